Background: an optimization exercise with open tools, aiming at small area. Do not read the settings as production practice.
RTL that was checked went through simulation tests only; none was proved equivalent to the original.
Runs are listed by start time; runs that overlapped did not see each other's results, and the first one shown may already differ from the original design.
The series may have gaps, and a smaller design here may also do less where the tests do not look.
Only the layout flow was run in runs 9 and 10; the RTL was not checked for function there.
Power is estimated from default activity; no workload was simulated.

[flow/design.v]
`timescale 1ns / 1ps
module top(
    input clk,
    input reset,
    input start,
    input [7:0] a,
    input [7:0] b,
    output [6:0] seg,
    output [7:0] an
);
wire [15:0] product;
wire sign;
wire [3:0] ten_thousands, thousands, hundreds, tens, ones;
signed_multiplier mult (
    .clk(clk),
    .reset(reset),
    .start(start),
    .a(a),
    .b(b),
    .product(product)
);
binary_to_bcd bcd_conv (
    .bin(product),
    .sign(sign),
    .ten_thousands(ten_thousands),
    .thousands(thousands),
    .hundreds(hundreds),
    .tens(tens),
    .ones(ones)
);
seven_segment display (
    .clk(clk),
    .reset(reset),
    .sign(sign),
    .ten_thousands(ten_thousands),
    .thousands(thousands),
    .hundreds(hundreds),
    .tens(tens),
    .ones(ones),
    .seg(seg),
    .an(an)
);
endmodule
module signed_multiplier(
    input clk,
    input reset,
    input start,
    input signed [7:0] a,
    input signed [7:0] b,
    output reg signed [15:0] product
);
reg [1:0] state;
localparam IDLE = 2'b00;
localparam CALC = 2'b01;
localparam DONE = 2'b10;
reg [15:0] product_reg;
reg [7:0] counter;
reg result_sign;
reg [7:0] a_abs, b_abs;
always @(posedge clk or posedge reset) begin
    if (reset) begin
        state <= IDLE;
        product <= 16'b0;
        product_reg <= 16'b0;
        counter <= 8'b0;
        result_sign <= 1'b0;
    end else case(state)
        IDLE: if (start) begin
            result_sign <= a[7] ^ b[7];
            a_abs <= a[7] ? -a : a;
            b_abs <= b[7] ? -b : b;
            product_reg <= 0;
            counter <= b[7] ? -b : b;
            state <= CALC;
        end
        CALC: if (counter) begin
            product_reg <= product_reg + a_abs;
            counter <= counter - 1;
        end else state <= DONE;
        DONE: begin
            product <= result_sign ? -product_reg : product_reg;
            state <= IDLE;
        end
    endcase
end
endmodule
module binary_to_bcd(
    input signed [15:0] bin,
    output reg sign,
    output reg [3:0] ten_thousands,
    output reg [3:0] thousands,
    output reg [3:0] hundreds,
    output reg [3:0] tens,
    output reg [3:0] ones
);
reg [35:0] shift_reg;
integer i;
always @(*) begin
    sign = bin[15];
    shift_reg = {20'd0, sign ? -bin : bin};
    for (i = 0; i < 16; i = i+1) begin
        if (shift_reg[19:16] >= 5) shift_reg[19:16] = shift_reg[19:16] +3;
        if (shift_reg[23:20] >= 5) shift_reg[23:20] = shift_reg[23:20] +3;
        if (shift_reg[27:24] >= 5) shift_reg[27:24] = shift_reg[27:24] + 3;
        if (shift_reg[31:28] >= 5) shift_reg[31:28] = shift_reg[31:28] + 3;
        if (shift_reg[35:32] >= 5) shift_reg[35:32] = shift_reg[35:32] + 3;
        shift_reg = shift_reg << 1;
    end
    ten_thousands = shift_reg[35:32];
    thousands = shift_reg[31:28];
    hundreds = shift_reg[27:24];
    tens = shift_reg[23:20];
    ones = shift_reg[19:16];
end
endmodule
module seven_segment(
    input clk,
    input reset,
    input sign,
    input [3:0] ten_thousands,
    input [3:0] thousands,
    input [3:0] hundreds,
    input [3:0] tens,
    input [3:0] ones,
    output reg [6:0] seg,
    output reg [7:0] an
);
reg [14:0] counter;
reg [2:0] sel;
always @(posedge clk or posedge reset) begin
    if (reset) counter <= 0;
    else counter <= counter + 1;
end
always @(posedge clk) begin
    if (reset) sel <= 0;
    else if (&counter) sel <= (sel == 3'd5) ? 0 : sel + 1;
end
always @(*) begin
    an = 8'b11111111;
    seg = 7'b1111111;
    case(sel)
        3'd0: begin  
            an = 8'b11111110;
            seg = sign ? 7'b0111111 : 7'b1111111;
        end
        3'd1: begin  
            an = 8'b11111101;
            seg = get_segment(ten_thousands);
        end
        3'd2: begin  
            an = 8'b11111011;
            seg = get_segment(thousands);
        end
        3'd3: begin  
            an = 8'b11110111;
            seg = get_segment(hundreds);
        end
        3'd4: begin  
            an = 8'b11101111;
            seg = get_segment(tens);
        end
        3'd5: begin  
            an = 8'b11011111;
            seg = get_segment(ones);
        end
    endcase
end
function [6:0] get_segment(input [3:0] num);
    case(num)
        4'd0: get_segment = 7'b1000000;
        4'd1: get_segment = 7'b1111001;
        4'd2: get_segment = 7'b0100100;
        4'd3: get_segment = 7'b0110000;
        4'd4: get_segment = 7'b0011001;
        4'd5: get_segment = 7'b0010010;
        4'd6: get_segment = 7'b0000010;
        4'd7: get_segment = 7'b1111000;
        4'd8: get_segment = 7'b0000000;
        4'd9: get_segment = 7'b0010000;
        default: get_segment = 7'b1111111;
    endcase
endfunction
endmodule
[flow/run.sh]
#!/bin/bash
# synth_recipe.tcl (not shown) runs the flow's synth.tcl, then flattens the netlist and writes it again
# the make line also repeats each setting of config.mk as NAME=value (left out here)
make -C /OpenROAD-flow-scripts/flow DESIGN_CONFIG=/design/flow/config.mk WORK_HOME=/design/flow/orfs CLKGATE_MAP_FILE= SYNTH_SCRIPT=/design/flow/synth_recipe.tcl finish
[flow/config.mk]
export PLATFORM = sky130hd
export DESIGN_NAME = top
export DESIGN_NICKNAME = top
export VERILOG_FILES = /design/flow/design.v
export SDC_FILE = /design/flow/constraint.sdc
export NUM_CORES = 4
export LEC_CHECK = 0
export CAP_MARGIN = 20
export CORE_MARGIN = 2
export CORE_UTILIZATION = 40
export SLEW_MARGIN = 20
[flow/constraint.sdc]
create_clock -name core_clock -period 30.0 [get_ports {clk}]
set_input_delay 6.0000 -clock core_clock [delete_from_list [all_inputs] [get_ports {clk}]]
set_output_delay 6.0000 -clock core_clock [all_outputs]
set_load 0.01 [all_outputs]
==> flow_summary.ini, run 1 <==
[outcome]
status = complete, no violations

[yosys]
async_reset_ff_share_pct = 84.1
yosysTopAreaCellShare_pct = 13.0
ys_types = 132
ys_ff_latch = 69
synth_edf_count = 8
synthTopCellsByArea = dfrtp_1, ha_1, a21oi_1
synthCells = 1427
synth.avg_cell_area_um2 = 7.81
synth_area_leader_cell = dfrtp_1
syn-cell-area_um2 = 11100
yosysSeqAreaShare_pct = 15.7
yosysWarningCount = 3
synth-main-ff-cell = dfrtp_1

[die]
die_h_um = 171
initial_utilization_pct = 40.3
coreArea_um2 = 27600
dieArea_um2 = 29200
die_w_um = 171
rows = 61
io_pins = 34

[layout]
area_delta_synth_final_pct = 8.41
n_antenna_cell = 0
largest_reg_flops = 32
num-fill-cells = 2880
fin_nets = 1540
drive_above_1_share_pct = 10.5

[global_routing]
gr-total-overflow = 0
grt_first_pass_wirelength_um = 44700
grt_pass1_vias = 9521
grtUsageMet1_pct = 24.9
top_usage_layer = met2
grt_use_met3_pct = 1.48
grt.total_usage_pct = 17.9
met2_usage_pct = 30.2
antenna_found_initial = 0
grt_max_degree = 39

[worst_setup_path]
regToRegSetupSlack_ns = 26.81
crit_slowest_cell = mux2i_1
crit-reg2reg-launch = mult.state[1]$_DFFE_PP0P_
crit_cells = 73
max_stage_delay_ns = 0.80
critPathBufInv = 8
regToRegEndpoint = mult.product_reg[14]$_DFFE_PP0P_
r2r_cells = 11
crit_required_ns = 24.00
crit_type = flip-flop to output pin
crit_end = seg[1]
crit_path_start_kind = flip-flop
cp_top_family = compound AO/OA/AOI/OAI gates
cp_common_cell = ha_1
worstSetupStartpoint = mult.product[0]$_DFFE_PP0N_
arrival_ns = 18.52
crit_fanout = 13
worst_setup_path_end_kind = output pin

[timing]
finalCritPeriodShare_pct = 81.7
rsz0062_at_grt = no
fin_ws_ns = 5.48
period_minus_slack_ns = 24.52
worst_pin_slew_ns = 1.03
fmax_mhz = 40.8
slew_violations = 0
relSlewSlack_pct = 29.9
clock-skew-final_ns = 0.00491
setup_viol = 0
tns_ns = 0
final_hold_viol_count = 0

[clock_network]
cts_sinks = 69
clock_path_buffers = 2
cts_buffers = 9
cts_resized = 0
cts_tree = built
cts.clk_slew.worst_paths_ns = 0.05
ctsHoldBuffers = 0
cts.htree.levels = 3
clockRootBuffer = clkbuf_16
cts_setup_buffers = 0
insertion_delay_ns = 0.33

[detailed_routing]
drtAntennaViolNets = 0
num_vias = 10400
wl_per_cell_um = 14.4
dr.pass1.iters = 7
wirelength_um = 26000
routed_via_density = 5.74
drt_iter0_markers = 639
drc = 0

[placement]
dp_slack_ns = 6.15
numPortBuffers = 31
gp_congestion = 0.882
hpwl_um = 20400

[job]
maxCapViolations = 0

[hold_path]
hp-class = flip-flop to flip-flop
[metrics by stage]
| step | util, % | std cells | cell area (um^2) | hold slack (ns) |
|---|---|---|---|---|
| floorplan | - | 1428 | 11200 | 0.422 |
| global placement | 42.5 | 1797 | 11700 | 0.444 |
| detailed placement | 42.5 | 1797 | 11700 | 0.446 |
| CTS | 43.7 | 1813 | 12100 | 0.454 |
| global route | 43.7 | 1813 | 12100 | 0.471 |
| finish | 43.7 | 1813 | 12100 | 0.451 |
[layout by cell type (no fill, tap or decap), types with 26 or more instances in the layout]
cell type          n
a21oi_1          107
clkdlybuf4s50_1   31
dfrtp_1           58
ha_1              90
inv_1             80
mux2i_1           26
nand2_1          109
nand3_1           50
nor2_1           131
nor3_1            31
o21ai_0           72
xnor2_1           53
xor2_1            39
[area by class of cell]
cell class	instances	area (um^2)	area share [%]
tap	378	473	3.91
multi-input combinational	1224	8840	73.1
inverter	92	345	2.86
clock inverter	2	60.1	0.497
clock buffer	14	287	2.37
timing repair buffer	34	333	2.75
sequential	69	1750	14.5
[per-layer routing]
layer / wire length [um] / share of wire, %
met1: 12700 / 49
met2: 12100 / 46
met3: 812 / 3.1
met4: 435 / 1.7
met5: 0 / 0
[how the worst min path moves through the flow]
| stage | cells after the start | startpoint | to |
|---|---|---|---|
| 2_1_floorplan | 1 | display.counter[0]$_DFF_PP0_ | display.counter[0]$_DFF_PP0_ |
| 3_3_place_gp | 1 | display.counter[0]$_DFF_PP0_ | display.counter[0]$_DFF_PP0_ |
| 3_5_place_dp | 1 | display.counter[0]$_DFF_PP0_ | display.counter[0]$_DFF_PP0_ |
| 4_1_cts | 1 | display.counter[0]$_DFF_PP0_ | display.counter[0]$_DFF_PP0_ |
| 5_1_grt | 1 | display.counter[0]$_DFF_PP0_ | display.counter[0]$_DFF_PP0_ |
| 6_report | 1 | display.counter[0]$_DFF_PP0_ | display.counter[0]$_DFF_PP0_ |
[cell families (layout without fill, tap and decap cells)]
family | after synthesis | in the layout | share of synthesized area (%)
adder cells (fa/ha/maj) | 93 | 93 | 10.5
flip-flops | 69 | 69 | 15.7
multiplexers | 64 | 64 | 7.09
buffers and inverters | 135 | 142 | 5.06
other | 1 | 2 | 0.0336
XOR/XNOR | 100 | 100 | 8.46
AND/OR/NAND/NOR | 507 | 507 | 23.7
AO/OA/AOI/OAI | 458 | 458 | 29.5
[worst reg2reg max path: stages (launching register included)]
cell     delay, ns
dfrtp_1       0.41
inv_1         0.10
ha_1          0.40
inv_1         0.21
a41oi_1       0.30
nor2b_1       0.57
nor2_1        0.30
a21oi_1       0.27
and2_1        0.22
nand2_1       0.08
xor2_1        0.14
nor2_1        0.05
[synthesized netlist by cell type (6+ instances only)]
library cell  number
or4_1              7
a21oi_1          107
inv_2             10
nand2_1          109
clkbuf_1          23
inv_1             81
nand3_1           50
o211ai_1          18
ha_1              90
a211oi_1          20
and2_1            17
xnor2_1           53
o31ai_1           15
o21ai_0           72
dfrtp_1           58
nor4_1            19
a21oi_2            6
buf_4              8
mux2i_4            8
and3_1            13
mux2_2            22
a21o_1            24
nor2b_1           17
xor2_1            39
o21a_1             6
o22ai_1           18
or3_1             16
buf_2             10
o21ai_1           20
a21boi_1           7
nor3_1            31
nor3b_1            6
a221o_1            7
a211o_1            6
nand4_1           12
mux2i_1           26
nand2b_1          24
nor2_1           131
edfxtp_1           8
a22oi_1            6
a31oi_1           15
Power of run 1 is not shown: the default activity estimate is doubtful for this run.
==> inputs of run 2 (changes only) <==
==> flow/design.v (replaced) <==
`timescale 1ns / 1ps
module top(
    input clk,
    input reset,
    input start,
    input [7:0] a,
    input [7:0] b,
    output reg [6:0] seg,
    output reg [7:0] an
);
reg [14:0] cnt;
reg [2:0] sel;
wire wrap = &cnt;
wire c31 = &cnt[4:0];
wire [4:0] s = cnt[4:0];
always @(posedge clk or posedge reset)
    if (reset) cnt <= 15'd0;
    else cnt <= cnt + 15'd1;
always @(posedge clk or posedge reset)
    if (reset) sel <= 3'd0;
    else if (wrap) sel <= (sel == 3'd5) ? 3'd0 : sel + 3'd1;
reg p, v;
always @(posedge clk or posedge reset)
    if (reset) begin
        p <= 1'b0;
        v <= 1'b0;
    end else begin
        p <= start | (p & ~(v & c31));
        v <= ~start & (v | (p & c31));
    end
wire run  = p & v;
wire mult = run & (s[4:3] == 2'b00);
wire conv = run & s[4] & (s[3:0] != 4'd15);
wire [3:0] i = s[3:0];
reg [7:0] ap;       
reg [6:0] hp;       
reg [7:0] bp;       
reg sgn;            
reg seen;           
wire sb = sgn ^ ap[7];
wire bb = bp[0] ^ (sb & seen);
wire [6:0] aoc = ap[6:0] ^ {7{ap[7]}};
wire [7:0] sum = {1'b0, hp} + (bb ? {1'b0, aoc} : 8'd0) + {7'd0, bb & ap[7]};
wire [17:0] r = {ap[2:0], hp, bp};
wire e1  = (i != 4'd0);
wire e5  = (i >= 4'd5);
wire e9  = (i >= 4'd9);
wire e13 = (i >= 4'd13);
function [3:0] add3(input [3:0] d, input en);
    add3 = (en && d >= 4'd5) ? d + 4'd3 : d;
endfunction
wire [3:0] o_c  = add3({r[0], r[17:15]}, e1);
wire [3:0] t_c  = add3(r[4:1], e5);
wire [3:0] h_c  = add3(r[8:5], e9);
wire [3:0] th_c = add3(r[12:9], e13);
wire [17:0] rc = {o_c[2:0] & {3{e1}}, r[14:13], th_c, h_c, t_c, o_c[3]};
wire [17:0] rn = {rc[16:0], rc[17]};
always @(posedge clk) begin
    if (start) begin
        ap <= a;
        bp <= b;
        hp <= 7'd0;
        sgn <= a[7] ^ b[7];
        seen <= 1'b0;
    end else if (mult) begin
        hp <= sum[7:1];
        bp <= {sum[0], bp[7:1]};
        seen <= seen | bp[0];
    end else if (conv) begin
        {ap[2:0], hp, bp} <= rn;
        seen <= (seen & e1) | r[14];
    end
end
function [6:0] seg7(input [3:0] d);
    case (d)
        4'd0: seg7 = 7'b1000000;
        4'd1: seg7 = 7'b1111001;
        4'd2: seg7 = 7'b0100100;
        4'd3: seg7 = 7'b0110000;
        4'd4: seg7 = 7'b0011001;
        4'd5: seg7 = 7'b0010010;
        4'd6: seg7 = 7'b0000010;
        4'd7: seg7 = 7'b1111000;
        4'd8: seg7 = 7'b0000000;
        4'd9: seg7 = 7'b0010000;
        default: seg7 = 7'b1111111;
    endcase
endfunction
reg [3:0] dig;
always @(*) begin
    an = 8'b11111111;
    dig = 4'd0;
    case (sel)
        3'd0: an = 8'b11111110;
        3'd1: begin an = 8'b11111101; dig = {3'd0, r[13]}; end
        3'd2: begin an = 8'b11111011; dig = r[12:9]; end
        3'd3: begin an = 8'b11110111; dig = r[8:5]; end
        3'd4: begin an = 8'b11101111; dig = r[4:1]; end
        3'd5: begin an = 8'b11011111; dig = {r[0], r[17:15]}; end
        default: ;
    endcase
    if (sel == 3'd0)
        seg = (v & sgn & seen) ? 7'b0111111 : 7'b1111111;
    else
        seg = seg7(v ? dig : 4'd0);
end
endmodule
==> run 2 against run 1 <==
Count of clock-buffer cells in the layout decreased by 8. Sequential cell count decreased by 24. Area after synthesis decreased by 70%. Wire length decreased by 71%. Global-route usage decreased by 0.32 points. Still clean. Final area decreased by 68%. Non-clock buffer count decreased by 1.
==> flow_summary.ini, run 2 <==
[timing]
setup_viol = 0
slew_violations = 0
worst_pin_slew_ns = 0.933
relSlewSlack_pct = 37.8
rsz0062_at_grt = no
clock-skew-final_ns = 0.00760
final_hold_viol_count = 0
hold-worst-slack_ns = 0.475
finalCritPeriodShare_pct = 31.7
period_minus_slack_ns = 9.52
tns_ns = 0
fmax_mhz = 105

[yosys]
ys_types = 58
synth.avg_cell_area_um2 = 8.88
yosys-top-cells-count = nor2_1, ha_1, nand2_1
yosysSeqAreaShare_pct = 34.5
yosysTopAreaCellShare_pct = 15.1
yosysWarningCount = 1
yosysMostFrequentCell = nor2_1
async_reset_ff_share_pct = 44.4
synthTopCellsByArea = edfxtp_1, dfrtp_1, ha_1
syn-cell-area_um2 = 3390
synth-main-ff-cell = dfrtp_1
synth_area_leader_cell = edfxtp_1
synthCells = 382
ys_ff_latch = 45
synth_edf_count = 17

[power]
power_density_nw_per_um2 = 34.2
power_w = 0.000134
power.leakage_nw = 1.49
vdd_drop_max_mv = 0.0288

[layout]
final_cell_mix = clkdlybuf4s50_1, nor2_1, nand2_1, ha_1, inv_1
largest_reg_flops = 15
top_regs = cnt x15, ap x8, bp x8
drive_above_1_share_pct = 5.61
fin_nets = 456
fin_area_um2 = 3910
largest_register = cnt
final_common_cell = clkdlybuf4s50_1
area_delta_synth_final_pct = 15.4
n_antenna_cell = 0

[global_routing]
grt.total_usage_pct = 17.6
grt_max_degree = 39
grt_first_pass_wirelength_um = 12600
grt_pass1_vias = 2624
antenna_found_initial = 0
gr-total-overflow = 0

[worst_setup_path]
worst_setup_path_end_kind = output pin
arrival_ns = 3.52
crit_required_ns = 24.00
crit_type = flip-flop to output pin
crit_fanout = 15
crit_path_start_kind = flip-flop

[detailed_routing]
wirelength_um = 7510
drc = 0
drt_iter0_markers = 149
wl_per_cell_um = 14.6
routed_via_density = 5.39
drtAntennaViolNets = 0
dr.pass1.iters = 4
num_vias = 2777

[clock_network]
clockRootBuffer = clkbuf_8
insertion_delay_ns = 0.30
cts_resized = 0
cts.htree.levels = 2
clock_path_buffers = 2
cts_setup_buffers = 0
cts_sinks = 45
cts_buffers = 5
ctsHoldBuffers = 0
cts_tree = built
cts.clk_slew.worst_paths_ns = 0.09

[placement]
hpwl_um = 5690
placed_cell_area_um2 = 3780
numPortBuffers = 31
gp_congestion = 0.843

[outcome]
status = complete, no violations

[die]
dieArea_um2 = 9230
die_h_um = 96.1
rows = 33
coreArea_um2 = 8220
io_pins = 34
die_w_um = 96.1
initial_utilization_pct = 41.3

[job]
maxCapViolations = 0

[hold_path]
hp-class = flip-flop to flip-flop
==> run 2: cell types whose count changed in the layout (fill, tap and decap cells not counted), sizes merged, moves of 24 or more <==
cell and change:
mux2 -24, dfrtp -38, nand2 -87, o21ai -72, a21oi -91, xor2 -35
ha -64, nor2 -102, xnor2 -35, nand3 -45, inv -66, mux2i -33
==> run 2: metrics by stage <==
stage	utilization, %	instances	setup slack (ns)
after floorplan	-	383	21.57
after global placement	46.0	507	20.93
after detailed placement	46.0	507	20.84
after CTS	47.6	515	20.48
after global routing	47.6	515	20.22
final	47.6	515	20.48
==> run 2: layer usage <==
| layer | vias to the layer above | global-route usage [%] | wire length, um |
|---|---|---|---|
| met3 | 7 | 2.43 | 276 |
| met4 | 0 | 4.76 | 114 |
| met5 | - | 0 | 0 |
| met2 | 63 | 28.1 | 3360 |
| li1 | 1417 | - | - |
| met1 | 1290 | 25.0 | 3760 |
==> run 2: report_power, final <==
group | internal, W | switching [W]
registers | 0.0000659 | 0.00000266
logic | 0.00000691 | 0.00000668
clock network | 0.0000298 | 0.0000218
==> run 2: final timing paths <==
path | startpoint | end | slack [ns] | cells past startpoint
max | sel[0]$_DFFE_PP0P_ | seg[0] | 20.48 | 12
min | cnt[12]$_DFF_PP0_ | cnt[12]$_DFF_PP0_ | 0.48 | 1
max reg2reg | ap[7]$_DFFE_PP_ | hp[6]$_SDFFE_PP0P_ | 26.87 | 11
min reg2reg | cnt[12]$_DFF_PP0_ | cnt[12]$_DFF_PP0_ | 0.48 | 1
max in group asynchronous | reset | sel[0]$_DFFE_PP0P_ | 23.40 | 2
min in group asynchronous | reset | cnt[11]$_DFF_PP0_ | 6.12 | 2
==> run 2: layout make-up <==
type	count	area [um^2]
tap	105	131
inverter	25	93.8
clock inverter	2	35.0
multi-input combinational	299	2060
timing repair buffer	33	325
fill	796	4310
clock buffer	6	93.8
sequential	45	1170
==> run 2: cells by family after synthesis <==
group	synth area share [%]
and+or+nand+nor	19.7
other	0.111
xor gates and xnor gates	7.49
buffers and inverters	4.80
muxes	2.32
DFF	34.5
adders and majority gates	10.8
AOI/OAI and AO/OA	20.3
==> run 2: worst max-delay path: stages, from the launching register on <==
cell and delay, ns:
dfrtp_1 0.66, inv_1 0.12, nor2_1 0.17, ha_1 0.30, nand2b_1 0.16, o221ai_2 0.19, nor2b_1 0.26, inv_1 0.11
ha_1 0.20, o21bai_1 0.15, a211o_1 0.32, o31a_1 0.11, clkdlybuf4s50_1 0.47
==> inputs of run 3 (changes only) <==
==> flow/design.v (replaced) <==
`timescale 1ns / 1ps
module top(
    input clk,
    input reset,
    input start,
    input [7:0] a,
    input [7:0] b,
    output [6:0] seg,
    output [7:0] an
);
reg [14:0] cnt;
reg [2:0] js;       
wire wrap = &cnt;
wire c31 = &cnt[4:0];
wire [4:0] s = cnt[4:0];
always @(posedge clk or posedge reset)
    if (reset) cnt <= 15'd0;
    else cnt <= cnt + 15'd1;
always @(posedge clk or posedge reset)
    if (reset) js <= 3'd0;
    else if (wrap) js <= {js[1:0], ~js[2]};
wire pos0 = ~js[2] & ~js[0];
wire pos1 = ~js[1] &  js[0];
wire pos2 = ~js[2] &  js[1];
wire pos3 =  js[2] &  js[0];
wire pos4 =  js[1] & ~js[0];
wire pos5 =  js[2] & ~js[1];
assign an = {2'b11, ~pos5, ~pos4, ~pos3, ~pos2, ~pos1, ~pos0};
reg p, v;
always @(posedge clk or posedge reset)
    if (reset) begin
        p <= 1'b0;
        v <= 1'b0;
    end else begin
        p <= start | (p & ~(v & c31));
        v <= ~start & (v | (p & c31));
    end
wire run  = p & v & ~start;
wire mult = run & ~s[4] & ~s[3];
wire conv = run & s[4] & ~(s[3] & s[2] & s[1] & s[0]);
wire [3:0] i = s[3:0];
reg [7:0] ap;       
reg [6:0] hp;       
reg [7:0] bp;       
reg sgn;            
reg seen;           
wire sb = sgn ^ ap[7];
wire bb = bp[0] ^ (sb & seen);
wire [6:0] aoc = (ap[6:0] ^ {7{ap[7]}}) & {7{bb}};
wire [7:0] sum = {1'b0, hp} + {1'b0, aoc} + {7'd0, bb & ap[7]};
wire [17:0] r = {ap[2:0], hp, bp};
wire e1  = |i;                         
wire e5  = i[3] | (i[2] & i[1]);       
wire e9  = i[3] & (i[2] | i[1] | i[0]);
wire e13 = i[3] & i[2] & (i[1] | i[0]);
function [3:0] add3(input [3:0] d, input en);
    reg c;
    begin
        c = en & (d[3] | (d[2] & (d[1] | d[0])));
        add3[3] = d[3] | c;
        add3[2] = c ? (d[3] & d[0]) : d[2];
        add3[1] = c ? ((d[1] & d[0]) | (d[3] & ~d[0])) : d[1];
        add3[0] = d[0] ^ c;
    end
endfunction
wire [3:0] o_c  = add3({r[0], r[17:15]}, e1);
wire [3:0] t_c  = add3(r[4:1], e5);
wire [3:0] h_c  = add3(r[8:5], e9);
wire [3:0] th_c = add3(r[12:9], e13);
wire [17:0] rc = {o_c[2:0] & {3{e1}}, r[14:13], th_c, h_c, t_c, o_c[3]};
wire [17:0] rn = {rc[16:0], rc[17]};
always @(posedge clk) begin
    if (start) begin
        ap <= a;
        bp <= b;
        hp <= 7'd0;
        sgn <= a[7] ^ b[7];
        seen <= 1'b0;
    end else if (mult) begin
        hp <= sum[7:1];
        bp <= {sum[0], bp[7:1]};
        seen <= seen | bp[0];
    end else if (conv) begin
        {ap[2:0], hp, bp} <= rn;
        seen <= (seen & e1) | r[14];
    end
end
wire [3:0] dig = ({4{pos1 & v}} & {3'd0, r[13]})
               | ({4{pos2 & v}} & r[12:9])
               | ({4{pos3 & v}} & r[8:5])
               | ({4{pos4 & v}} & r[4:1])
               | ({4{pos5 & v}} & {r[0], r[17:15]});
wire w = dig[3], x = dig[2], y = dig[1], z = dig[0];
wire [6:0] dec;
assign dec[0] = (~w & ~x & ~y & z) | (x & ~y & ~z);
assign dec[1] = x & (y ^ z);
assign dec[2] = ~x & y & ~z;
assign dec[3] = (~w & ~x & ~y & z) | (x & ~y & ~z) | (x & y & z);
assign dec[4] = z | (x & ~y);
assign dec[5] = (~w & ~x & z) | (~x & y) | (y & z);
assign dec[6] = (~w & ~x & ~y) | (x & y & z);
wire minus = v & sgn & seen;
assign seg = pos0 ? {~minus, 6'b111111} : dec;
endmodule
==> flow/flow/run.sh (new file) <==
#!/bin/bash
# Layout flow: the standard ORFS flow (standard.sh's make command) with
#  - synthesis by flow/synth.tcl: synth_recipe.tcl with ABC run on flow/area.abc
#    and no adder pre-mapping (ADDER_MAP_FILE empty), registers unchanged;
#  - buf_1 cells as the port buffers;
#  - CTS without dummy loads.
# Every tool's output goes to the ORFS logs under orfs/logs; make's own
# output goes to make.log here.
set -euo pipefail
W=$(pwd)
export MY_ABC_SCRIPT=$W/flow/area.abc
export ADDER_MAP_FILE=
export BUFFER_PORTS_ARGS="-buffer_cell sky130_fd_sc_hd__buf_1"
export CTS_ARGS="${MY_CTS_ARGS:--sink_clustering_enable -repair_clock_nets -dont_use_dummy_load}"
sed "s#SYNTH_SCRIPT=[^ ]*#SYNTH_SCRIPT=$W/flow/synth.tcl#" standard.sh > my_standard.sh
grep -q "SYNTH_SCRIPT=$W/flow/synth.tcl" my_standard.sh
bash my_standard.sh > make.log 2>&1
test -s out/final.def
==> flow/flow/area.abc (new file) <==
strash
&get -n
&fraig -x
&put
scorr
dc2
strash
&get -n
&dch -f
&nf -R 1000
&put
==> flow/flow/synth.tcl (new file) <==
# synth_recipe.tcl with ABC's script replaced by $MY_ABC_SCRIPT
proc synth {args} { yosys synth -nofsm -noshare {*}$args }
proc abc {args} {
  set i [lsearch -exact $args -script]
  if { $i >= 0 && [info exists ::env(MY_ABC_SCRIPT)] } {
    lset args [expr {$i + 1}] $::env(MY_ABC_SCRIPT)
  }
  yosys abc {*}$args
}
source $::env(SCRIPTS_DIR)/synth.tcl
# left out here: clear keep_hierarchy, flatten, clean up, hide names made inside functions, write 1_2_yosys.v
==> flow/standard.sh (new file) <==
#!/bin/bash
# synth_recipe.tcl (not shown) runs the flow's synth.tcl, then flattens the netlist and writes it again
# the make line also repeats each setting of config.mk as NAME=value (left out here)
make -C /OpenROAD-flow-scripts/flow DESIGN_CONFIG=/design/flow/config.mk WORK_HOME=/design/flow/orfs CLKGATE_MAP_FILE= SYNTH_SCRIPT=/design/flow/synth_recipe.tcl "${@:-finish}"
removed: flow/run.sh
==> run 3 against run 2 <==
First-iteration DRC count up 15%. Die area down 24%. Non-clock buffer count unchanged. Count of clock-buffer cells in the layout down 1. Clock power down 34%. Global-route usage down 0.83 points. Final cell count down 24%. Core utilization down 2.3 points. Highest routed layer unchanged.
==> flow_summary.ini, run 3 <==
[worst_setup_path]
r2r_cells = 17
worst_setup_path_end_kind = output pin
crit_end = seg[3]
regToRegSetupSlack_ns = 25.63
crit_path_start_kind = flip-flop
crit_required_ns = 24.00
crit_fanout = 7
crit-reg2reg-launch = ap[7]$_DFFE_PP_
arrival_ns = 2.71
crit_type = flip-flop to output pin
worstSetupStartpoint = js[0]$_DFFE_PP0P_
regToRegEndpoint = hp[6]$_SDFFE_PP0P_

[timing]
setup_viol = 0
rsz0062_at_grt = no
worst_pin_slew_ns = 0.889
fmax_mhz = 115
slew_violations = 0
clock-skew-final_ns = 0.0203
period_minus_slack_ns = 8.71
relSlewSlack_pct = 40.6
finalCritPeriodShare_pct = 29.0
final_hold_viol_count = 0
tns_ns = 0

[die]
die_w_um = 83.9
io_pins = 34
coreArea_um2 = 6280
die_h_um = 83.9
initial_utilization_pct = 40.7
rows = 29
dieArea_um2 = 7040

[detailed_routing]
wl_per_cell_um = 14.6
routed_via_density = 5.41
dr.pass1.iters = 4
drt_iter0_markers = 171
num_vias = 2106
drc = 0
drtAntennaViolNets = 0
wirelength_um = 5700

[clock_network]
cts_buffers = 5
cts_setup_buffers = 0
cts_tree = built
cts.htree.levels = 2
clock_path_buffers = 2
cts_resized = 0
clockRootBuffer = clkbuf_8
ctsHoldBuffers = 0
cts_sinks = 45
cts.clk_slew.worst_paths_ns = 0.09
insertion_delay_ns = 0.30

[yosys]
async_reset_ff_share_pct = 44.4
synth_top_family_by_area = compound AO/OA/AOI/OAI gates
synth_xor_area_share_pct = 10.6
ys_ff_latch = 45
synth_edf_count = 17
synth_adder_area_share_pct = 0.784
syn-cell-area_um2 = 2550
ys_types = 45
synth_area_leader_cell = edfxtp_1
synth.avg_cell_area_um2 = 9.28
synthTopCellsByArea = edfxtp_1, dfrtp_1, xor2_1
yosys.area_share.simple_pct = 18.9
synthCells = 275
yosysTopAreaCellShare_pct = 20.0
yosysWarningCount = 1
yosysSeqAreaShare_pct = 45.9
synth_mux_area_share_pct = 2.11
synth-main-ff-cell = dfrtp_1
yosysMostFrequentCell = nand2_1
yosys-top-cells-count = nand2_1, nor2_1, dfrtp_1, xor2_1, o21ai_0
synth_compound_area_share_pct = 19.8

[layout]
drive_above_1_share_pct = 2.56
largest_reg_flops = 15
fin_cells = 389
fin_nets = 333
largest_register = cnt
final_common_cell = nand2_1
n_antenna_cell = 0
top_regs = cnt x15, ap x8, bp x8
fin_area_um2 = 2840
final_cell_mix = nand2_1, buf_1, nor2_1
area_delta_synth_final_pct = 11.4

[placement]
hpwl_um = 4240
gp_congestion = 0.850
dp_cells = 384
numPortBuffers = 31
placed_cell_area_um2 = 2770

[power]
comb_power_share_pct = 8.2
power_density_nw_per_um2 = 39.2
p_sw_w = 0.0000267
pwr-share-clk_pct = 30.4
intPower_w = 0.0000847
power_w = 0.000111
p_sw_share_pct = 24.0
power.leakage_nw = 1.12
vdd_drop_max_mv = 0.0193
seqPwrFrac_pct = 61.4

[job]
maxCapViolations = 0

[global_routing]
grt.total_usage_pct = 16.8
antenna_found_initial = 0
grt_pass1_vias = 1933
grt_first_pass_wirelength_um = 9380
grt_max_degree = 35
gr-total-overflow = 0

[outcome]
status = complete, no violations

[hold_path]
hp-class = flip-flop to flip-flop
hp-start = cnt[12]$_DFF_PP0_
## run 3: cell count changes after synthesis, sizes merged, moves of 8 or more
cell,change
inv,-25
nor2b,-9
nor3,-8
nand2b,-9
nand2,+15
clkinv,+8
xnor2,-10
ha,-26
xor2,+12
## run 3: metal layers
| layer | global-route usage [%] | part of all wire [%] | vias to the layer above |
|---|---|---|---|
| met5 | 0 | 0 | - |
| met4 | 5.57 | 1.1 | 0 |
| met3 | 4.25 | 4.7 | 5 |
| met2 | 25.7 | 45 | 46 |
| met1 | 23.2 | 49 | 978 |
| li1 | - | - | 1077 |
## run 3: logic make-up (layout without fill, tap and decap cells)
kind of cell	Yosys count	count (layout)
XOR/XNOR	31	31
other	1	2
multiplexers	5	5
adder cells (fa/ha/maj)	2	2
flip-flops	45	45
AO/OA/AOI/OAI	76	76
buffers and inverters	10	46
AND/OR/NAND/NOR	105	105
## run 3: worst min path at each step
stage,cells past startpoint,to,slack (ns)
after floorplan,1,cnt[14]$_DFF_PP0_,0.44
after global placement,1,cnt[14]$_DFF_PP0_,0.46
after detailed placement,1,cnt[12]$_DFF_PP0_,0.47
after CTS,1,cnt[12]$_DFF_PP0_,0.48
after global routing,1,cnt[13]$_DFF_PP0_,0.50
final,1,cnt[12]$_DFF_PP0_,0.48
## run 3: per-stage QoR
| stage | hold slack, ns | worst slack (ns) | utilization, % |
|---|---|---|---|
| floorplan | 0.441 | 21.87 | - |
| global placement | 0.456 | 21.78 | 44.2 |
| detailed placement | 0.469 | 21.66 | 44.2 |
| CTS | 0.482 | 21.31 | 45.3 |
| global route | 0.499 | 20.99 | 45.3 |
| finish | 0.478 | 21.29 | 45.3 |
## run 3: area by class of cell
cell class | count | area [um^2]
multi-input combinational | 221 | 1350
clock buffer | 5 | 68.8
tap | 77 | 96.3
inverter | 8 | 30.0
sequential | 45 | 1170
timing repair buffer | 33 | 131
fill | 637 | 3430
## run 3: worst max-delay path: stages, from the launching register on
cell and delay (ns):
dfrtp_1 0.44, nand2_1 0.11, nor2_1 0.08, a222oi_1 0.32, a21boi_0 0.50, and3_1 0.25
clkinv_1 0.07, o21ai_0 0.21, o21a_1 0.16, or2_0 0.10, buf_1 0.15
## run 3: power groups by stage
stage	Clock, W	Combinational [W]	Sequential (W)
floorplan	0	0.00000649	0.0000687
global placement	0	0.00000915	0.0000696
detailed placement	0	0.00000929	0.0000697
CTS	0.0000351	0.00000934	0.0000683
global route	0.0000376	0.0000105	0.0000687
finish	0.0000339	0.00000915	0.0000684
==> inputs of run 4 (changes only) <==
--- a/flow/flow/run.sh
+++ b/flow/flow/run.sh
@@ -13,3 +13,3 @@
 export BUFFER_PORTS_ARGS="-buffer_cell sky130_fd_sc_hd__buf_1"
-export CTS_ARGS="${MY_CTS_ARGS:--sink_clustering_enable -repair_clock_nets -dont_use_dummy_load}"
+export CTS_ARGS="-sink_clustering_enable -sink_clustering_size 50 -sink_clustering_max_diameter 400 -buf_list sky130_fd_sc_hd__clkbuf_8 -repair_clock_nets -dont_use_dummy_load"
 sed "s#SYNTH_SCRIPT=[^ ]*#SYNTH_SCRIPT=$W/flow/synth.tcl#" standard.sh > my_standard.sh
--- a/flow/config.mk
+++ b/flow/config.mk
@@ -9,3 +9,3 @@
 export CORE_MARGIN = 2
-export CORE_UTILIZATION = 40
+export CORE_UTILIZATION = 70
 export SLEW_MARGIN = 20
==> run 4 against run 3 <==
Combinational power fell by 2%. Total power about the same. Final area is 1.5% lower. Register-to-register slack about the same. Maximum frequency up 0.49%. Critical path type unchanged. Count of clock-buffer cells in the layout did not move. First-iteration DRC count rose by 54%.
==> flow_summary.ini, run 4 <==
[outcome]
status = complete, no violations

[power]
p_sw_w = 0.0000267
intPower_w = 0.0000847
vdd_drop_max_mv = 0.0412
power_density_nw_per_um2 = 39.8
power.leakage_nw = 1.12
comb_power_share_pct = 8.1
seqPwrFrac_pct = 61.4
pwr-share-clk_pct = 30.6
p_sw_share_pct = 24.0

[worst_setup_path]
crit-reg2reg-launch = ap[7]$_DFFE_PP_
arrival_ns = 2.67
crit_fanout = 7
worstSetupStartpoint = js[0]$_DFFE_PP0P_
worst_setup_path_end_kind = output pin
crit_path_start_kind = flip-flop
crit_type = flip-flop to output pin
crit_required_ns = 24.00

[yosys]
yosysTopAreaCellShare_pct = 20.0
yosysWarningCount = 1
yosys-top-cells-count = nand2_1, nor2_1, dfrtp_1, xor2_1, o21ai_0
async_reset_ff_share_pct = 44.4
synth-main-ff-cell = dfrtp_1
synthTopCellsByArea = edfxtp_1, dfrtp_1, xor2_1
yosysSeqAreaShare_pct = 45.9
ys_types = 45
synth_area_leader_cell = edfxtp_1
ys_ff_latch = 45
synth_edf_count = 17
syn-cell-area_um2 = 2550
yosysMostFrequentCell = nand2_1
synth.avg_cell_area_um2 = 9.28
synthCells = 275

[detailed_routing]
drc = 0
num_vias = 2191
drtAntennaViolNets = 0
dr.pass1.iters = 5
drt_iter0_markers = 264
routed_via_density = 6.12
wl_per_cell_um = 15.3
wirelength_um = 5490

[clock_network]
cts.htree.levels = 2
cts_tree = built
cts_resized = 0
ctsHoldBuffers = 0
insertion_delay_ns = 0.30
cts_sinks = 45
cts_setup_buffers = 0
clock_path_buffers = 2
clockRootBuffer = clkbuf_8
cts_buffers = 5
cts.clk_slew.worst_paths_ns = 0.08

[timing]
setup_viol = 0
rsz0062_at_grt = no
fin_ws_ns = 21.33
slew_violations = 0
relSlewSlack_pct = 40.1
finalCritPeriodShare_pct = 28.9
tns_ns = 0
period_minus_slack_ns = 8.67
fmax_mhz = 115
clock-skew-final_ns = 0.0138
final_hold_viol_count = 0
worst_pin_slew_ns = 0.896

[job]
maxCapViolations = 0

[layout]
fin_nets = 333
final_cell_mix = nand2_1, buf_1, nor2_1
drive_above_1_share_pct = 2.24
final_common_cell = nand2_1
num-fill-cells = 227
largest_register = cnt
top_regs = cnt x15, ap x8, bp x8
fin_area_um2 = 2800
n_antenna_cell = 0
largest_reg_flops = 15
area_delta_synth_final_pct = 9.66

[global_routing]
grt_max_degree = 35
antenna_found_initial = 0
gr-total-overflow = 0
grt.total_usage_pct = 30.1
grt_first_pass_wirelength_um = 9570
grt_pass1_vias = 2037

[placement]
gp_congestion = 0.923
placed_cell_area_um2 = 2730
hpwl_um = 4000
dp_slack_ns = 21.71
numPortBuffers = 31

[die]
die_h_um = 64.4
rows = 21
initial_utilization_pct = 74.7
dieArea_um2 = 4150
io_pins = 34
die_w_um = 64.4
coreArea_um2 = 3420

[hold_path]
hp-start = cnt[12]$_DFF_PP0_
hp-class = flip-flop to flip-flop
==> run 4: layout make-up <==
class	instances	area (um^2)	share of cell area (%)
inverter	8	30.0	1.07
multi-input combinational	221	1340	47.9
tap	46	57.6	2.06
sequential	45	1170	41.8
timing repair buffer	33	131	4.69
clock buffer	5	68.8	2.46
==> run 4: critical path, cell delays in order (launching register included) <==
cell and delay [ns]:
dfrtp_1 0.44, nand2_1 0.11, nor2_1 0.08, a222oi_1 0.33
a21boi_0 0.45, and3_1 0.24, clkinv_1 0.08, o21ai_0 0.25
o21a_1 0.16, or2_0 0.10, buf_1 0.14
==> run 4: worst paths after layout <==
path	depth (start not counted)	endpoint	slack, ns
min reg2reg	1	cnt[12]$_DFF_PP0_	0.48
min	1	cnt[12]$_DFF_PP0_	0.48
max in group asynchronous	2	p$_DFF_PP0_	23.99
min in group asynchronous	2	cnt[12]$_DFF_PP0_	5.68
max	10	seg[3]	21.33
max reg2reg	17	hp[6]$_SDFFE_PP0P_	25.63
==> run 4: kinds of logic after synthesis <==
kind of cell / count (synthesis) / share of synthesized area, %
buf+inv: 10 / 1.76
xor+xnor: 31 / 10.6
mux: 5 / 2.11
flops: 45 / 45.9
other cells: 1 / 0.147
simple gates: 105 / 18.9
fa+ha+maj: 2 / 0.784
compound gates: 76 / 19.8
==> run 4: layer usage <==
| layer | GRT usage (%) | part of all wire [%] | vias to the layer above |
|---|---|---|---|
| li1 | - | - | 1072 |
| met1 | 42.8 | 44 | 1002 |
| met2 | 46.4 | 45 | 102 |
| met3 | 6.69 | 9.0 | 15 |
| met4 | 9.57 | 2.4 | 0 |
| met5 | 0 | 0 | - |
==> run 4: power groups by stage <==
stage | combinational [W] | sequential, W | clock [W]
floorplan | 0.00000649 | 0.0000687 | 0
global placement | 0.00000865 | 0.0000695 | 0
detailed placement | 0.00000892 | 0.0000695 | 0
CTS | 0.00000901 | 0.0000682 | 0.0000337
global route | 0.0000105 | 0.0000686 | 0.0000358
finish | 0.00000898 | 0.0000684 | 0.0000340
==> run 4: stage by stage <==
| stage | hold WS [ns] | util (%) | total power [W] | cells |
|---|---|---|---|---|
| 2_1_floorplan | 0.441 | - | 0.0000752 | 276 |
| 3_3_place_gp | 0.457 | 79.9 | 0.0000782 | 353 |
| 3_5_place_dp | 0.465 | 79.9 | 0.0000784 | 353 |
| 4_1_cts | 0.481 | 81.9 | 0.000111 | 358 |
| 5_1_grt | 0.507 | 81.9 | 0.000115 | 358 |
| 6_report | 0.475 | 81.9 | 0.000111 | 358 |
==> inputs of run 5 (changes only) <==
--- a/flow/design.v
+++ b/flow/design.v
@@ -15,6 +15,6 @@
 wire [4:0] s = cnt[4:0];
-always @(posedge clk or posedge reset)
+always @(posedge clk)
     if (reset) cnt <= 15'd0;
     else cnt <= cnt + 15'd1;
-always @(posedge clk or posedge reset)
+always @(posedge clk)
     if (reset) js <= 3'd0;
@@ -29,3 +29,3 @@
 reg p, v;
-always @(posedge clk or posedge reset)
+always @(posedge clk)
     if (reset) begin
==> run 5 against run 4 <==
Final cell count up 4.2%. Critical path depth fell by 1. Global-route usage down 0.62 points. Largest cell class unchanged.
==> flow_summary.ini, run 5 <==
[placement]
gp_congestion = 0.885
hpwl_um = 4100
dp_slack_ns = 21.69
numPortBuffers = 31
placed_cell_area_um2 = 2670

[die]
rows = 21
die_h_um = 63.6
die_w_um = 63.6
coreArea_um2 = 3360
dieArea_um2 = 4040
io_pins = 34
initial_utilization_pct = 73.9

[detailed_routing]
wirelength_um = 5730
dr.pass1.iters = 5
num_vias = 2306
drtAntennaViolNets = 0
wl_per_cell_um = 15.4
routed_via_density = 6.18
drt_iter0_markers = 237
drc = 0

[hold_path]
hp-class = flip-flop to flip-flop
min_path_cells = 2

[yosys]
synthCells = 289
syn-cell-area_um2 = 2480
synth_mux_area_share_pct = 1.61
synth-main-ff-cell = dfxtp_1
synth_adder_area_share_pct = 0.806
synth_area_leader_cell = dfxtp_1
synth_compound_area_share_pct = 24.0
async_reset_ff_share_pct = 0
synth_top_family_by_area = compound AO/OA/AOI/OAI gates
ys_types = 43
synth.avg_cell_area_um2 = 8.60
yosysSeqAreaShare_pct = 43.1
synth_xor_area_share_pct = 7.05
ys_ff_latch = 45
yosys.area_share.simple_pct = 21.8
yosysMostFrequentCell = nand2_1
synthTopCellsByArea = dfxtp_1, edfxtp_1, nand2_1
yosys-top-cells-count = nand2_1, nor2_1, dfxtp_1
synth_edf_count = 17
yosysTopAreaCellShare_pct = 22.6
yosysWarningCount = 1

[clock_network]
cts_sinks = 45
cts_tree = built
cts_setup_buffers = 0
clockRootBuffer = clkbuf_8
ctsHoldBuffers = 0
cts.clk_slew.worst_paths_ns = 0.08
cts_buffers = 5
clock_path_buffers = 2
insertion_delay_ns = 0.29
cts.htree.levels = 2
cts_resized = 0

[power]
seqPwrFrac_pct = 60.4
p_sw_share_pct = 24.8
intPower_w = 0.0000861
power.leakage_nw = 0.974
comb_power_share_pct = 10.6
pwr-share-clk_pct = 29.0
power_density_nw_per_um2 = 41.8
vdd_drop_max_mv = 0.0451
p_sw_w = 0.0000284

[timing]
setup_viol = 0
fin_ws_ns = 21.39
rsz0062_at_grt = no
finalCritPeriodShare_pct = 28.7
tns_ns = 0
slew_violations = 0
relSlewSlack_pct = 43.1
worst_pin_slew_ns = 0.853
clock-skew-final_ns = 0.0201
final_hold_viol_count = 0
fmax_mhz = 116
hold-worst-slack_ns = 0.489
period_minus_slack_ns = 8.61

[global_routing]
met2_usage_pct = 47.5
top_usage_layer = met2
gr-total-overflow = 0
grt_first_pass_wirelength_um = 9290
grt_max_degree = 37
grt_use_met3_pct = 6.07
grtUsageMet1_pct = 38.8
antenna_found_initial = 0
grt.total_usage_pct = 29.5
grt_pass1_vias = 2019

[worst_setup_path]
cp_cell_sequence = nand2b_1 -> nor2_1 -> a222oi_1 -> a21boi_0 -> nand3_1 -> o21ai_0 -> o21a_1 -> or2_0 -> buf_1
arrival_ns = 2.61
crit_slowest_cell = a21boi_0
worst_setup_path_end_kind = output pin
max_stage_delay_ns = 0.49
crit_fanout = 7
crit_path_start_kind = flip-flop
crit_type = flip-flop to output pin
crit_required_ns = 24.00
r2r_cells = 17

[layout]
top_regs = cnt x15, ap x8, bp x8
area_delta_synth_final_pct = 10.2
largest_register = cnt
final_cell_mix = nand2_1, buf_1, nor2_1
fin_nets = 348
drive_above_1_share_pct = 2.45
largest_reg_flops = 15
n_antenna_cell = 0
fin_area_um2 = 2740
final_common_cell = nand2_1

[outcome]
status = complete, no violations

[job]
maxCapViolations = 0
-- run 5: changes by cell type in the layout (fill, tap and decap cells not counted), sizes merged, moves of 7 or more --
cell / delta
dfrtp: -20
dfxtp: +20
a21oi: +9
nor3: +9
nand2: -7
-- run 5: kinds of logic (layout without fill, tap and decap cells) --
logic type,count (synthesis),count (layout)
buffers and inverters,8,45
XOR/XNOR,20,20
multiplexers,4,4
flip-flops,45,45
adder cells (fa/ha/maj),2,2
AO/OA/AOI/OAI,93,93
other,1,2
AND/OR/NAND/NOR,116,116
-- run 5: worst paths after layout --
path | to | from | slack (ns)
setup / recovery | seg[3] | js[1]$_SDFFE_PP0P_ | 21.39
hold reg to reg | cnt[11]$_SDFF_PP0_ | cnt[11]$_SDFF_PP0_ | 0.49
hold / removal | cnt[11]$_SDFF_PP0_ | cnt[11]$_SDFF_PP0_ | 0.49
setup reg to reg | hp[5]$_SDFFE_PP0P_ | ap[7]$_DFFE_PP_ | 26.14
-- run 5: power groups by stage --
stage          combinational (W)  clock [W]  sequential [W]
2_1_floorplan         0.00000833          0       0.0000695
3_3_place_gp           0.0000115          0       0.0000703
3_5_place_dp           0.0000120          0       0.0000704
4_1_cts                0.0000120  0.0000329       0.0000691
5_1_grt                0.0000136  0.0000360       0.0000694
6_report               0.0000121  0.0000332       0.0000692
-- run 5: area by class of cell --
class | instances | area (um^2)
Tap cell | 46 | 57.6
Sequential cell | 45 | 1070
Timing Repair Buffer | 34 | 139
Clock buffer | 5 | 68.8
Multi-Input combinational cell | 237 | 1380
Fill cell | 248 | 624
Inverter | 6 | 22.5
-- run 5: stage by stage --
step	cells	utilization, %	power [W]
3_5_place_dp	368	79.4	0.0000824
6_report	373	81.4	0.000115
4_1_cts	373	81.4	0.000114
5_1_grt	373	81.4	0.000119
3_3_place_gp	368	79.4	0.0000818
2_1_floorplan	290	-	0.0000778
-- run 5: critical path: cells and delay by family (launching register included) --
kind	cells	cell delay (ns)
simple gates	4	0.52
compound gates	4	1.24
flops	1	0.41
buf+inv	1	0.15
-- run 5: routing by layer --
layer  vias to the layer above  part of all wire, %  routed length [um]
li1                       1139                    -                   -
met1                      1061                   43                2490
met2                        91                   47                2720
met3                        15                  6.5                 370
met4                         0                  2.7                 153
met5                         -                    0                   0
==> inputs of run 6 (changes only) <==
==> flow/flow/area.abc (replaced) <==
strash
&get -n
&fraig -x
&put
scorr
&get -n
&deepsyn -T 20 -S 2
&put
strash
&get -n
&dch -f
&nf -R 1000
&put
--- a/flow/config.mk
+++ b/flow/config.mk
@@ -7,5 +7,5 @@
 export LEC_CHECK = 0
-export CAP_MARGIN = 20
+export CAP_MARGIN = 0
 export CORE_MARGIN = 2
 export CORE_UTILIZATION = 70
-export SLEW_MARGIN = 20
+export SLEW_MARGIN = 0
==> run 6 against run 5 <==
Hold slack better by 0.0046 ns. Combinational power is 6% higher. Largest cell class unchanged. Critical endpoint is now seg[1]. Final area is 3.2% lower. Critical path depth is 3 lower. Die area is 2.8% lower. Total power is 0.78% higher. Largest power group unchanged.
==> flow_summary.ini, run 6 <==
[layout]
largest_register = cnt
drive_above_1_share_pct = 1.88
fin_nets = 341
area_delta_synth_final_pct = 9.91
final_cell_mix = buf_1, nand2_1, nor2_1
final_common_cell = buf_1
largest_reg_flops = 15
post-route-util_pct = 80.0
n_antenna_cell = 0
fin_area_um2 = 2650
top_regs = cnt x15, ap x8, bp x8

[die]
rows = 21
die_w_um = 62.7
dieArea_um2 = 3930
io_pins = 34
coreArea_um2 = 3310
initial_utilization_pct = 72.8
die_h_um = 62.7

[timing]
fin_ws_ns = 21.68
finalCritPeriodShare_pct = 27.7
slew_violations = 0
tns_ns = 0
final_hold_viol_count = 0
rsz0062_at_grt = no
worst_pin_slew_ns = 0.836
setup_viol = 0
clock-skew-final_ns = 0.0197
relSlewSlack_pct = 43.8
period_minus_slack_ns = 8.32
fmax_mhz = 120

[worst_setup_path]
crit_fanout = 9
crit_type = flip-flop to output pin
worst_setup_path_end_kind = output pin
crit_path_start_kind = flip-flop
arrival_ns = 2.32
crit_required_ns = 24.00
crit_slowest_cell = dfxtp_1
max_stage_delay_ns = 0.51
critPathBufInv = 1
cp_cell_sequence = nor2b_1 -> a222oi_1 -> nand4_1 -> or2_0 -> a41o_1 -> buf_1
cp_top_family = compound AO/OA/AOI/OAI gates

[clock_network]
cts_sinks = 45
cts_resized = 0
cts.htree.levels = 2
cts_buffers = 5
ctsHoldBuffers = 0
cts_setup_buffers = 0
cts.clk_slew.worst_paths_ns = 0.08
cts_tree = built
clock_path_buffers = 2
clockRootBuffer = clkbuf_8
insertion_delay_ns = 0.30

[detailed_routing]
met3WireLength_um = 538
route.met2.wl_um = 2570
top_layer_used = met4
drt_iter0_markers = 337
dr.pass1.iters = 5
wirelength_um = 5540
met1_length_um = 2300
num_vias = 2351
drtAntennaViolNets = 0
wl_per_cell_um = 15.1
routed_via_density = 6.42
drc = 0

[power]
power_density_nw_per_um2 = 43.5
vdd_drop_max_mv = 0.0423
power_w = 0.000115
power.leakage_nw = 0.915

[yosys]
synthTopCellsByArea = dfxtp_1, edfxtp_1, a21oi_1
yosysWarningCount = 1
synth_area_leader_cell = dfxtp_1
async_reset_ff_share_pct = 0
synth.avg_cell_area_um2 = 8.49
synth_edf_count = 17
synthCells = 284
ys_ff_latch = 45
yosys-top-cells-count = nand2_1, nor2_1, a21oi_1, dfxtp_1, o21ai_0
syn-cell-area_um2 = 2410
ys_types = 41
synth-main-ff-cell = dfxtp_1
yosysTopAreaCellShare_pct = 23.2
yosysSeqAreaShare_pct = 44.4

[global_routing]
grt_max_degree = 29
grt_pass1_vias = 2145
grt.total_usage_pct = 30.4
grt_first_pass_wirelength_um = 9540
antenna_found_initial = 0
gr-total-overflow = 0

[job]
maxCapViolations = 0

[hold_path]
hp-class = flip-flop to flip-flop

[placement]
hpwl_um = 4040
numPortBuffers = 31
dp_slack_ns = 22.03
placed_cell_area_um2 = 2580
gp_congestion = 0.922

[outcome]
status = complete, no violations
==> run 6: cell count changes in the layout (fill, tap and decap cells not counted), sizes merged, moves of 4 or more <==
cell | before | now
nand2b | 7 | 0
nand2 | 34 | 30
mux2i | 4 | 0
a32oi | 0 | 4
xor2 | 14 | 5
nand4 | 0 | 4
clkinv | 6 | 15
nor2b | 2 | 8
==> run 6: area by class of cell <==
| cell class | count | area, um^2 |
|---|---|---|
| Inverter | 15 | 56.3 |
| Timing Repair Buffer | 32 | 124 |
| Tap cell | 46 | 57.6 |
| Fill cell | 242 | 661 |
| Clock buffer | 5 | 68.8 |
| Sequential cell | 45 | 1070 |
| Multi-Input combinational cell | 223 | 1270 |
==> run 6: worst min-delay path, cell delays in order, from the launching register on <==
cell and delay [ns]:
dfxtp_1 0.31, nor2_1 0.09, nor3_1 0.05
==> run 6: cell families after synthesis <==
| kind of cell | count (synthesis) | synth area share (%) |
|---|---|---|
| buffers and inverters | 17 | 2.96 |
| AND/OR/NAND/NOR | 108 | 20.7 |
| flip-flops | 45 | 44.4 |
| XOR/XNOR | 13 | 4.72 |
| adder cells (fa/ha/maj) | 2 | 0.830 |
| other | 1 | 0.156 |
| AO/OA/AOI/OAI | 98 | 26.3 |
==> run 6: metal layers <==
layer,vias to the layer above,global-route usage (%)
met2,143,49.2
met1,1056,40.6
met4,0,10.3
met3,19,6.67
met5,-,0
li1,1133,-
==> run 6: metrics by stage <==
stage / cells / hold slack [ns]
after floorplan: 285 / 0.451
after global routing: 366 / 0.526
after CTS: 366 / 0.498
after global placement: 361 / 0.469
final: 366 / 0.493
after detailed placement: 361 / 0.486
==> run 6: power breakdown <==
part            total, W  internal (W)  leakage (nW)  switching, W
sequential     0.0000691     0.0000661         0.393    0.00000293
clock          0.0000335     0.0000150        0.0359     0.0000185
combinational  0.0000128    0.00000506         0.486    0.00000771
total           0.000115     0.0000862         0.915     0.0000292
==> run 6: worst paths after layout <==
path | slack [ns] | start | depth (start not counted) | end
worst min register to register | 0.49 | cnt[11]$_SDFF_PP0_ | 2 | cnt[11]$_SDFF_PP0_
worst max-delay path | 21.68 | js[2]$_SDFFE_PP0P_ | 6 | seg[1]
worst max register to register | 26.28 | bp[0]$_DFFE_PP_ | 15 | hp[6]$_SDFFE_PP0P_
worst min-delay path | 0.49 | cnt[11]$_SDFF_PP0_ | 2 | cnt[11]$_SDFF_PP0_
==> inputs of run 7 (changes only) <==
--- a/flow/flow/run.sh
+++ b/flow/flow/run.sh
@@ -13,3 +13,3 @@
 export BUFFER_PORTS_ARGS="-buffer_cell sky130_fd_sc_hd__buf_1"
-export CTS_ARGS="-sink_clustering_enable -sink_clustering_size 50 -sink_clustering_max_diameter 400 -buf_list sky130_fd_sc_hd__clkbuf_8 -repair_clock_nets -dont_use_dummy_load"
+export CTS_ARGS="-sink_clustering_enable -buf_list {sky130_fd_sc_hd__clkbuf_4 sky130_fd_sc_hd__clkbuf_8} -root_buf sky130_fd_sc_hd__clkbuf_8 -repair_clock_nets -dont_use_dummy_load"
 sed "s#SYNTH_SCRIPT=[^ ]*#SYNTH_SCRIPT=$W/flow/synth.tcl#" standard.sh > my_standard.sh
==> run 7 against run 6 <==
Area after synthesis did not move. Maximum frequency did not move. Sequential share of layout area did not move. Non-clock buffer count did not move. Clock power barely moved. Global-route usage did not move.
==> flow_summary.ini, run 7 <==
[outcome]
status = complete, no violations

[yosys]
synthTopCellsByArea = dfxtp_1, edfxtp_1, a21oi_1
yosysSeqAreaShare_pct = 44.4
synth_area_leader_cell = dfxtp_1
async_reset_ff_share_pct = 0
yosysTopAreaCellShare_pct = 23.2
synth.avg_cell_area_um2 = 8.49
synth_edf_count = 17
ys_ff_latch = 45
ys_types = 41
synth-main-ff-cell = dfxtp_1
yosys-top-cells-count = nand2_1, nor2_1, a21oi_1, dfxtp_1, o21ai_0
synthCells = 284
yosysWarningCount = 1
syn-cell-area_um2 = 2410

[placement]
dp_cells = 361
hpwl_um = 4040
placed_cell_area_um2 = 2580
dp_slack_ns = 22.03
gp_congestion = 0.922
numPortBuffers = 31

[clock_network]
insertion_delay_ns = 0.30
cts_tree = built
clock_path_buffers = 2
ctsHoldBuffers = 0
cts_setup_buffers = 0
cts_buffers = 5
cts_resized = 0
cts_sinks = 45
cts.clk_slew.worst_paths_ns = 0.08
clockRootBuffer = clkbuf_8
cts.htree.levels = 2

[hold_path]
whs_endpoint = cnt[11]$_SDFF_PP0_
min_path_cells = 2
hp-start = cnt[11]$_SDFF_PP0_
hp-class = flip-flop to flip-flop

[worst_setup_path]
max_stage_delay_ns = 0.51
arrival_ns = 2.32
worst_setup_path_end_kind = output pin
crit_slowest_cell = dfxtp_1
crit_path_start_kind = flip-flop
regToRegEndpoint = hp[6]$_SDFFE_PP0P_
regToRegSetupSlack_ns = 26.28
cp_cell_sequence = nor2b_1 -> a222oi_1 -> nand4_1 -> or2_0 -> a41o_1 -> buf_1
crit_fanout = 9
crit-reg2reg-launch = bp[0]$_DFFE_PP_
crit_type = flip-flop to output pin
r2r_cells = 15
crit_required_ns = 24.00

[layout]
area_delta_synth_final_pct = 9.91
largest_register = cnt
fin_cells = 366
fin_nets = 341
n_antenna_cell = 0
largest_reg_flops = 15
final_common_cell = buf_1
post-route-util_pct = 80.0
fin_area_um2 = 2650
drive_above_1_share_pct = 1.88
num-fill-cells = 242
top_regs = cnt x15, ap x8, bp x8
final_cell_mix = buf_1, nand2_1, nor2_1

[timing]
rsz0062_at_grt = no
final_hold_viol_count = 0
fin_ws_ns = 21.68
fmax_mhz = 120
slew_violations = 0
period_minus_slack_ns = 8.32
clock-skew-final_ns = 0.0197
setup_viol = 0
tns_ns = 0
worst_pin_slew_ns = 0.836
finalCritPeriodShare_pct = 27.7
relSlewSlack_pct = 43.8

[die]
io_pins = 34
dieArea_um2 = 3930
initial_utilization_pct = 72.8
coreArea_um2 = 3310
die_h_um = 62.7
die_w_um = 62.7
rows = 21

[detailed_routing]
drt_iter0_markers = 337
wirelength_um = 5540
drc = 0
dr.pass1.iters = 5
drtAntennaViolNets = 0
wl_per_cell_um = 15.1
num_vias = 2351
routed_via_density = 6.42

[global_routing]
gr-total-overflow = 0
grt.total_usage_pct = 30.4
antenna_found_initial = 0
grt_max_degree = 29
grt_pass1_vias = 2145
grt_first_pass_wirelength_um = 9540

[power]
vdd_drop_max_mv = 0.0423
power.leakage_nw = 0.915
power_density_nw_per_um2 = 43.5

[job]
maxCapViolations = 0
[run 7: worst max path at each step]
| stage | from | to | cells past startpoint |
|---|---|---|---|
| floorplan | js[2]$_SDFFE_PP0P_ | seg[1] | 5 |
| global placement | js[2]$_SDFFE_PP0P_ | seg[1] | 6 |
| detailed placement | js[2]$_SDFFE_PP0P_ | seg[1] | 6 |
| CTS | js[2]$_SDFFE_PP0P_ | seg[1] | 6 |
| global route | js[2]$_SDFFE_PP0P_ | seg[1] | 6 |
| finish | js[2]$_SDFFE_PP0P_ | seg[1] | 6 |
[run 7: power by group]
part | total (W) | internal [W] | switching, W
sequential | 0.0000691 | 0.0000661 | 0.00000293
clock | 0.0000335 | 0.0000150 | 0.0000185
combinational | 0.0000128 | 0.00000506 | 0.00000771
total | 0.000115 | 0.0000862 | 0.0000292
[run 7: routing by layer]
metal  GRT usage [%]  vias to the layer above  routed length (um)
met4            10.3                        0                 130
met3            6.67                       19                 538
li1                -                     1133                   -
met1            40.6                     1056                2300
met5               0                        -                   0
met2            49.2                      143                2570
[run 7: cell families (layout without fill, tap and decap cells)]
family / count (synthesis) / count (layout) / share of synthesized area (%)
simple gates: 108 / 108 / 20.7
other cells: 1 / 2 / 0.156
buf+inv: 17 / 52 / 2.96
fa+ha+maj: 2 / 2 / 0.830
compound gates: 98 / 98 / 26.3
xor+xnor: 13 / 13 / 4.72
flops: 45 / 45 / 44.4
[run 7: metrics by stage]
step	power, W	hold slack [ns]
after floorplan	0.0000784	0.451
after global placement	0.0000823	0.469
after detailed placement	0.0000828	0.486
after CTS	0.000115	0.498
after global routing	0.000120	0.526
final	0.000115	0.493
[run 7: cell type report]
type | instances | area, um^2 | area share (%)
multi-input cells | 223 | 1270 | 48.0
flip-flops and latches | 45 | 1070 | 40.4
repair buffers | 32 | 124 | 4.67
clock buffers | 5 | 68.8 | 2.60
well taps | 46 | 57.6 | 2.17
inverters | 15 | 56.3 | 2.12
[run 7: critical path: cells and delay by family (launching register included)]
kind	cells	cell delay [ns]
DFF	1	0.51
AOI/OAI and AO/OA	2	0.74
and+or+nand+nor	3	0.64
buffers and inverters	1	0.12
==> inputs of run 8 (changes only) <==
--- a/flow/flow/run.sh
+++ b/flow/flow/run.sh
@@ -13,3 +13,3 @@
 export BUFFER_PORTS_ARGS="-buffer_cell sky130_fd_sc_hd__buf_1"
-export CTS_ARGS="-sink_clustering_enable -buf_list {sky130_fd_sc_hd__clkbuf_4 sky130_fd_sc_hd__clkbuf_8} -root_buf sky130_fd_sc_hd__clkbuf_8 -repair_clock_nets -dont_use_dummy_load"
+export CTS_ARGS="-sink_clustering_enable -buf_list sky130_fd_sc_hd__clkbuf_4 -root_buf sky130_fd_sc_hd__clkbuf_8 -repair_clock_nets -dont_use_dummy_load"
 sed "s#SYNTH_SCRIPT=[^ ]*#SYNTH_SCRIPT=$W/flow/synth.tcl#" standard.sh > my_standard.sh
==> run 8 against run 7 <==
Worst setup slack unchanged. Largest power group unchanged. Final cell count is the same. Combinational power barely moved. First-iteration DRC count did not move. Wire length stayed put. Clock power barely moved. Die area unchanged. Sequential share of layout area stayed put. Clock skew unchanged. Critical endpoint unchanged. Total power stayed put. Synthesized cell count stayed put. Count of clock-buffer cells in the layout unchanged.
==> flow_summary.ini, run 8 <==
[worst_setup_path]
crit_path_start_kind = flip-flop
worst_setup_path_end_kind = output pin
cp_top_family = compound AO/OA/AOI/OAI gates
cp_cell_sequence = nor2b_1 -> a222oi_1 -> nand4_1 -> or2_0 -> a41o_1 -> buf_1
max_stage_delay_ns = 0.51
regToRegSetupSlack_ns = 26.28
crit_required_ns = 24.00
arrival_ns = 2.32
crit_fanout = 9
crit_type = flip-flop to output pin
crit_slowest_cell = dfxtp_1
critPathBufInv = 1

[timing]
worst_pin_slew_ns = 0.836
slew_violations = 0
tns_ns = 0
relSlewSlack_pct = 43.8
clock-skew-final_ns = 0.0197
finalCritPeriodShare_pct = 27.7
fmax_mhz = 120
final_hold_viol_count = 0
period_minus_slack_ns = 8.32
rsz0062_at_grt = no
setup_viol = 0

[die]
dieArea_um2 = 3930
initial_utilization_pct = 72.8
die_h_um = 62.7
io_pins = 34
rows = 21
die_w_um = 62.7
coreArea_um2 = 3310

[outcome]
status = complete, no violations

[layout]
final_cell_mix = buf_1, nand2_1, nor2_1
num-fill-cells = 242
drive_above_1_share_pct = 1.88
n_antenna_cell = 0
final_common_cell = buf_1
fin_nets = 341
largest_register = cnt
fin_area_um2 = 2650
top_regs = cnt x15, ap x8, bp x8
area_delta_synth_final_pct = 9.91
largest_reg_flops = 15

[detailed_routing]
routed_via_density = 6.42
wirelength_um = 5540
drt_iter0_markers = 337
drtAntennaViolNets = 0
num_vias = 2351
dr.pass1.iters = 5
wl_per_cell_um = 15.1
drc = 0

[hold_path]
hp-class = flip-flop to flip-flop

[clock_network]
cts_buffers = 5
insertion_delay_ns = 0.30
cts.clk_slew.worst_paths_ns = 0.08
clock_path_buffers = 2
cts_tree = built
cts_sinks = 45
cts_resized = 0
clockRootBuffer = clkbuf_8
cts.htree.levels = 2
ctsHoldBuffers = 0
cts_setup_buffers = 0

[yosys]
ys_ff_latch = 45
synth_edf_count = 17
async_reset_ff_share_pct = 0
syn-cell-area_um2 = 2410
ys_types = 41
yosysWarningCount = 1
synth_area_leader_cell = dfxtp_1
synthCells = 284
yosysSeqAreaShare_pct = 44.4
synth.avg_cell_area_um2 = 8.49
synthTopCellsByArea = dfxtp_1, edfxtp_1, a21oi_1
yosys-top-cells-count = nand2_1, nor2_1, a21oi_1, dfxtp_1, o21ai_0
yosysTopAreaCellShare_pct = 23.2
synth-main-ff-cell = dfxtp_1

[placement]
hpwl_um = 4040
numPortBuffers = 31
gp_congestion = 0.922
placed_cell_area_um2 = 2580

[global_routing]
antenna_found_initial = 0
grt_first_pass_wirelength_um = 9540
grt_pass1_vias = 2145
grt_max_degree = 29
grt.total_usage_pct = 30.4
gr-total-overflow = 0

[power]
power.leakage_nw = 0.915
power_density_nw_per_um2 = 43.5
vdd_drop_max_mv = 0.0423

[job]
maxCapViolations = 0
run 8: path summary, 6_finish.rpt:
kind / start / endpoint / cells past startpoint
worst max-delay path: js[2]$_SDFFE_PP0P_ / seg[1] / 6
worst min-delay path: cnt[11]$_SDFF_PP0_ / cnt[11]$_SDFF_PP0_ / 2
worst max register to register: bp[0]$_DFFE_PP_ / hp[6]$_SDFFE_PP0P_ / 15
worst min register to register: cnt[11]$_SDFF_PP0_ / cnt[11]$_SDFF_PP0_ / 2
run 8: layout make-up:
class	instances	area (um^2)	share of cell area, %
multi-input cells	223	1270	48.0
flip-flops and latches	45	1070	40.4
repair buffers	32	124	4.67
clock buffers	5	68.8	2.60
well taps	46	57.6	2.17
inverters	15	56.3	2.12
run 8: logic make-up after synthesis:
group	share of synthesized area (%)
adders and majority gates	0.830
other	0.156
buffers and inverters	2.96
xor gates and xnor gates	4.72
and+or+nand+nor	20.7
AOI/OAI and AO/OA	26.3
DFF	44.4
run 8: metal layers:
layer  part of all wire [%]  track usage (%)
met1                     42             40.6
met2                     46             49.2
met3                    9.7             6.67
met4                    2.3             10.3
met5                      0                0
run 8: worst min-delay path, stage by stage (launching register included):
cell	delay, ns
dfxtp_1	0.31
nor2_1	0.09
nor3_1	0.05
run 8: stage by stage:
| step | util, % | hold WS (ns) | setup slack, ns | total power, W | cells |
|---|---|---|---|---|---|
| finish | 80.0 | 0.493 | 21.68 | 0.000115 | 366 |
| CTS | 80.0 | 0.498 | 21.69 | 0.000115 | 366 |
| floorplan | - | 0.451 | 22.38 | 0.0000784 | 285 |
| global route | 80.0 | 0.526 | 21.49 | 0.000120 | 366 |
| detailed placement | 78.0 | 0.486 | 22.03 | 0.0000828 | 361 |
| global placement | 78.0 | 0.469 | 22.07 | 0.0000823 | 361 |
run 8: power by group:
part           switching [W]   total, W  internal [W]
logic             0.00000771  0.0000128    0.00000506
clock network      0.0000185  0.0000335     0.0000150
registers         0.00000293  0.0000691     0.0000661
total              0.0000292   0.000115     0.0000862
==> inputs of run 9 (changes only) <==
--- a/flow/design.v
+++ b/flow/design.v
@@ -48,4 +48,4 @@
 wire bb = bp[0] ^ (sb & seen);
-wire [6:0] aoc = (ap[6:0] ^ {7{ap[7]}}) & {7{bb}};
-wire [7:0] sum = {1'b0, hp} + {1'b0, aoc} + {7'd0, bb & ap[7]};
+wire [7:0] lo = {1'b0, hp} + {1'b0, ap[6:0] & {7{bb}}};
+wire [7:0] sum = {lo[7] ^ (ap[7] & ~bb), lo[6:0]};
 wire [17:0] r = {ap[2:0], hp, bp};
@@ -69,3 +69,4 @@
 wire [3:0] th_c = add3(r[12:9], e13);
-wire [17:0] rc = {o_c[2:0] & {3{e1}}, r[14:13], th_c, h_c, t_c, o_c[3]};
+wire x14 = r[14] ^ ap[7];
+wire [17:0] rc = {o_c[2:0] & {3{e1}}, x14, r[13], th_c, h_c, t_c, o_c[3]};
 wire [17:0] rn = {rc[16:0], rc[17]};
@@ -75,3 +76,3 @@
         bp <= b;
-        hp <= 7'd0;
+        hp <= {7{a[7]}};
         sgn <= a[7] ^ b[7];
@@ -84,3 +85,3 @@
         {ap[2:0], hp, bp} <= rn;
-        seen <= (seen & e1) | r[14];
+        seen <= (seen & e1) | x14;
     end
--- a/flow/flow/run.sh
+++ b/flow/flow/run.sh
@@ -13,3 +13,3 @@
 export BUFFER_PORTS_ARGS="-buffer_cell sky130_fd_sc_hd__buf_1"
-export CTS_ARGS="-sink_clustering_enable -buf_list sky130_fd_sc_hd__clkbuf_4 -root_buf sky130_fd_sc_hd__clkbuf_8 -repair_clock_nets -dont_use_dummy_load"
+export CTS_ARGS="-sink_clustering_enable -sink_clustering_size 50 -sink_clustering_max_diameter 400 -buf_list sky130_fd_sc_hd__clkbuf_8 -repair_clock_nets -dont_use_dummy_load"
 sed "s#SYNTH_SCRIPT=[^ ]*#SYNTH_SCRIPT=$W/flow/synth.tcl#" standard.sh > my_standard.sh
==> run 9 against run 8 <==
First-iteration DRC count shrank 34%. Critical path depth grew 2. Highest routed layer unchanged. Final cell count shrank 2.7%. Largest cell class unchanged. Hold slack lost 0.016 ns. Critical path type unchanged.
==> flow_summary.ini, run 9 <==
[die]
rows = 21
die_h_um = 62.6
io_pins = 34
coreArea_um2 = 3310
dieArea_um2 = 3920
initial_utilization_pct = 72.6
die_w_um = 62.6

[detailed_routing]
wl_per_cell_um = 16.2
wirelength_um = 5780
drc = 0
num_vias = 2286
drt_iter0_markers = 223
routed_via_density = 6.42
dr.pass1.iters = 5
drtAntennaViolNets = 0

[layout]
largest_register = cnt
drive_above_1_share_pct = 2.58
fin_area_um2 = 2660
largest_reg_flops = 15
top_regs = cnt x15, ap x8, bp x8
area_delta_synth_final_pct = 10.6
final_common_cell = nor2_1
fin_cells = 356
n_antenna_cell = 0
fin_nets = 331
final_cell_mix = nor2_1, buf_1, a21oi_1

[power]
power_w = 0.000119
power.leakage_nw = 0.926
power_density_nw_per_um2 = 44.9
vdd_drop_max_mv = 0.0421

[outcome]
status = complete, no violations

[worst_setup_path]
r2r_cells = 20
crit_fanout = 10
worst_setup_path_end_kind = output pin
regToRegSetupSlack_ns = 25.69
regToRegEndpoint = hp[6]$_DFFE_PP_
crit_path_start_kind = flip-flop
arrival_ns = 2.62
crit_type = flip-flop to output pin
crit-reg2reg-launch = ap[7]$_DFFE_PP_
crit_required_ns = 24.00

[clock_network]
cts_tree = built
insertion_delay_ns = 0.30
cts.clk_slew.worst_paths_ns = 0.08
clockRootBuffer = clkbuf_8
clock_path_buffers = 2
cts.htree.levels = 2
cts_sinks = 45
cts_resized = 0
ctsHoldBuffers = 0
cts_setup_buffers = 0
cts_buffers = 5

[timing]
clock-skew-final_ns = 0.0234
setup_viol = 0
fmax_mhz = 116
rsz0062_at_grt = no
period_minus_slack_ns = 8.62
relSlewSlack_pct = 47.9
worst_pin_slew_ns = 0.782
slew_violations = 0
final_hold_viol_count = 0
tns_ns = 0
finalCritPeriodShare_pct = 28.7

[placement]
dp_cells = 351
hpwl_um = 4300
numPortBuffers = 31
placed_cell_area_um2 = 2590
gp_congestion = 0.868

[yosys]
yosysMostFrequentCell = nor2_1
synth-main-ff-cell = edfxtp_1
ys_ff_latch = 45
synth_area_leader_cell = edfxtp_1
async_reset_ff_share_pct = 0
yosysSeqAreaShare_pct = 47.5
synth.avg_cell_area_um2 = 8.84
synthCells = 272
yosys-top-cells-count = nor2_1, a21oi_1, edfxtp_1
yosysTopAreaCellShare_pct = 30.0
synthTopCellsByArea = edfxtp_1, dfxtp_1, a21oi_1
synth_edf_count = 24
ys_types = 38
syn-cell-area_um2 = 2400
yosysWarningCount = 1

[global_routing]
grt_first_pass_wirelength_um = 9630
grt.total_usage_pct = 31.4
grt_max_degree = 21
gr-total-overflow = 0
antenna_found_initial = 0
grt_pass1_vias = 2121

[hold_path]
hp-class = flip-flop to flip-flop
min_path_cells = 1
whs_endpoint = cnt[0]$_SDFF_PP0_
hp-start = cnt[0]$_SDFF_PP0_

[job]
maxCapViolations = 0
[run 9: changes by cell type after synthesis, moves of 3 or more]
cell | before | now
nand2_1 | 30 | 20
dfxtp_1 | 28 | 21
edfxtp_1 | 17 | 24
nor3_1 | 15 | 21
a211oi_1 | 1 | 4
and2_0 | 2 | 5
clkinv_1 | 15 | 12
nand4_1 | 4 | 1
nor2_1 | 30 | 33
o21ai_0 | 22 | 19
[run 9: cell families after synthesis]
family / synth area share, %
flops: 47.5
fa+ha+maj: 0.416
buf+inv: 2.50
other cells: 0.156
compound gates: 24.2
simple gates: 21.3
xor+xnor: 4.01
[run 9: through the flow]
step	hold WS (ns)	setup slack [ns]	util, %
after floorplan	0.429	21.96	-
after global placement	0.442	21.91	78.2
after detailed placement	0.474	21.77	78.2
after CTS	0.486	21.43	80.3
after global routing	0.501	21.10	80.3
final	0.478	21.38	80.3
[run 9: layout make-up]
type,count,area (um^2)
multi-input combinational,214,1210
clock buffer,5,68.8
fill,245,653
tap,46,57.6
inverter,12,45.0
timing repair buffer,34,139
sequential,45,1140
[run 9: critical path: stages (launching register included)]
cell      delay [ns]
dfxtp_1         0.52
nor2b_1         0.17
a222oi_1        0.47
nand2_1         0.16
o31ai_1         0.34
clkinv_1        0.14
a21boi_0        0.23
or2_0           0.14
buf_1           0.15
[run 9: metal layers]
layer	vias up	routed length, um	GRT usage, %
met5	-	0	0
met4	0	131	12.5
met3	20	606	7.03
met2	134	2660	51.1
met1	1028	2380	40.9
li1	1104	-	-
[run 9: worst max-delay path by stage]
stage                     depth (start not counted)                from      to
after CTS                                         8  js[2]$_SDFFE_PP0P_  seg[3]
final                                             8  js[2]$_SDFFE_PP0P_  seg[3]
after detailed placement                          8  js[2]$_SDFFE_PP0P_  seg[3]
after global placement                            8  js[2]$_SDFFE_PP0P_  seg[3]
after global routing                              8  js[2]$_SDFFE_PP0P_  seg[3]
after floorplan                                   7  js[2]$_SDFFE_PP0P_  seg[3]
[run 9: power by group]
| group | internal (W) | total, W | switching, W |
|---|---|---|---|
| logic | 0.00000566 | 0.0000141 | 0.00000845 |
| registers | 0.0000686 | 0.0000728 | 0.00000423 |
| clock network | 0.0000150 | 0.0000325 | 0.0000175 |
| total | 0.0000892 | 0.000119 | 0.0000302 |
==> inputs of run 10 (changes only) <==
--- a/flow/design.v
+++ b/flow/design.v
@@ -44,5 +44,4 @@
 reg [7:0] bp;       
-reg sgn;            
+reg sb;             
 reg seen;           
-wire sb = sgn ^ ap[7];
 wire bb = bp[0] ^ (sb & seen);
@@ -77,3 +76,3 @@
         hp <= {7{a[7]}};
-        sgn <= a[7] ^ b[7];
+        sb <= b[7];
         seen <= 1'b0;
@@ -102,3 +101,3 @@
 assign dec[6] = (~w & ~x & ~y) | (x & y & z);
-wire minus = v & sgn & seen;
+wire minus = v & (sb ^ ap[7]) & seen;
 assign seg = pos0 ? {~minus, 6'b111111} : dec;
==> run 10 against run 9 <==
Still clean on timing, DRC and antenna. Die area rose by 0.54%. Worst setup slack improved by 0.021 ns. Area after synthesis up 0.57%. Sequential cell count stayed put. Maximum frequency is 0.25% higher. Core utilization down 0.22 points. Largest cell class unchanged.
==> flow_summary.ini, run 10 <==
[worst_setup_path]
arrival_ns = 2.60
worst_setup_path_end_kind = output pin
regToRegEndpoint = hp[6]$_DFFE_PP_
crit_path_start_kind = flip-flop
r2r_cells = 13
crit_fanout = 7
crit_type = flip-flop to output pin
crit_required_ns = 24.00
crit-reg2reg-launch = bp[0]$_DFFE_PP_
regToRegSetupSlack_ns = 26.16

[yosys]
synth_edf_count = 24
synth_adder_area_share_pct = 0.828
syn-cell-area_um2 = 2420
synth.avg_cell_area_um2 = 9.02
yosysWarningCount = 1
synth_area_leader_cell = edfxtp_1
synth_xor_area_share_pct = 4.35
synth_compound_area_share_pct = 23.8
ys_ff_latch = 45
yosysTopAreaCellShare_pct = 29.8
async_reset_ff_share_pct = 0
synth_mux_area_share_pct = 0
yosysSeqAreaShare_pct = 47.2
ys_types = 45
synth_top_family_by_area = compound AO/OA/AOI/OAI gates
synthTopCellsByArea = edfxtp_1, dfxtp_1, nor2_1
synthCells = 268
synth-main-ff-cell = edfxtp_1
yosys.area_share.simple_pct = 22.5
yosys-top-cells-count = nor2_1, nand2_1, a21oi_1, edfxtp_1, dfxtp_1
yosysMostFrequentCell = nor2_1

[clock_network]
cts_buffers = 5
cts_setup_buffers = 0
cts_sinks = 45
cts_tree = built
cts_resized = 0
clockRootBuffer = clkbuf_8
cts.clk_slew.worst_paths_ns = 0.07
clock_path_buffers = 2
ctsHoldBuffers = 0
insertion_delay_ns = 0.29
cts.htree.levels = 2

[layout]
area_delta_synth_final_pct = 10.5
fin_nets = 327
n_antenna_cell = 0
largest_reg_flops = 15
final_common_cell = nor2_1
final_cell_mix = nor2_1, buf_1, nand2_1
post-route-util_pct = 80.1
top_regs = cnt x15, ap x8, bp x8
largest_register = cnt
multi_input_area_um2 = 1250
register_area_um2 = 1140
num-fill-cells = 249
drive_above_1_share_pct = 2.61

[detailed_routing]
routed_via_density = 6.35
dr.pass1.iters = 8
drc = 0
wirelength_um = 5590
drt_iter0_markers = 200
wl_per_cell_um = 15.9
drtAntennaViolNets = 0
num_vias = 2236

[timing]
slew_violations = 0
tns_ns = 0
fmax_mhz = 116
worst_pin_slew_ns = 0.887
period_minus_slack_ns = 8.60
rsz0062_at_grt = no
finalCritPeriodShare_pct = 28.7
clock-skew-final_ns = 0.00420
fin_ws_ns = 21.40
hold-worst-slack_ns = 0.490
relSlewSlack_pct = 40.4
setup_viol = 0
final_hold_viol_count = 0

[power]
power.leakage_nw = 0.919
power_density_nw_per_um2 = 44.9
vdd_drop_max_mv = 0.0394

[global_routing]
grt.total_usage_pct = 31.0
grt_pass1_vias = 1978
grt_first_pass_wirelength_um = 9360
antenna_found_initial = 0
grt_max_degree = 25
gr-total-overflow = 0

[die]
io_pins = 34
die_h_um = 62.8
coreArea_um2 = 3340
die_w_um = 62.8
dieArea_um2 = 3940
rows = 21
initial_utilization_pct = 72.4

[placement]
gp_congestion = 0.893
numPortBuffers = 31
dp_slack_ns = 21.75
hpwl_um = 4070

[hold_path]
hp-class = flip-flop to flip-flop
whs_endpoint = cnt[11]$_SDFF_PP0_
min_path_cells = 2
hp-start = cnt[11]$_SDFF_PP0_

[job]
maxCapViolations = 0

[outcome]
status = complete, no violations
run 10: layout make-up:
cell class	instances	area share, %
multi-input cells	218	46.8
flip-flops and latches	45	42.7
repair buffers	34	5.20
clock buffers	5	2.58
well taps	46	2.15
inverters	4	0.562
run 10: power breakdown:
group	switching [W]	total [W]	leakage (nW)	internal (W)
Sequential	0.00000421	0.0000727	0.404	0.0000685
Combinational	0.00000813	0.0000141	0.479	0.00000598
Clock	0.0000182	0.0000332	0.0359	0.0000150
Total	0.0000306	0.000120	0.919	0.0000895
run 10: how the worst max path moves through the flow:
stage / startpoint / endpoint / slack (ns) / cells past startpoint
3_5_place_dp: js[1]$_SDFFE_PP0P_ / seg[6] / 21.75 / 9
2_1_floorplan: js[1]$_SDFFE_PP0P_ / seg[3] / 21.98 / 7
5_1_grt: js[1]$_SDFFE_PP0P_ / seg[6] / 21.16 / 9
6_report: js[1]$_SDFFE_PP0P_ / seg[6] / 21.40 / 9
3_3_place_gp: js[1]$_SDFFE_PP0P_ / seg[6] / 21.84 / 9
4_1_cts: js[1]$_SDFFE_PP0P_ / seg[6] / 21.42 / 9
run 10: metal layers:
| layer | routed length, um | share of wire, % | vias to the layer above | GRT usage (%) |
|---|---|---|---|---|
| li1 | - | - | 1092 | - |
| met1 | 2410 | 43 | 1024 | 42.6 |
| met2 | 2620 | 47 | 109 | 47.8 |
| met3 | 479 | 8.6 | 11 | 8.11 |
| met4 | 85 | 1.5 | 0 | 10.6 |
| met5 | 0 | 0 | - | 0 |
run 10: kinds of logic (layout without fill, tap and decap cells):
logic type               after synthesis  after routing
buffers and inverters                  6             43
other                                  1              2
AND/OR/NAND/NOR                      116            116
flip-flops                            45             45
AO/OA/AOI/OAI                         86             86
XOR/XNOR                              12             12
adder cells (fa/ha/maj)                2              2
run 10: stage by stage:
| stage | area (um^2) | std cells | total power (W) |
|---|---|---|---|
| floorplan | 2420 | 269 | 0.0000827 |
| global placement | 2600 | 347 | 0.0000873 |
| detailed placement | 2600 | 347 | 0.0000877 |
| CTS | 2670 | 352 | 0.000120 |
| global route | 2670 | 352 | 0.000125 |
| finish | 2670 | 352 | 0.000120 |
run 10: worst max-delay path, cell delays in order, from the launching register on:
cell and delay (ns):
dfxtp_1 0.42, nand2b_1 0.15, nor2_1 0.07, a222oi_1 0.37, a21boi_0 0.48, nand3_1 0.12, o21ai_0 0.24, nor2_1 0.10
a41oi_1 0.20, buf_1 0.17
==> inputs of run 11 (changes only) <==
--- a/flow/design.v
+++ b/flow/design.v
@@ -47,3 +47,5 @@
 wire bb = bp[0] ^ (sb & seen);
-wire [7:0] lo = {1'b0, hp} + {1'b0, ap[6:0] & {7{bb}}};
+wire bm = bb & mult;
+wire cth;
+wire [7:0] lo = {1'b0, hp} + {1'b0, (ap[6:0] & {7{bm}}) | {4'd0, cth, cth, 1'b0}};
 wire [7:0] sum = {lo[7] ^ (ap[7] & ~bb), lo[6:0]};
@@ -67,3 +69,4 @@
 wire [3:0] h_c  = add3(r[8:5], e9);
-wire [3:0] th_c = add3(r[12:9], e13);
+assign cth = e13 & (r[12] | (r[11] & (r[10] | r[9])));
+wire [3:0] th_c = lo[4:1];
 wire x14 = r[14] ^ ap[7];
--- a/flow/flow/run.sh
+++ b/flow/flow/run.sh
@@ -2,4 +2,6 @@
 # Layout flow: the standard ORFS flow (standard.sh's make command) with
-#  - synthesis by flow/synth.tcl: synth_recipe.tcl with ABC run on flow/area.abc
-#    and no adder pre-mapping (ADDER_MAP_FILE empty), registers unchanged;
+#  - synthesis by flow/synth.tcl: synth_recipe.tcl, except that ABC maps the
+#    logic with each flow/abc_*.abc script and the smallest result is kept,
+#    and there is no adder pre-mapping (ADDER_MAP_FILE empty); the registers
+#    are the standard synthesis's;
 #  - buf_1 cells as the port buffers;
@@ -10,3 +12,3 @@
 W=$(pwd)
-export MY_ABC_SCRIPT=$W/flow/area.abc
+export MY_ABC_SCRIPTS="$(ls $W/flow/abc_*.abc | tr '\n' ' ')"
 export ADDER_MAP_FILE=
==> flow/flow/abc_a1.abc (new file) <==
strash
dch
map -a
topo
==> flow/flow/abc_c1.abc (new file) <==
strash
&get -n
&fraig -x
&put
scorr
dc2
strash
&get -n
&dch -f
&nf -R 1000
&put
==> flow/flow/abc_d1.abc (new file) <==
strash
&get -n
&fraig -x
&put
scorr
&get -n
&deepsyn -T 60
&put
strash
&get -n
&dch -f
&nf -R 1000
&put
==> flow/flow/abc_d3.abc (new file) <==
strash
&get -n
&fraig -x
&put
scorr
&get -n
&deepsyn -T 20 -S 2
&put
strash
&get -n
&dch -f
&nf -R 1000
&put
==> flow/flow/synth.tcl (replaced) <==
# synth_recipe.tcl, with ABC run once per script in $MY_ABC_SCRIPTS (each on
# the same netlist) and the mapping of least cell area kept.
proc synth {args} { yosys synth -nofsm -noshare {*}$args }
proc abc {args} {
  set i [lsearch -exact $args -script]
  if { $i < 0 || ![info exists ::env(MY_ABC_SCRIPTS)] } {
    yosys abc {*}$args
    return
  }
  set libargs {}
  foreach lib $::env(LIB_FILES) { lappend libargs -liberty $lib }
  yosys design -save pre_abc
  set best_area ""
  foreach sc $::env(MY_ABC_SCRIPTS) {
    yosys design -load pre_abc
    lset args [expr {$i + 1}] $sc
    yosys abc {*}$args
    set st [yosys tee -q -s result.string stat {*}$libargs]
    if { ![regexp {Chip area for module[^:]*:\s*([0-9.]+)} $st -> area] } {
      error "no area from stat after abc with $sc"
    }
    puts "ABC script $sc: area $area"
    if { $best_area eq "" || $area < $best_area } {
      set best_area $area
      set best_sc $sc
      yosys design -save best_abc
    }
  }
  puts "ABC script chosen: $best_sc (area $best_area)"
  yosys design -load best_abc
}
source $::env(SCRIPTS_DIR)/synth.tcl
# left out here: clear keep_hierarchy, flatten, clean up, hide names made inside functions, write 1_2_yosys.v
removed: flow/flow/area.abc
==> run 11 against run 10 <==
Still clean on timing, DRC and antenna. Non-clock buffer count fell by 2. Area after synthesis is 1.6% lower. Clock power shrank 1%. Maximum frequency increased by 4.0%. Final area fell by 2.0%. Die area is 1.5% lower. Total power is 2.0% lower. Hold slack improved by 0.0096 ns. Largest power group unchanged.
==> flow_summary.ini, run 11 <==
[yosys]
yosysWarningCount = 1
async_reset_ff_share_pct = 0
syn-cell-area_um2 = 2380
yosysSeqAreaShare_pct = 48.0
synth.avg_cell_area_um2 = 9.25
yosys-top-cells-count = nor2_1, a21oi_1, edfxtp_1
synthCells = 257
ys_ff_latch = 45
synth_area_leader_cell = edfxtp_1
ys_types = 41
synthTopCellsByArea = edfxtp_1, dfxtp_1, a21oi_1
synth_edf_count = 24
synth-main-ff-cell = edfxtp_1
yosysTopAreaCellShare_pct = 30.3
yosysMostFrequentCell = nor2_1

[detailed_routing]
routed_via_density = 6.40
dr.pass1.iters = 5
drtAntennaViolNets = 0
drt_iter0_markers = 175
wl_per_cell_um = 16.1
drc = 0
wirelength_um = 5470
num_vias = 2170

[power]
power_w = 0.000118
power.leakage_nw = 0.891
vdd_drop_max_mv = 0.0390
power_density_nw_per_um2 = 44.9

[clock_network]
clock_path_buffers = 2
cts_tree = built
cts.clk_slew.worst_paths_ns = 0.08
insertion_delay_ns = 0.30
clockRootBuffer = clkbuf_8
cts.htree.levels = 2
cts_buffers = 5
cts_setup_buffers = 0
cts_resized = 0
cts_sinks = 45
ctsHoldBuffers = 0

[die]
io_pins = 34
initial_utilization_pct = 71.8
die_w_um = 62.3
dieArea_um2 = 3880
coreArea_um2 = 3310
rows = 21
die_h_um = 62.3

[timing]
rsz0062_at_grt = no
slew_violations = 0
setup_viol = 0
relSlewSlack_pct = 41.2
tns_ns = 0
finalCritPeriodShare_pct = 27.6
period_minus_slack_ns = 8.27
fmax_mhz = 121
worst_pin_slew_ns = 0.883
fin_ws_ns = 21.73
clock-skew-final_ns = 0.0181
hold-worst-slack_ns = 0.500
final_hold_viol_count = 0

[worst_setup_path]
crit_type = flip-flop to output pin
cp_common_cell = nand2_1
crit_slowest_cell = dfxtp_1
cp_top_family = simple AND/OR/NAND/NOR gates
crit_required_ns = 24.00
max_stage_delay_ns = 0.51
crit_path_start_kind = flip-flop
crit_fanout = 10
critPathBufInv = 1
worst_setup_path_end_kind = output pin
cp_cell_sequence = nor2b_1 -> a222oi_1 -> nand2_1 -> nand2_1 -> and4b_1 -> nand3_1 -> nand2_1 -> or2_0 -> buf_1
arrival_ns = 2.27

[job]
maxCapViolations = 0

[layout]
final_cell_mix = buf_1, nor2_1, a21oi_1
largest_register = cnt
fin_nets = 314
area_delta_synth_final_pct = 10.0
drive_above_1_share_pct = 2.05
top_regs = cnt x15, ap x8, bp x8
post-route-util_pct = 79.1
largest_reg_flops = 15
final_common_cell = buf_1
n_antenna_cell = 0

[global_routing]
grt_first_pass_wirelength_um = 9240
grt_pass1_vias = 1955
antenna_found_initial = 0
gr-total-overflow = 0
grt_max_degree = 20
grt.total_usage_pct = 30.6

[placement]
hpwl_um = 4090
numPortBuffers = 31
gp_congestion = 0.941
dp_slack_ns = 21.89

[outcome]
status = complete, no violations

[hold_path]
hp-class = flip-flop to flip-flop
==> run 11: cell types whose count changed in the layout (fill, tap and decap cells not counted), sizes merged, moves of 3 or more <==
cell | previous run | this run
nand2b | 5 | 1
a32oi | 0 | 3
nor2b | 1 | 5
xnor2 | 6 | 9
clkinv | 4 | 9
nor2 | 38 | 29
nand2 | 25 | 21
nor3 | 18 | 14
==> run 11: kinds of logic (layout without fill, tap and decap cells) <==
kind of cell,count (synthesis),after routing,share of synthesized area [%]
buf+inv,11,46,2.05
other cells,1,2,0.158
simple gates,93,93,18.4
mux,1,1,0.421
xor+xnor,15,15,5.52
compound gates,88,88,24.2
flops,45,45,48.0
fa+ha+maj,3,3,1.26
==> run 11: layer usage <==
layer	wire length (um)	global-route usage, %	part of all wire, %
met2	2590	50.3	47
met3	468	6.52	8.6
met5	0	0	0
met4	98	10.8	1.8
met1	2310	40.5	42
==> run 11: cell type report <==
cell class                      count  area, um^2
Clock buffer                        5        68.8
Fill cell                         259         693
Inverter                            9        33.8
Multi-Input combinational cell    202        1190
Sequential cell                    45        1140
Tap cell                           46        57.6
Timing Repair Buffer               32         124
==> run 11: report_power, final <==
part	internal, W	switching, W	total (W)
Clock	0.0000150	0.0000178	0.0000328
Combinational	0.00000517	0.00000719	0.0000124
Sequential	0.0000686	0.00000388	0.0000724
==> run 11: path summary, 6_finish.rpt <==
check	start	endpoint	slack [ns]	cells past startpoint
setup / recovery	js[2]$_SDFFE_PP0P_	seg[3]	21.73	9
setup reg to reg	v$_SDFF_PP0_	hp[6]$_DFFE_PP_	24.78	19
hold reg to reg	cnt[0]$_SDFF_PP0_	cnt[0]$_SDFF_PP0_	0.50	1
hold / removal	cnt[0]$_SDFF_PP0_	cnt[0]$_SDFF_PP0_	0.50	1
==> run 11: metrics by stage <==
step	instance area, um^2	cells
2_1_floorplan	2380	258
3_3_place_gp	2550	334
3_5_place_dp	2550	334
4_1_cts	2620	339
5_1_grt	2620	339
6_report	2620	339
==> inputs of run 12 (changes only) <==
--- a/flow/design.v
+++ b/flow/design.v
@@ -49,9 +49,10 @@
 wire cth;
-wire [7:0] lo = {1'b0, hp} + {1'b0, (ap[6:0] & {7{bm}}) | {4'd0, cth, cth, 1'b0}};
+wire [7:0] lo = {1'b0, hp} + {1'b0, (ap[6:0] & {7{bm}}) | {3'd0, cth, cth, 2'd0}};
 wire [7:0] sum = {lo[7] ^ (ap[7] & ~bb), lo[6:0]};
-wire [17:0] r = {ap[2:0], hp, bp};
+wire [16:0] r = {ap[1:0], hp, bp};
 wire e1  = |i;                         
-wire e5  = i[3] | (i[2] & i[1]);       
-wire e9  = i[3] & (i[2] | i[1] | i[0]);
-wire e13 = i[3] & i[2] & (i[1] | i[0]);
+wire eo  = i[3] | i[2];                
+wire et  = i[3] | (i[2] & i[1]);       
+wire eh  = i[3] & (i[2] | i[1]);       
+wire eth = i[3] & i[2] & i[1];         
 function [3:0] add3(input [3:0] d, input en);
@@ -66,10 +67,10 @@
 endfunction
-wire [3:0] o_c  = add3({r[0], r[17:15]}, e1);
-wire [3:0] t_c  = add3(r[4:1], e5);
-wire [3:0] h_c  = add3(r[8:5], e9);
-assign cth = e13 & (r[12] | (r[11] & (r[10] | r[9])));
-wire [3:0] th_c = lo[4:1];
+wire [3:0] o_c  = add3({r[1:0], r[16:15]}, eo);
+wire [3:0] t_c  = add3(r[5:2], et);
+wire [3:0] h_c  = add3(r[9:6], eh);
+assign cth = eth & (r[13] | (r[12] & (r[11] | r[10])));
+wire [3:0] th_c = lo[5:2];
 wire x14 = r[14] ^ ap[7];
-wire [17:0] rc = {o_c[2:0] & {3{e1}}, x14, r[13], th_c, h_c, t_c, o_c[3]};
-wire [17:0] rn = {rc[16:0], rc[17]};
+wire [16:0] rc = {o_c[1:0] & {2{e1}}, x14, th_c, h_c, t_c, o_c[3:2]};
+wire [16:0] rn = {rc[15:0], rc[16]};
 always @(posedge clk) begin
@@ -86,3 +87,3 @@
     end else if (conv) begin
-        {ap[2:0], hp, bp} <= rn;
+        {ap[1:0], hp, bp} <= rn;
         seen <= (seen & e1) | x14;
@@ -90,7 +91,7 @@
 end
-wire [3:0] dig = ({4{pos1 & v}} & {3'd0, r[13]})
-               | ({4{pos2 & v}} & r[12:9])
-               | ({4{pos3 & v}} & r[8:5])
-               | ({4{pos4 & v}} & r[4:1])
-               | ({4{pos5 & v}} & {r[0], r[17:15]});
+wire [3:0] dig = ({4{pos1 & v}} & {3'd0, r[14]})
+               | ({4{pos2 & v}} & r[13:10])
+               | ({4{pos3 & v}} & r[9:6])
+               | ({4{pos4 & v}} & r[5:2])
+               | ({4{pos5 & v}} & {r[1:0], r[16:15]});
 wire w = dig[3], x = dig[2], y = dig[1], z = dig[0];
==> run 12 against run 11 <==
Final cell count shrank 0.59%. Global-route usage shrank 1.8 points. Critical path depth grew 1. Die area shrank 0.38%. Total power is 2.2% lower. Wire length fell by 5.9%. Non-clock buffer count unchanged.
==> flow_summary.ini, run 12 <==
[worst_setup_path]
arrival_ns = 2.59
max_stage_delay_ns = 0.50
worstSetupStartpoint = js[1]$_SDFFE_PP0P_
worst_setup_path_end_kind = output pin
r2r_cells = 12
crit_path_start_kind = flip-flop
crit-reg2reg-launch = cnt[3]$_SDFF_PP0_
cp_common_cell = nor2_1
crit_required_ns = 24.00
crit_slowest_cell = a21boi_0
cp_cell_sequence = nand2b_1 -> nor2_1 -> a222oi_1 -> a21boi_0 -> nand3_1 -> o21ai_0 -> nor2_1 -> nor2_1 -> a21o_1 -> buf_1
crit_type = flip-flop to output pin
regToRegEndpoint = hp[5]$_DFFE_PP_
crit_fanout = 6
regToRegSetupSlack_ns = 26.23

[hold_path]
hp-class = flip-flop to flip-flop
hp-start = cnt[11]$_SDFF_PP0_
whs_endpoint = cnt[11]$_SDFF_PP0_
min_path_cells = 2

[layout]
top_regs = cnt x15, ap x8, bp x8
final_common_cell = buf_1
area_delta_synth_final_pct = 10.1
num-fill-cells = 224
n_antenna_cell = 0
final_cell_mix = buf_1, nor2_1, a21oi_1, nand2_1, edfxtp_1
largest_register = cnt
post-route-util_pct = 79.4
drive_above_1_share_pct = 2.06
largest_reg_flops = 15
fin_nets = 312

[global_routing]
grt_first_pass_wirelength_um = 8780
grt_pass1_vias = 1950
grt.total_usage_pct = 28.8
top_usage_layer = met2
gr-total-overflow = 0
grt_use_met3_pct = 6.88
antenna_found_initial = 0
met2_usage_pct = 45.2
grt_max_degree = 22
grtUsageMet1_pct = 38.5

[clock_network]
cts_resized = 0
cts_tree = built
cts.clk_slew.worst_paths_ns = 0.08
cts_buffers = 5
cts_setup_buffers = 0
clock_path_buffers = 2
cts_sinks = 45
cts.htree.levels = 2
clockRootBuffer = clkbuf_8
insertion_delay_ns = 0.30
ctsHoldBuffers = 0

[yosys]
yosysWarningCount = 1
async_reset_ff_share_pct = 0
synthCells = 255
syn-cell-area_um2 = 2370
synth_area_leader_cell = edfxtp_1
yosysMostFrequentCell = nor2_1
synth_edf_count = 24
synth-main-ff-cell = edfxtp_1
yosysSeqAreaShare_pct = 48.2
synthTopCellsByArea = edfxtp_1, dfxtp_1, a21oi_1
ys_types = 42
ys_ff_latch = 45
synth.avg_cell_area_um2 = 9.29
yosys-top-cells-count = nor2_1, a21oi_1, edfxtp_1, nand2_1, dfxtp_1
yosysTopAreaCellShare_pct = 30.4

[timing]
fin_ws_ns = 21.41
tns_ns = 0
clock-skew-final_ns = 0.0225
worst_pin_slew_ns = 0.957
slew_violations = 0
period_minus_slack_ns = 8.59
relSlewSlack_pct = 36.2
final_hold_viol_count = 0
setup_viol = 0
fmax_mhz = 116
rsz0062_at_grt = no
finalCritPeriodShare_pct = 28.6

[placement]
dp_slack_ns = 21.76
gp_congestion = 0.952
hpwl_um = 3900
numPortBuffers = 31

[power]
power_density_nw_per_um2 = 44.1
power_w = 0.000115
vdd_drop_max_mv = 0.0349
power.leakage_nw = 0.877

[die]
die_w_um = 62.2
dieArea_um2 = 3870
rows = 21
initial_utilization_pct = 72.1
coreArea_um2 = 3280
die_h_um = 62.2
io_pins = 34

[detailed_routing]
num_vias = 2122
routed_via_density = 6.30
dr.pass1.iters = 5
wirelength_um = 5150
drt_iter0_markers = 138
wl_per_cell_um = 15.3
drc = 0
drtAntennaViolNets = 0

[job]
maxCapViolations = 0

[outcome]
status = complete, no violations
run 12: final cells by class:
type / instances / area (um^2) / area share (%)
multi-input combinational: 202 / 1190 / 45.6
sequential: 45 / 1140 / 43.8
timing repair buffer: 32 / 124 / 4.75
clock buffer: 5 / 68.8 / 2.64
tap: 46 / 57.6 / 2.21
inverter: 7 / 26.3 / 1.01
run 12: worst max-delay path, delay by kind of cell, from the launching register on:
family          cells  cell delay (ns)
buf+inv             1             0.14
simple gates        5             0.55
compound gates      4             1.16
flops               1             0.42
run 12: through the flow:
stage | hold slack, ns | std cells | cell area, um^2
finish | 0.494 | 337 | 2610
global route | 0.522 | 337 | 2610
CTS | 0.492 | 337 | 2610
detailed placement | 0.480 | 332 | 2540
global placement | 0.458 | 332 | 2540
floorplan | 0.444 | 256 | 2370
run 12: routing by layer:
metal	vias up	part of all wire [%]
li1	1033	-
met1	944	42
met2	133	45
met3	12	11
met4	0	2.1
met5	-	0
run 12: power by group:
| group | total, W | internal (W) | switching, W |
|---|---|---|---|
| logic | 0.00000994 | 0.00000426 | 0.00000569 |
| registers | 0.0000726 | 0.0000685 | 0.00000411 |
| clock network | 0.0000325 | 0.0000150 | 0.0000175 |
run 12: how the worst max path moves through the flow:
stage                  end  slack, ns
finish              seg[3]      21.41
global route        seg[3]      21.08
CTS                 seg[3]      21.41
detailed placement  seg[3]      21.76
global placement    seg[3]      21.85
floorplan           seg[3]      21.97
run 12: cell families (layout without fill, tap and decap cells):
| logic type | Yosys count | after routing | synth area share (%) |
|---|---|---|---|
| AO/OA/AOI/OAI | 89 | 89 | 24.6 |
| multiplexers | 1 | 1 | 0.423 |
| flip-flops | 45 | 45 | 48.2 |
| buffers and inverters | 9 | 44 | 1.74 |
| other | 1 | 2 | 0.158 |
| XOR/XNOR | 13 | 13 | 4.81 |
| adder cells (fa/ha/maj) | 4 | 4 | 1.69 |
| AND/OR/NAND/NOR | 93 | 93 | 18.4 |

==> re-timing with driven ports <==
How much do the figures lean on ideal ports? The routed layouts below were timed once more, with nothing changed but the port constraints.
Step 1 (the two cells are an assumption about what drives the block):
set clk [get_ports {clk}]
set_driving_cell -lib_cell sky130_fd_sc_hd__clkbuf_16 $clk
set_driving_cell -lib_cell sky130_fd_sc_hd__buf_2 [delete_from_list [all_inputs] $clk]
Step 2 times the ports against the registers' clock, not the clock port: input delays grow and output delays shrink by t, the midpoint of the rising clock arrivals with the driver on.
Three values: no drivers, after step 1, after step 2; two values: the first two.
run | shift t [ns] | setup WS [ns] | pins driven straight from the clock port
run 1 | 0.363 | 5.477 / 5.443 / 5.806 | 1
run 2 | 0.328 | 20.478 / 20.447 / 20.775 | 1
run 3 | 0.324 | 21.287 / 21.259 / 21.582 | 1
run 4 | 0.322 | 21.330 / 21.302 / 21.624 | 1
run 5 | 0.313 | 21.385 / 21.355 / 21.628 | 1
run 6 | 0.313 | 21.684 / 21.660 / 21.973 | 1
run 7 | 0.313 | 21.684 / 21.660 / 21.973 | 1
run 8 | 0.313 | 21.684 / 21.660 / 21.973 | 1
run 9 | 0.315 | 21.376 / 21.352 / 21.666 | 1
run 10 | 0.318 | 21.397 / 21.368 / 21.686 | 1
run 11 | 0.313 | 21.730 / 21.704 / 21.804 | 1
run 12 | 0.315 | 21.405 / 21.380 / 21.695 | 1
After both steps setup and hold are still met in every run listed.
